This design comes from an exercise in tuning for small area on the open sky130 flow, not from production work. In this exercise RTL edits were held to simulation tests only and were not proved equivalent to the original. Order is by start time. A run may have started before the one above it ended, and the first run may already hold edits. The series may have gaps, and a smaller design here may also do less where the tests do not look. Power is estimated from default activity; no workload was simulated.

### flow/run.sh
#!/bin/bash
# synth_recipe.tcl (not shown) runs the flow's synth.tcl, then flattens the netlist and writes it again
# the make line also repeats each setting of config.mk as NAME=value (left out here)
make -C /OpenROAD-flow-scripts/flow DESIGN_CONFIG=/design/flow/config.mk WORK_HOME=/design/flow/orfs CLKGATE_MAP_FILE= SYNTH_SCRIPT=/design/flow/synth_recipe.tcl finish
### flow/config.mk
export PLATFORM = sky130hd
export DESIGN_NAME = SDHOST
export DESIGN_NICKNAME = SDHOST
export VERILOG_FILES = /design/flow/design.v
export SDC_FILE = /design/flow/constraint.sdc
export NUM_CORES = 4
export LEC_CHECK = 0
export CAP_MARGIN = 20
export CORE_MARGIN = 2
export CORE_UTILIZATION = 40
export SLEW_MARGIN = 20
### flow/constraint.sdc
create_clock -name core_clock -period 5.0 [get_ports {clock}]
set_input_delay 1.0000 -clock core_clock [delete_from_list [all_inputs] [get_ports {clock}]]
set_output_delay 1.0000 -clock core_clock [all_outputs]
set_load 0.01 [all_outputs]
### flow/design.v
module reg_008h(
	clk,
	rst,
	CommandArgument_in,
	CommandArgument_out
	);
parameter width = 32;
input rst;						 
input clk;						 
input	[31:0] CommandArgument_in;
output	[31:0] CommandArgument_out;
wire [(width-1):0] data_in;
	wire rst;		
	wire clk;
	wire	[31:0] CommandArgument_in;
	wire	[31:0] CommandArgument_out;
	reg [(width-1):0] data_out;
	assign data_in  =	CommandArgument_in;
	assign	CommandArgument_out	= data_out;
always @(posedge clk) begin
	if (rst) begin
		data_out <= 32'b0;
	end
	else begin
		data_out <= data_in;
	end
end
endmodule
module reg_00eh(
	clk,
	rst,
	CommandIndex_in,
	CommandType_in,
	DataPresentState_in,
	CommandIndezCheckEnable_in,
	CommandCRCCheckEnable_in,
	ResponseTypeSelect_in,
	CommandIndex_out,
	CommandType_out,
	DataPresentState_out,
	CommandIndezCheckEnable_out,
	CommandCRCCheckEnable_out,
	ResponseTypeSelect_out
	);
parameter width = 16;
input rst;						 
input clk;						 
input	[5:0] CommandIndex_in;
input	[1:0] CommandType_in;
input	DataPresentState_in;
input	CommandIndezCheckEnable_in;		 
input	CommandCRCCheckEnable_in;
input	[1:0] ResponseTypeSelect_in;
output	[5:0] CommandIndex_out;
output	[1:0] CommandType_out;
output	DataPresentState_out;			 
output	CommandIndezCheckEnable_out;
output	CommandCRCCheckEnable_out;
output	[1:0] ResponseTypeSelect_out;
wire [(width-1):0] data_in;
	wire rst;		
	wire clk;
	wire	[5:0] CommandIndex_in;
	wire	[1:0] CommandType_in;
	wire	DataPresentState_in;
	wire	CommandIndezCheckEnable_in;
	wire	CommandCRCCheckEnable_in;
	wire	[1:0] ResponseTypeSelect_in;
	wire	[5:0] CommandIndex_out;
	wire	[1:0] CommandType_out;
	wire	DataPresentState_out;
	wire	CommandIndezCheckEnable_out;
	wire	CommandCRCCheckEnable_out;
	wire	[1:0] ResponseTypeSelect_out;
	reg [(width-1):0] data_out;
	assign data_in [15:14] = 0 ;		
	assign data_in [2] = 0 ;
	assign data_in [13:8] =	CommandIndex_in;
	assign data_in [7:6] =	CommandType_in;
	assign data_in [5] =	DataPresentState_in;
	assign data_in [4] =	CommandIndezCheckEnable_in;
	assign data_in [3] =	CommandCRCCheckEnable_in;
	assign data_in [1:0] =	ResponseTypeSelect_in;
	assign	CommandIndex_out	= data_out [13:8];
	assign	CommandType_out	= data_out [7:6];
	assign	DataPresentState_out	= data_out [5];
	assign	CommandIndezCheckEnable_out	= data_out [4];
	assign	CommandCRCCheckEnable_out	= data_out [3];
	assign	ResponseTypeSelect_out	= data_out [1:0];
always @(posedge clk) begin
	if (rst) begin
		data_out <= 16'b0;
	end
	else begin
		data_out <= data_in;
	end
end
endmodule
module reg_010h(
	clk,
	rst,
	ack,
	enb_block0,
	Response_in,
	Response_out
	);
parameter width = 128;
input rst;						 
input clk;						 
input enb_block0;
output 	ack;
input	[127:0] Response_in;
output	[127:0] Response_out;
wire [(width-1):0] data_in;
	wire rst;		
	wire clk;
	wire enb_block0;
	reg ack;
	wire	[127:0] Response_in;
	wire	[127:0] Response_out;
	reg [(width-1):0] data_out;
	assign data_in = Response_in;
	assign	Response_out = data_out [127:0];
always @(posedge clk) begin
	if (rst) begin
		data_out <= 128'b0;
	end
	else if (enb_block0) begin
		data_out <= data_in;
	end
	else begin
		data_out <= data_out;
	end
end
always @(*) begin
	if (data_in == data_out) begin
		ack = 1'b1;		
	end
	else begin
		ack = 1'b0;
	end
end
endmodule
module reg_024h(
	clk,
	rst,
	CMDLineSignalLevel_in,
	DAT3LineSignalLevel_in,
	WriteProtectSwitchPinLevel,
	CardDetectPinLevel_in,
	CardStateStable_in,
	CardInserted_in,
	BufferReadEnable_in,
	BufferWriteEnable_in,
	ReadTransferActive_in,
	WriteTransferActive_in,
	DATlineActive_in,
	CommandInhibitdat_in,
	CommandInhibitcmd_in,
	CMDLineSignalLevel_out,
	DAT3LineSignalLevel_out,
	WriteProtectSwitchPinLevout,
	CardDetectPinLevel_out,
	CardStateStable_out,
	CardInserted_out,
	BufferReadEnable_out,
	BufferWriteEnable_out,
	ReadTransferActive_out,
	WriteTransferActive_out,
	DATlineActive_out,
	CommandInhibitdat_out,
	CommandInhibitcmd_out
	);
parameter width = 32;
input rst;						 
input clk;						 
input CMDLineSignalLevel_in;
input [3:0] DAT3LineSignalLevel_in;
input WriteProtectSwitchPinLevel;
input CardDetectPinLevel_in;
input CardStateStable_in;
input CardInserted_in;
input BufferReadEnable_in;
input BufferWriteEnable_in;
input ReadTransferActive_in;
input WriteTransferActive_in;
input DATlineActive_in;
input CommandInhibitdat_in;
input CommandInhibitcmd_in;
output CMDLineSignalLevel_out;
output [3:0] DAT3LineSignalLevel_out;
output WriteProtectSwitchPinLevout;
output CardDetectPinLevel_out;
output CardStateStable_out;
output CardInserted_out;
output BufferReadEnable_out;
output BufferWriteEnable_out;
output ReadTransferActive_out;
output WriteTransferActive_out;
output DATlineActive_out;
output CommandInhibitdat_out;
output CommandInhibitcmd_out;
wire [(width-1):0] data_in;
	wire rst;		
	wire clk;
	wire CMDLineSignalLevel_in;
	wire [3:0] DAT3LineSignalLevel_in;
	wire WriteProtectSwitchPinLevel;
	wire CardDetectPinLevel_in;
	wire CardStateStable_in;
	wire CardInserted_in;
	wire BufferReadEnable_in;
	wire BufferWriteEnable_in;
	wire ReadTransferActive_in;
	wire WriteTransferActive_in;
	wire DATlineActive_in;
	wire CommandInhibitdat_in;
	wire CommandInhibitcmd_in;
	wire CMDLineSignalLevel_out;
	wire [3:0] DAT3LineSignalLevel_out;
	wire WriteProtectSwitchPinLevout;
	wire CardDetectPinLevel_out;
	wire CardStateStable_out;
	wire CardInserted_out;
	wire BufferReadEnable_out;
	wire BufferWriteEnable_out;
	wire ReadTransferActive_out;
	wire WriteTransferActive_out;
	wire DATlineActive_out;
	wire CommandInhibitdat_out;
	wire CommandInhibitcmd_out;
	reg [(width-1):0] data_out;
	assign data_in [31:25] = 7'b00 ;		
	assign data_in [15:12] = 4'b00 ;
	assign data_in [7:3] = 5'b00 ;
	assign data_in [24] = CMDLineSignalLevel_in;
	assign data_in [23:20] = DAT3LineSignalLevel_in;
	assign data_in [19] = WriteProtectSwitchPinLevel;
	assign data_in [18] = CardDetectPinLevel_in;
	assign data_in [17] = CardStateStable_in;
	assign data_in [16] = CardInserted_in;
	assign data_in [11] = BufferReadEnable_in;
	assign data_in [10] = BufferWriteEnable_in;
	assign data_in [9] = ReadTransferActive_in;
	assign data_in [8] = WriteTransferActive_in;
	assign data_in [2] = DATlineActive_in;
	assign data_in [1] = CommandInhibitdat_in;
	assign data_in [0] = CommandInhibitcmd_in;
	assign  CMDLineSignalLevel_out = data_out [24];
	assign  DAT3LineSignalLevel_out = data_out [23:20];
	assign  WriteProtectSwitchPinLevout = data_out [19];
	assign  CardDetectPinLevel_out = data_out [18];
	assign  CardStateStable_out = data_out [17];
	assign  CardInserted_out = data_out [16];
	assign  BufferReadEnable_out = data_out [11];
	assign  BufferWriteEnable_out = data_out [10];
	assign  ReadTransferActive_out = data_out [9] ;
	assign  WriteTransferActive_out = data_out [8] ;
	assign  DATlineActive_out = data_out [2] ;
	assign  CommandInhibitdat_out = data_out [1] ;
	assign  CommandInhibitcmd_out = data_out [0] ;
always @(posedge clk) begin
	if (rst) begin
		data_out <= 32'b0;
	end
	else if (1) begin
		data_out <= data_in;
	end
	else begin
		data_out <= data_out;
	end
end
endmodule
module reg_030h(
	clk,
	rst,
	ack,
	enb_block0,
	ErrInterrupt_in,
	CardInterrupt_in,
	CardRemoval_in,
	CardInsertion_in,
	BuffReadReady_in,
	BuffWriteReady_in,
	DMAInterrupt_in,
	BlockGapEvent_in,
	TransferComplete_in,
	CommandComplete_in,
	ErrInterrupt_out,
	CardInterrupt_out,
	CardRemoval_out,
	CardInsertion_out,
	BuffReadReady_out,
	BuffWriteReady_out,
	DMAInterrupt_out,
	BlockGapEvent_out,
	TransferComplete_out,
	CommandComplete_out
	);
parameter width = 16;
input rst;						 
input clk;						 
input enb_block0;
output 	ack;
input ErrInterrupt_in;
input CardInterrupt_in;
input CardRemoval_in;
input CardInsertion_in;
input BuffReadReady_in;
input BuffWriteReady_in;
input DMAInterrupt_in;
input BlockGapEvent_in;
input TransferComplete_in;
input CommandComplete_in;
output ErrInterrupt_out;
output CardInterrupt_out;
output CardRemoval_out;
output CardInsertion_out;
output BuffReadReady_out;
output BuffWriteReady_out;
output DMAInterrupt_out;
output BlockGapEvent_out;
output TransferComplete_out;
output CommandComplete_out;
wire [(width-1):0] data_in;
	wire rst;		
	wire clk;
	wire enb_block0;
	reg ack;
	wire ErrInterrupt_in;
	wire CardInterrupt_in;
	wire CardRemoval_in;
	wire CardInsertion_in;
	wire BuffReadReady_in;
	wire BuffWriteReady_in;
	wire DMAInterrupt_in;
	wire BlockGapEvent_in;
	wire TransferComplete_in;
	wire CommandComplete_in;
	wire ErrInterrupt_out;
	wire CardInterrupt_out;
	wire CardRemoval_out;
	wire CardInsertion_out;
	wire BuffReadReady_out;
	wire BuffWriteReady_out;
	wire DMAInterrupt_out;
	wire BlockGapEvent_out;
	wire TransferComplete_out;
	wire CommandComplete_out;
	reg [(width-1):0] data_out;
	assign data_in [14:9] = 0 ;
	assign data_in [15] = ErrInterrupt_in;
	assign data_in [8] = CardInterrupt_in;
	assign data_in [7] = CardRemoval_in;
	assign data_in [6] = CardInsertion_in;
	assign data_in [5] = BuffReadReady_in;
	assign data_in [4] = BuffWriteReady_in;
	assign data_in [3] = DMAInterrupt_in;
	assign data_in [2] = BlockGapEvent_in;
	assign data_in [1] = TransferComplete_in;
	assign data_in [0] = CommandComplete_in;
	assign ErrInterrupt_out = data_out [15];
	assign CardInterrupt_out = data_out [8];
	assign CardRemoval_out = data_out [7];
	assign CardInsertion_out = data_out [6];
	assign BuffReadReady_out = data_out [5];
	assign BuffWriteReady_out = data_out [4];
	assign DMAInterrupt_out = data_out [3];
	assign BlockGapEvent_out = data_out [2];
	assign TransferComplete_out = data_out [1];
	assign CommandComplete_out = data_out [0];
always @(posedge clk) begin
	if (rst) begin
		data_out <= 32'b0;
	end
	else if (1) begin
		data_out <= data_in;
	end
	else begin
		data_out <= data_out;
	end
end
always @(*) begin
	if (data_in == data_out) begin
		ack = 1'b1;		
	end
	else begin
		ack = 1'b0;
	end
end
endmodule
module reg_032h(
	clk,
	rst,
	VendorErr_in, 
	ADMAErr_in, 
	AutoCMD12Err_in, 
	CurrentLimitErr_in, 
	DataEndBitErr_in, 
	DataCRCErr_in, 
	DataTimeoutErr_in, 
	CommandIndexErr_in, 
	CommandEndBitErr_in, 
	CommandCRCErr_in, 
	CommandTimeoutErr_in, 
	VendorErr_out,
	ADMAErr_out,
	AutoCMD12Err_out,
	CurrentLimitErr_out,
	DataEndBitErr_out,
	DataCRCErr_out,
	DataTimeoutErr_out,
	CommandIndexErr_out,
	CommandEndBitErr_out,
	CommandCRCErr_out,
	CommandTimeoutErr_out
	);
parameter width = 16;
input rst;						 
input clk;						 
input [3:0] VendorErr_in;
input ADMAErr_in;
input AutoCMD12Err_in;
input CurrentLimitErr_in;
input DataEndBitErr_in;
input DataCRCErr_in;
input DataTimeoutErr_in;
input CommandIndexErr_in;
input CommandEndBitErr_in;
input CommandCRCErr_in;
input CommandTimeoutErr_in;
output [3:0] VendorErr_out;
output ADMAErr_out;
output AutoCMD12Err_out;
output CurrentLimitErr_out;
output DataEndBitErr_out;
output DataCRCErr_out;
output DataTimeoutErr_out;
output CommandIndexErr_out;
output CommandEndBitErr_out;
output CommandCRCErr_out;
output CommandTimeoutErr_out;
wire [(width-1):0] data_in;
	wire rst;		
	wire clk;
	wire [3:0] VendorErr_in;
	wire ADMAErr_in;
	wire AutoCMD12Err_in;
	wire CurrentLimitErr_in;
	wire DataEndBitErr_in;
	wire DataCRCErr_in;
	wire DataTimeoutErr_in;
	wire CommandIndexErr_in;
	wire CommandEndBitErr_in;
	wire CommandCRCErr_in;
	wire CommandTimeoutErr_in;
	wire [3:0] VendorErr_out;
	wire ADMAErr_out;
	wire AutoCMD12Err_out;
	wire CurrentLimitErr_out;
	wire DataEndBitErr_out;
	wire DataCRCErr_out;
	wire DataTimeoutErr_out;
	wire CommandIndexErr_out;
	wire CommandEndBitErr_out;
	wire CommandCRCErr_out;
	wire CommandTimeoutErr_out;
	reg [(width-1):0] data_out;
	assign data_in [11:10] = 0 ;
	assign data_in [15:12] = VendorErr_in;
	assign data_in [9] = ADMAErr_in;
	assign data_in [8] = AutoCMD12Err_in;
	assign data_in [7] = CurrentLimitErr_in;
	assign data_in [6] = DataEndBitErr_in;
	assign data_in [5] = DataCRCErr_in;
	assign data_in [4] = DataTimeoutErr_in;
	assign data_in [3] = CommandIndexErr_in;
	assign data_in [2] = CommandEndBitErr_in;
	assign data_in [1] = CommandCRCErr_in;
	assign data_in [0] = CommandTimeoutErr_in;
	assign VendorErr_out = data_out [15:12];
	assign ADMAErr_out = data_out [9];
	assign AutoCMD12Err_out = data_out [8];
	assign CurrentLimitErr_out = data_out [7];
	assign DataEndBitErr_out = data_out [6];
	assign DataCRCErr_out = data_out [5];
	assign DataTimeoutErr_out = data_out [4];
	assign CommandIndexErr_out = data_out [3];
	assign CommandEndBitErr_out = data_out [2];
	assign CommandCRCErr_out = data_out [1];
	assign CommandTimeoutErr_out = data_out [0];
always @(posedge clk) begin
	if (rst) begin
		data_out <= 32'b0;
	end
	else if (1) begin
		data_out <= data_in;
	end
	else begin
		data_out <= data_out;
	end
end
endmodule
module pad(output_input, enable, data_in, data_out, sd_clock, reset, i_port, o_port);
	input output_input;	 
	input enable;		 
	input data_in;		 
	input sd_clock;		 
	input reset;		 
	input i_port;		 
	output data_out;	 
	output o_port;		 
	reg data_out;
	reg o_port;
	always @(posedge sd_clock) begin
		if (reset) begin
			o_port <= 1'b1;
			data_out <= 1'b1;
		end else if (enable) begin
			if (output_input == 1) begin
				o_port <= data_in;
				data_out <= 1'b1;
			end else begin
				o_port <= 1'b1;
				data_out <= i_port;
			end
		end else begin
			o_port <= 1'b1;
			data_out <= 1'b1;
		end
	end
endmodule
module wrapper_serial_paralelo (parallel, serial, sd_clock, enable, reset, complete);
	input enable;
	input serial;
	input reset;
	input sd_clock;
	output [n-1:0] parallel;
	output         complete;
	parameter n = 128;
	reg [n-1:0] parallel;
	reg [6:0] count;
	assign complete = enable && (count == n-1);
	always @ (posedge sd_clock)
		begin
			if (reset) begin
				parallel [n-1:0] <= 0;
				count <= 0;
			end else begin
				if (enable) begin
					parallel [n-1-count] <= serial;
					count <= count + 1;
				end
			end
		end
endmodule
module wrapper_paralelo_serial (enable, parallel, serial, complete, reset, sd_clock, load_send);
	input           enable;			 
	input           load_send;		 
	input [n-1 : 0] parallel;		 
	input           reset;
	input           sd_clock;
	output serial;				 
	output complete;			 
	parameter n = 40;
	reg serial;
	reg complete;
	reg [5:0] count;
	reg [6:0] crc;
	reg [n-1 : 0] parallel_cargado;
	wire data_bit = parallel_cargado [n-1-count];
	wire crc_fb = data_bit ^ crc[6];
	always @ (posedge sd_clock)
		begin
			if (reset) begin
				serial <= 1;
				complete <= 0;
				count <= 0;
				crc <= 0;
				parallel_cargado <= 0;
			end else begin
				if (enable) begin
					parallel_cargado <= parallel;
				end
				complete <= 0;
				if (load_send && !complete) begin
					if (count < n) begin
						serial <= data_bit;
						crc <= {crc[5:0], 1'b0} ^ (crc_fb ? 7'h09 : 7'h00);
					end else if (count < n + 7) begin
						serial <= crc[6 - (count - n)];
					end else begin
						serial <= 1'b1;
					end
					if (count == n + 7) begin
						complete <= 1;
						count <= 0;
					end else begin
						count <= count + 1;
					end
				end else begin
					serial <= 1;
				end
			end
		end
endmodule
module control_capa_fisica(strobe_in, no_response, pad_response, line_in, reception_complete, transmission_complete, strobe_out, response, command_timeout, load_send, enable_pts_wrapper, enable_stp_wrapper, pad_state, pad_enable, reset, sd_clock, reset_wrapper);
   input           strobe_in;				 
   input           no_response;				 
   input [127 : 0] pad_response;			 
   input           line_in;				 
   input 	   reception_complete;			 
   input 	   transmission_complete;		 
   input 	   reset;				 
   input 	   sd_clock;				 
   output 	    strobe_out;				 
   output [127 : 0] response;				 
   output 	    command_timeout;			 
   output 	    load_send;				 
   output 	    enable_pts_wrapper;			 
   output 	    enable_stp_wrapper;			 
   output           reset_wrapper;			 
   output 	    pad_state;				 
   output	    pad_enable;				 
   reg 	         strobe_out;
   reg [127 : 0] response;
   reg   	 command_timeout;
   reg [7:0] 	 state;
   reg [7:0] 	 count;
   parameter reset_state = 8'b00000001;
   parameter idle = 8'b00000010;
   parameter load_command = 8'b00000100;
   parameter send_command = 8'b00001000;
   parameter wait_response = 8'b00010000;
   parameter receive_response = 8'b00100000;
   parameter send_response = 8'b01000000;
   parameter timeout_cycles = 136;
   assign enable_pts_wrapper = (state == load_command);
   assign load_send          = (state == send_command);
   assign enable_stp_wrapper = (state == receive_response) || (state == wait_response && line_in == 0);
   assign reset_wrapper      = reset || (state == idle) || (state == reset_state);
   assign pad_state          = (state == load_command) || (state == send_command) || (state == wait_response) || (state == receive_response);
   assign pad_enable         = (state == load_command) || (state == send_command);
   always @(posedge sd_clock) begin
      if (reset) begin
	 state           <= reset_state;
	 strobe_out      <= 0;
	 response        <= 128'h0;
	 command_timeout <= 0;
	 count           <= 0;
      end else begin
	 strobe_out <= 0;
	 case (state)
	   reset_state:
	     state <= idle;
	   idle:
	     begin
		command_timeout <= 0;
		count <= 0;
		if (strobe_in == 1)
		  state <= load_command;
	     end
	   load_command:
	     state <= send_command;
	   send_command:
	     if (transmission_complete == 1) begin
		if (no_response == 1)
		  state <= send_response;
		else
		  state <= wait_response;
	     end
	   wait_response:
	     begin
		count <= count + 1;
		if (line_in == 0) begin
		   state <= receive_response;
		end else if (count == timeout_cycles) begin
		   command_timeout <= 1;
		   state <= send_response;
		end
	     end
	   receive_response:
	     if (reception_complete == 1)
	       state <= send_response;
	   send_response:
	     begin
		strobe_out <= 1;
		response <= pad_response;
		state <= idle;
	     end
	   default: state <= reset_state;
	 endcase
      end
   end
endmodule
module capa_fisica(strobe_in, cmd_to_send, strobe_out, no_response, response, command_timeout, reset, sd_clock, cmd_pin_in, cmd_pin_out);
   input          strobe_in;
   input [39 : 0] cmd_to_send;
   input          no_response;
   input          reset;
   input 	  sd_clock;
   input	  cmd_pin_in;
   output 	   strobe_out;
   output [127 : 0] response;
   output 	   command_timeout;
   output	   cmd_pin_out;
   wire 	  enable_pts_wrapper;
   wire 	  enable_stp_wrapper;
   wire [127 : 0 ] pad_response;
   wire 	  reception_complete;
   wire 	  transmission_complete;
   wire		  load_send;
   wire		  pad_state;
   wire 	  pad_enable;
   wire		  reset_wrapper;
   wire		  data_in;
   wire  	  data_out;
   control_capa_fisica control1(	.strobe_in(strobe_in),
					.no_response(no_response),
					.pad_response(pad_response),
					.line_in(data_out),
					.reception_complete(reception_complete),
					.transmission_complete(transmission_complete),
					.strobe_out(strobe_out),
					.response(response),
					.command_timeout(command_timeout),
					.load_send(load_send),
					.enable_pts_wrapper(enable_pts_wrapper),
					.enable_stp_wrapper(enable_stp_wrapper),
					.pad_state(pad_state),
					.pad_enable(pad_enable),
					.reset(reset),
					.sd_clock(sd_clock),
					.reset_wrapper(reset_wrapper)
					);
   wrapper_paralelo_serial PTS1(	.enable(enable_pts_wrapper),
					.parallel(cmd_to_send),
					.serial(data_in),
					.complete(transmission_complete),
					.reset(reset_wrapper),
					.sd_clock(sd_clock),
					.load_send(load_send)
					);
   wrapper_serial_paralelo STP1(	.parallel(pad_response),
					.serial(data_out),
					.sd_clock(sd_clock),
					.enable(enable_stp_wrapper),
					.reset(reset_wrapper),
					.complete(reception_complete)
					);
   pad pad1 (				.output_input(pad_enable),
					.enable(pad_state),
					.data_in(data_in),
					.data_out(data_out),
					.sd_clock(sd_clock),
					.reset(reset),
					.i_port(cmd_pin_in),
					.o_port(cmd_pin_out)
					);
endmodule
module control_cmd(new_command, clock, reset, cmd_argument, cmd_index, response_type, strobe_in, cmd_in, time_out, response, command_complete, command_timeout, strobe_out, no_response, cmd_out, enable_response, enable_command_complete);
   input           new_command;            
   input           clock;                  
   input           reset;                  
   input [31 : 0]  cmd_argument;           
   input [5 : 0]   cmd_index;              
   input [1 : 0]   response_type;          
   input           strobe_in;              
   input [127 : 0] cmd_in;                 
   input 	   time_out;               
   output [127 : 0] response;              
   output 	    command_complete;      
   output 	    command_timeout;       
   output 	    strobe_out;            
   output 	    no_response;           
   output [39 : 0]  cmd_out;               
   output	    enable_response;       
   output	    enable_command_complete;  
   reg [127 : 0] response;
   reg 	         command_complete;
   reg 	         command_timeout;
   reg 	         strobe_out;
   reg 	         no_response;
   reg [39 : 0]  cmd_out;
   reg		 enable_response;
   reg		 enable_command_complete;
   reg [3:0] state;
   parameter reset_state = 4'b0001;
   parameter idle = 4'b0010;
   parameter setting_outputs = 4'b0100;
   parameter processing = 4'b1000;
   always @(posedge clock) begin
      if (reset) begin
	 state                   <= reset_state;
	 response                <= 128'h0;
	 command_complete        <= 0;
	 command_timeout         <= 0;
	 strobe_out              <= 0;
	 no_response             <= 0;
	 cmd_out                 <= 40'h0;
	 enable_response         <= 0;
	 enable_command_complete <= 0;
      end else begin
	 command_complete        <= 0;
	 command_timeout         <= 0;
	 strobe_out              <= 0;
	 enable_response         <= 0;
	 enable_command_complete <= 0;
	 case (state)
	   reset_state :
	     state <= idle;
	   idle :
	     if (new_command == 1) begin
		cmd_out[39]    <= 0;
		cmd_out[38]    <= 1;
		cmd_out[37:32] <= cmd_index[5:0];
		cmd_out[31:0]  <= cmd_argument[31:0];
		no_response    <= (response_type == 2'b00);
		state <= setting_outputs;
	     end
	   setting_outputs :
	     begin
		strobe_out <= 1;
		state <= processing;
	     end
	   processing :
	     if (strobe_in == 1) begin
		enable_command_complete <= 1;
		command_complete <= 1;
		command_timeout <= time_out;
		if (!no_response && !time_out) begin
		   enable_response <= 1;
		   response[127:0] <= cmd_in[127:0];
		end
		state <= idle;
	     end
	   default: state <= reset_state;
	 endcase
      end
   end
endmodule  
module CMD(new_command, cmd_argument, cmd_index, response_type, command_complete, command_timeout, cmd_pin_in, cmd_pin_out, clock, reset, response, enable_response, enable_command_complete);
   input          new_command;
   input [31:0]   cmd_argument;
   input [5:0]    cmd_index;
   input [1:0]    response_type;
   input	  clock;
   input	  reset;
   input	  cmd_pin_in;
   output 	   command_complete;
   output 	   command_timeout;
   output 	   cmd_pin_out;
   output [127:0]  response;
   output	   enable_response;
   output	   enable_command_complete;
   wire		   strobe_out_cf;
   wire		   strobe_out_ci;
   wire		   no_response_ci;
   wire [39:0]	   cmd_out_ci;
   wire [127:0]    response_out_cf;
   wire		   time_out_cf;
   control_cmd control_i1(		.new_command(new_command),
					.clock(clock),
					.reset(reset),
					.cmd_argument(cmd_argument),
					.cmd_index(cmd_index),
					.response_type(response_type),
					.strobe_in(strobe_out_cf),
					.cmd_in(response_out_cf),
					.time_out(time_out_cf),
					.response(response),
					.command_complete(command_complete),
					.command_timeout(command_timeout),
					.strobe_out(strobe_out_ci),
					.no_response(no_response_ci),
					.cmd_out(cmd_out_ci),
					.enable_response(enable_response),
					.enable_command_complete(enable_command_complete)
					);
   capa_fisica control_f1(		.strobe_in(strobe_out_ci),
					.cmd_to_send(cmd_out_ci),
					.strobe_out(strobe_out_cf),
					.no_response(no_response_ci),
					.response(response_out_cf),
					.command_timeout(time_out_cf),
					.reset(reset),
					.sd_clock(clock),
					.cmd_pin_in(cmd_pin_in),
					.cmd_pin_out(cmd_pin_out)
					);
endmodule
module SDHOST(clock, reset, cmd_pin_in, cmd_pin_out, response_outReg, R024h_CPU, R024h_CPU_out, R00eh_CPU, R00eh_CPU_out, R008h_CPU, R008h_CPU_out, R032h_CPU, R032h_CPU_out, R030h_CPU, R030h_CPU_out);
	input 		clock;
	input 		reset;
	input		cmd_pin_in;
	output		cmd_pin_out;
	input [31:0]    R024h_CPU;
	input [15:0]    R00eh_CPU;
	input [31:0]    R008h_CPU;
	input [15:0]    R032h_CPU;
	input [15:0]    R030h_CPU;
	output [127:0] response_outReg;
	output [31:0] 	 R024h_CPU_out;
	output [15:0]    R00eh_CPU_out;
	output [31:0]    R008h_CPU_out;
	output [15:0]    R032h_CPU_out;
	output [15:0]    R030h_CPU_out;
	wire  		clock;
	wire		reset;
	wire		cmd_pin_in;
	wire		cmd_pin_out;
	wire [127:0] 	response_outReg;
	wire command_complete;
	wire command_timeout;
	wire [127:0]	response_outCMD;
	wire		enable_response;
	wire		enable_command_complete;
	wire [31:0]	R024h_CPU;
	wire [31:0] R024h_CPU_out;
	wire [15:0]	R00eh_CPU;
	wire [15:0] R00eh_CPU_out;
	wire [31:0]	R008h_CPU;
	wire [31:0] R008h_CPU_out;
	wire [15:0]	R032h_CPU;
	wire [15:0] R032h_CPU_out;
	wire [15:0]	R030h_CPU;
	wire [15:0] R030h_CPU_out;
	assign R032h_CPU_out [11:10]  = 0;
	assign R030h_CPU_out [14:9] = 0;
	assign R024h_CPU_out [31:25]= 0;
	assign R024h_CPU_out [15:12] = 0;
	assign R024h_CPU_out [7:3] = 0;
	assign R00eh_CPU_out [15:14] = 0;
	assign R00eh_CPU_out [2] = 0;
	CMD CMD1 (		.new_command(R024h_CPU_out[0]),
					.cmd_argument(R008h_CPU_out),
					.cmd_index(R00eh_CPU_out [13:8]),
					.response_type(R00eh_CPU_out [1:0]),
					.command_complete(command_complete),
					.command_timeout(command_timeout),
					.cmd_pin_in(cmd_pin_in),
					.cmd_pin_out(cmd_pin_out),
					.clock(clock),
					.reset(reset),
					.response(response_outCMD),
					.enable_response(enable_response),
					.enable_command_complete(enable_command_complete)
					);
	reg_00eh R00eh (.clk(clock),
					.rst(reset),
					.CommandIndex_in(R00eh_CPU [13:8]),
					.CommandType_in(R00eh_CPU [7:6]),
					.DataPresentState_in(R00eh_CPU [5]),
					.CommandIndezCheckEnable_in(R00eh_CPU [4]),
					.CommandCRCCheckEnable_in(R00eh_CPU [3]),
					.ResponseTypeSelect_in(R00eh_CPU [1:0]),
					.CommandIndex_out(R00eh_CPU_out [13:8]),
					.CommandType_out(R00eh_CPU_out [7:6]),
					.DataPresentState_out(R00eh_CPU_out [5]),
					.CommandIndezCheckEnable_out(R00eh_CPU_out [4]),
					.CommandCRCCheckEnable_out(R00eh_CPU_out [3]),
					.ResponseTypeSelect_out(R00eh_CPU_out [1:0])
					);
	reg_008h R008h(	.clk(clock),
					.rst(reset),
					.CommandArgument_in(R008h_CPU),
					.CommandArgument_out(R008h_CPU_out)
					);
	reg_010h R010h(	.clk(clock),
					.rst(reset),
					.enb_block0(enable_response),
					.Response_in(response_outCMD),
					.Response_out(response_outReg)
					);
	reg_030h R030h(	.clk(clock),
					.rst(reset),
					.enb_block0(enable_command_complete),
					.ErrInterrupt_in(R030h_CPU [15]),
					.CardInterrupt_in(R030h_CPU [8]),
					.CardRemoval_in(R030h_CPU [7]),
					.CardInsertion_in(R030h_CPU [6]),
					.BuffReadReady_in(R030h_CPU [5]),
					.BuffWriteReady_in(R030h_CPU [4]),
					.DMAInterrupt_in(R030h_CPU [3]),
					.BlockGapEvent_in(R030h_CPU [2]),
					.TransferComplete_in(R030h_CPU [1]),
					.CommandComplete_in(command_complete),
					.ErrInterrupt_out(R030h_CPU_out [15]),
					.CardInterrupt_out(R030h_CPU_out [8]),
					.CardRemoval_out(R030h_CPU_out [7]),
					.CardInsertion_out(R030h_CPU_out [6]),
					.BuffReadReady_out(R030h_CPU_out [5]),
					.BuffWriteReady_out(R030h_CPU_out [4]),
					.DMAInterrupt_out(R030h_CPU_out [3]),
					.BlockGapEvent_out(R030h_CPU_out [2]),
					.TransferComplete_out(R030h_CPU_out [1]),
					.CommandComplete_out(R030h_CPU_out [0])
					);
	reg_032h R032h (			.clk(clock),
					.rst(reset),
					.VendorErr_in(R032h_CPU [15:12]),
					.ADMAErr_in(R032h_CPU [9]),
					.AutoCMD12Err_in(R032h_CPU [8]),
					.CurrentLimitErr_in(R032h_CPU [7]),
					.DataEndBitErr_in(R032h_CPU [6]),
					.DataCRCErr_in(R032h_CPU [5]),
					.DataTimeoutErr_in(R032h_CPU [4]),
					.CommandIndexErr_in(R032h_CPU [3]),
					.CommandEndBitErr_in(R032h_CPU [2]),
					.CommandCRCErr_in(R032h_CPU [1]),
					.CommandTimeoutErr_in(R032h_CPU [0] | command_timeout),
					.VendorErr_out(R032h_CPU_out [15:12]),
					.ADMAErr_out(R032h_CPU_out [9]),
					.AutoCMD12Err_out(R032h_CPU_out [8]),
					.CurrentLimitErr_out(R032h_CPU_out [7]),
					.DataEndBitErr_out(R032h_CPU_out [6]),
					.DataCRCErr_out(R032h_CPU_out [5]),
					.DataTimeoutErr_out(R032h_CPU_out [4]),
					.CommandIndexErr_out(R032h_CPU_out [3]),
					.CommandEndBitErr_out(R032h_CPU_out [2]),
					.CommandCRCErr_out(R032h_CPU_out [1]),
					.CommandTimeoutErr_out(R032h_CPU_out [0])
	);
	reg_024h R024h (.clk(clock),
					.rst(reset),
					.CMDLineSignalLevel_in(R024h_CPU [24]),
					.DAT3LineSignalLevel_in(R024h_CPU [23:20]),
					.WriteProtectSwitchPinLevel(R024h_CPU [19]),
					.CardDetectPinLevel_in(R024h_CPU [18]),
					.CardStateStable_in(R024h_CPU [17]),
					.CardInserted_in(R024h_CPU [16]),
					.BufferReadEnable_in(R024h_CPU [11]),
					.BufferWriteEnable_in(R024h_CPU [10]),
					.ReadTransferActive_in(R024h_CPU [9]),
					.WriteTransferActive_in(R024h_CPU [8]),
					.DATlineActive_in(R024h_CPU [2]),
					.CommandInhibitdat_in(R024h_CPU [1]),
					.CommandInhibitcmd_in(R024h_CPU [0]),
					.CMDLineSignalLevel_out(R024h_CPU_out [24]),
					.DAT3LineSignalLevel_out(R024h_CPU_out [23:20]),
					.WriteProtectSwitchPinLevout(R024h_CPU_out [19]),
					.CardDetectPinLevel_out(R024h_CPU_out [18]),
					.CardStateStable_out(R024h_CPU_out [17]),
					.CardInserted_out(R024h_CPU_out [16]),
					.BufferReadEnable_out(R024h_CPU_out [11]),
					.BufferWriteEnable_out(R024h_CPU_out [10]),
					.ReadTransferActive_out(R024h_CPU_out [9]),
					.WriteTransferActive_out(R024h_CPU_out [8]),
					.DATlineActive_out(R024h_CPU_out [2]),
					.CommandInhibitdat_out(R024h_CPU_out [1]),
					.CommandInhibitcmd_out(R024h_CPU_out [0])
					);
endmodule
==> summary.txt, run 1 <==
Synthesis
  – Post-synth EDFFs: 0
  – Top FF cell, synth: dfxtp_1
  – Seq cells post-synth: 725
  – Synth area leader: dfxtp_1
  – Sequential fraction of the synthesis area: 53.66%
  – Post-synth top area share: 53.66%
  – Cells after Synth: 3137
  – Synth warn: 11
  – Syn_area_per_cell: 8.622 um^2
  – Synth unique cells: 69
  – Synth Cell Area: ~0.027 mm^2
  – Asr flop ratio synth: 0%
  – Synth top area cells: dfxtp_1 54%, nand2_1 11%, a21oi_1 9.0%

Run
  – Max-cap violations: 0

CTS
  – Clk Latency, worst-skew pair: 0.62 ns
  – Max Root-Sink Buffers: 3
  – Clk sinks: 725
  – Clk slew on worst S/H paths: 0.06 ns
  – # Post-CTS Setup Buffers: 0
  – Total CTS buffers: 79
  – CTS tree: done
  – Root buffer cell: clkbuf_16
  – Post-CTS Hold Buffers: 0
  – CTS resizes: 0
  – H-tree levels: 3

Worst setup path
  – CP Max Fanout: 20
  – CP cell instances: ha_1, nand3_4, nor2_1, ha_1, a311oi_2, nand4_1, or3_1, a21oi_1
  – CP Class: flip-flop to flip-flop
  – CP most frequent cell: ha_1
  – Biggest cell delay along the critical path: 0.80 ns
  – CP arrival: ~4.3 ns
  – Flop2flop setup slack: 1.21 ns
  – Critical path's slowest cell: nand4_1
  – Setup crit end kind: flip-flop
  – Worst Path Required: 5.53 ns
  – Critical Path Start Type: flip-flop

Cells and area
  – Fin util: 48.80%
  – Share of cells above drive strength 1: roughly 5.7%
  – Filler cells: 6363
  – Layout Area Growth over Synthesis: 20.97%
  – Finished Cell Area: roughly 0.033 mm^2
  – Final nets: 3399

Global routing
  – Gr usage total: 18.51%
  – Vias in the first global route: around 21000
  – Largest net degree at the start of global routing: approximately 230
  – Grt ovf: 0
  – Initial antenna violation count: 3
  – First-pass GRT wire length: 107000 um

Timing
  – Clk_skew: 0.02462 ns
  – Final setup vio count: 0
  – Setup TNS: 0 ns
  – Fin crit period: 3.790 ns
  – F_max: 263.8 MHz
  – Final period util: 75.80%
  – Slew @ Worst Pin: ~1.2 ns
  – Unrepaired setup endpoints after global routing: false
  – Final max-slew violation count: 0
  – Hold WS: approximately 0.44 ns
  – Final worst slack: 1.210 ns
  – Max transition margin: 19.50%
  – Final Hold Viols: 0

Route
  – Vias per cell: 5.019
  – DR DRC count: 0
  – DR iter-0 viols: about 1300
  – Antenna-violating nets left: 0
  – DRT Pass-1 Iters: 5
  – Vias: 21080
  – Final WL: 65490 um
  – Wire per inst: 15.59 um

Floorplan
  – Die area: about 0.070 mm^2
  – Row cnt: 95
  – Chip width: 264.0 um
  – Die H: 264.0 um
  – Num ports: between 300 and 400
  – Core area: between 0.06 and 0.07 mm^2
  – Initial Utilization: 40.34%

Power and ir drop
  – Worst-case vdd ir drop: 0.2823 mV
  – P per Cell Area: 369.0 mW/mm^2
  – Static leakage: ~10 nW

Place
  – Gpl congestion: around 0.84
  – HPWL Detailed: 42050 um
  – Post-DP Area: approximately 0.030 mm^2
  – I/O Buffers: 300
  – Worst slack, placed: 1.428 ns

Outcome
  – Status: finished clean

Hold path
  – Hold Crit Class: flip-flop to flip-flop
cell families after synthesis:
group | count (synthesis) | synth area share [%]
AO/OA/AOI/OAI | 604 | 11.89
XOR/XNOR | 22 | 0.8790
adder cells (fa/ha/maj) | 8 | 0.3701
buffers and inverters | 302 | 5.362
flip-flops | 725 | 53.66
multiplexers | 160 | 6.315
other | 1 | 0.01387
AND/OR/NAND/NOR | 1315 | 21.51
state kept, by name, indices dropped and copies added (netlist names), 10 cells and up:
signal / flops
R00eh.data_out: 13
R024h.data_out: 16
R010h.data_out: 128
CMD1.control_i1.cmd_out: 39
CMD1.control_f1.STP1.parallel: 128
R008h.data_out: 32
CMD1.control_i1.response: 128
CMD1.control_f1.control1.response: 128
R032h.data_out: 14
R030h.data_out: 10
CMD1.control_f1.PTS1.parallel_cargado: 39
worst paths after layout:
check	start	endpoint	cells after the start
min reg2reg	CMD1.control_i1.command_complete	R030h.data_out[0]	1
max reg2reg	CMD1.control_f1.STP1.count[0]	CMD1.control_f1.STP1.parallel[91]	8
min	CMD1.control_i1.command_complete	R030h.data_out[0]	1
max	CMD1.control_f1.STP1.count[0]	CMD1.control_f1.STP1.parallel[91]	8
per-layer routing:
metal  GRT usage, %  wire, um  up-vias
li1               -         -    10630
met1          22.90     28550     9861
met2          31.98     31640      466
met3          3.598      3331      122
met4          6.711      1959        2
met5              0        12        -
critical path: cells and delay by family (launching register included):
family                   cells  cell delay [ns]
AND/OR/NAND/NOR              4             1.69
adder cells (fa/ha/maj)      2             0.71
flip-flops                   1             0.50
AO/OA/AOI/OAI                2             0.78
power breakdown:
group          total [mW]  internal, mW  switching, mW
Clock                5.75          3.45           2.30
Sequential           5.86          5.82         0.0318
Combinational       0.465         0.176          0.289
Total                12.1          9.45           2.62
metrics by stage:
stage,power (mW),instances
after global placement,6.436,4067
after global routing,12.51,4201
after CTS,12.24,4199
final,12.07,4201
after detailed placement,6.448,4067
after floorplan,6.269,3163
area by class of cell:
| class | instances | area (um^2) | share of cell area (%) |
|---|---|---|---|
| clock inverter | 20 | 257.7 | 0.7878 |
| multi-input combinational | 2136 | 11250 | 34.39 |
| clock buffer | 112 | 2305 | 7.045 |
| tap | 873 | 1092 | 3.339 |
| antenna | 1 | 2.502 | 0.007649 |
| timing repair buffer | 322 | 3243 | 9.913 |
| inverter | 12 | 45.04 | 0.1377 |
| sequential | 725 | 14520 | 44.38 |
cells in the final DEF, fill, tap and decap left out, types with 5 or more instances in the layout:
| master | instances |
|---|---|
| buf_4 | 16 |
| nand4_1 | 30 |
| mux4_2 | 8 |
| inv_1 | 10 |
| mux2_2 | 5 |
| nor3_1 | 9 |
| nor2b_1 | 91 |
| xnor2_1 | 10 |
| buf_12 | 5 |
| dfxtp_1 | 723 |
| nand2b_1 | 5 |
| nor2_1 | 174 |
| bufinv_16 | 5 |
| nand3b_1 | 5 |
| conb_1 | 27 |
| a21oi_1 | 484 |
| o21ai_0 | 87 |
| clkbuf_8 | 14 |
| nor4_2 | 8 |
| or3_1 | 82 |
| clkinv_2 | 10 |
| ha_1 | 8 |
| mux2i_1 | 147 |
| nand3_1 | 66 |
| xor2_1 | 9 |
| nand2_1 | 809 |
| clkbuf_16 | 82 |
| clkbuf_1 | 16 |
| clkdlybuf4s50_1 | 299 |
cells in the mapped netlist (8+ instances only):
cell and number:
o21ai_0 87, xor2_1 9, clkbuf_1 173, nor4_2 11, xnor2_1 10, buf_4 65, mux2i_1 147, a21oi_1 484
nand3_1 66, dfxtp_1 725, nand4_1 30, buf_1 14, nor2b_1 91, nor2_1 174, nor3_1 10, mux4_2 8
or3_1 83, nand2_1 809, ha_1 8, buf_2 34, inv_1 10
==> run 2, diff against run 1 <==
==> flow/design.v (replaced) <==
module SDHOST(clock, reset, cmd_pin_in, cmd_pin_out, response_outReg, R024h_CPU, R024h_CPU_out, R00eh_CPU, R00eh_CPU_out, R008h_CPU, R008h_CPU_out, R032h_CPU, R032h_CPU_out, R030h_CPU, R030h_CPU_out);
	input          clock;
	input          reset;
	input          cmd_pin_in;
	output         cmd_pin_out;
	output [127:0] response_outReg;
	input  [31:0]  R024h_CPU;
	output [31:0]  R024h_CPU_out;
	input  [15:0]  R00eh_CPU;
	output [15:0]  R00eh_CPU_out;
	input  [31:0]  R008h_CPU;
	output [31:0]  R008h_CPU_out;
	input  [15:0]  R032h_CPU;
	output [15:0]  R032h_CPU_out;
	input  [15:0]  R030h_CPU;
	output [15:0]  R030h_CPU_out;
	reg [15:0] r024;    
	reg [12:0] r00e;    
	reg [31:0] r008;
	reg [13:0] r032;    
	reg [8:0]  r030;    
	reg        cc;      
	reg [125:0] sh;
	reg [126:0] resp;
	reg [6:0]   crc;
	reg [6:0]   cnt;
	reg         txr;    
	reg         txn;    
	reg         wt;     
	reg         rx;     
	wire ld      = r024[0];               
	wire tx      = txr | txn;
	wire dp      = tx & (cnt <= 7'd38);   
	wire fend    = tx & (cnt == 7'd46);   
	wire c126    = (cnt == 7'd126);
	wire start   = wt & ~cmd_pin_in;
	wire tmo     = wt & c126;
	wire rdone   = rx & c126;
	wire crc_fb  = sh[125] ^ crc[6];
	assign cmd_pin_out = dp ? sh[125] : crc[6];
	always @(posedge clock) begin
		if (reset) begin
			r024 <= 0;
			r00e <= 0;
			r008 <= 0;
			r032 <= 0;
			r030 <= 0;
			cc   <= 0;
			txr  <= 0;
			txn  <= 0;
			wt   <= 0;
			rx   <= 0;
			crc  <= 7'h7f;
		end else begin
			r024 <= {R024h_CPU[24:16], R024h_CPU[11:8], R024h_CPU[2:0]};
			r00e <= {R00eh_CPU[13:3], R00eh_CPU[1:0]};
			r008 <= R008h_CPU;
			r032 <= {R032h_CPU[15:12], R032h_CPU[9:1], R032h_CPU[0] | tmo};
			r030 <= {R030h_CPU[15], R030h_CPU[8:1]};
			cc   <= (txn & fend) | tmo | rdone;
			txr  <= (ld & (r00e[1:0] != 2'b00)) | (txr & ~fend);
			txn  <= (ld & (r00e[1:0] == 2'b00)) | (txn & ~fend);
			wt   <= (txr & fend) | (wt & cmd_pin_in & ~c126);
			rx   <= (start & ~c126) | (rx & ~c126);
			if (ld)
				crc <= 7'h00;
			else if (dp)
				crc <= {crc[5:0], 1'b0} ^ (crc_fb ? 7'h09 : 7'h00);
			else
				crc <= {crc[5:0] , 1'b1} & {~R024h_CPU[0], 6'h3f};
		end
	end
	always @(posedge clock) begin
		if (reset)
			resp <= 0;
		else if (rdone)
			resp <= {sh, cmd_pin_in};
	end
	always @(posedge clock) begin
		cnt <= (ld | start) ? 7'd0 : cnt + 7'd1;
		sh  <= {sh[124] | ld, ld ? {r00e[12:7], r008} : sh[123:86], sh[85:0], cmd_pin_in};
	end
	assign response_outReg = {1'b0, resp};
	assign R024h_CPU_out = {7'b0, r024[15:7], 4'b0, r024[6:3], 5'b0, r024[2:0]};
	assign R00eh_CPU_out = {2'b0, r00e[12:2], 1'b0, r00e[1:0]};
	assign R008h_CPU_out = r008;
	assign R032h_CPU_out = {r032[13:10], 2'b0, r032[9:0]};
	assign R030h_CPU_out = {r030[8], 6'b0, r030[7:0], cc};
endmodule
==> summary.txt, run 2 <==
Timing
  – Final max-slew violation count: 0 (unchanged)
  – Final Hold Viols: 0 (unchanged)
  – Max transition margin: 30.13% (+11 points)
  – Slew @ Worst Pin: 1.048 ns (-0.1595 ns)
  – F_max: 270.9 MHz (+2.7%)
  – Fin crit period: 3.692 ns (-0.09814 ns)
  – Hold WS: 0.3458 ns (-0.09424 ns)
  – Final period util: 73.84% (-2.0 points)
  – Setup TNS: 0 ns (unchanged)
  – Final setup vio count: 0 (unchanged)
  – Clk_skew: 0.01357 ns (-0.01105 ns)
  – Unrepaired setup endpoints after global routing: false

Floorplan
  – Row cnt: 59 (-38%)
  – Chip width: 166.8 um (-37%)
  – Core area: 0.02606 mm^2 (-61%)
  – Die area: 0.02781 mm^2 (-60%)
  – Initial Utilization: 40.66% (+0.32 points)
  – Num ports: 356 (unchanged)
  – Die H: 166.8 um (-37%)

Worst setup path
  – Critical Path Start Type: flip-flop
  – CP Class: flip-flop to primary output
  – Worst Path Required: 4.00 ns (-1.53 ns)
  – CP Max Fanout: 5 (-75%)
  – CP arrival: 2.69 ns (-1.63 ns)
  – Worst r2r path cells: 6 (-2)
  – Setup crit end kind: primary output

Synthesis
  – Post-synthesis xor/xnor area fraction: 0.4959% (-0.38 points)
  – Cells after Synth: 1015 (-68%)
  – Multiplexer area fraction after synthesis: 4.145% (-2.2 points)
  – Top-count cell post-synth: dfxtp_1
  – Post-synth top cells: 356 x dfxtp_1, 257 x nand2_1, 134 x a21oi_1
  – Seq cells post-synth: 356 (-51%)
  – Synth top area cells: dfxtp_1 67%, nand2_1 9.1%, a21oi_1 6.3%
  – Synth unique cells: 35 (-49%)
  – Post-synthesis compound-gate area fraction: 7.451% (-4.4 points)
  – Sequential fraction of the synthesis area: 67.26% (+14 points)
  – Syn_area_per_cell: 10.44 um^2 (+21%)
  – Post-synth EDFFs: 0 (unchanged)
  – Largest family of logic cells by synthesized area: simple AND/OR/NAND/NOR gates
  – Top FF cell, synth: dfxtp_1
  – Post-synth top area share: 67.26% (+14 points)
  – Synth area leader: dfxtp_1
  – Synth Cell Area: 0.01060 mm^2 (-61%)
  – Synth Area in Simple Gates: 15.49% (-6.0 points)
  – Asr flop ratio synth: 0% (unchanged)
  – Adder-cell share of the synthesized area: 0.2362% (-0.13 points)
  – Synth warn: 1 (-10)

Power and ir drop
  – Static leakage: 5.562 nW (-47%)
  – Worst-case vdd ir drop: 0.2723 mV (-3.6%)
  – P per Cell Area: 408.9 mW/mm^2 (+11%)

CTS
  – Clk sinks: 356 (-51%)
  – Max Root-Sink Buffers: 3 (unchanged)
  – Total CTS buffers: 38 (-52%)
  – H-tree levels: 2 (-1)
  – Root buffer cell: clkbuf_16
  – Clk Latency, worst-skew pair: 0.51 ns (-0.11 ns)
  – CTS resizes: 0 (unchanged)
  – # Post-CTS Setup Buffers: 0 (unchanged)
  – CTS tree: done
  – Clk slew on worst S/H paths: 0.06 ns (about the same)
  – Post-CTS Hold Buffers: 0 (unchanged)

Global routing
  – Vias in the first global route: 7037 (-66%)
  – Grt ovf: 0 (unchanged)
  – Gr usage total: 16.81% (-1.7 points)
  – Largest net degree at the start of global routing: 136 (-40%)
  – First-pass GRT wire length: 37890 um (-65%)
  – Initial antenna violation count: 1 (-2)

Outcome
  – Status: finished clean

Run
  – Max-cap violations: 0 (unchanged)

Route
  – DR DRC count: 0 (unchanged)
  – Vias: 7378 (-65%)
  – Final WL: 24080 um (-63%)
  – Vias per cell: 4.445 (-11%)
  – DRT Pass-1 Iters: 4 (-1)
  – DR iter-0 viols: 395 (-69%)
  – Antenna-violating nets left: 0 (unchanged)
  – Wire per inst: 14.51 um (-6.9%)

Cells and area
  – Number of inserted diodes: 0 (-1)
  – Most frequent cells in the layout: 355 x dfxtp_1, 298 x clkdlybuf4s50_1, 257 x nand2_1
  – Reg with most FFs: resp
  – Max reg flops: between 100 and 150
  – Commonest non-fill, non-tap cell in the layout: dfxtp_1
  – Finished Cell Area: 0.01496 mm^2 (-54%)
  – Layout Area Growth over Synthesis: 41.20%
  – Top Registers: resp (127), sh (126), r008 (32)
  – Final nets: 1416 (-58%)
  – Filler cells: 2352 (-63%)
  – Share of cells above drive strength 1: 8.226% (+2.5 points)

Hold path
  – Hold Crit Class: flip-flop to flip-flop
  – Hold-critical path depth: 0 (-1)

Place
  – Gpl congestion: 0.7497 (-11%)
  – HPWL Detailed: 15740 um (-63%)
  – I/O Buffers: 299 (-0.33%)
  – Post-DP Area: 0.01368 mm^2 (-55%)
run 2: power breakdown:
part           internal [mW]  switching, mW
Clock                   1.73           1.06
Combinational          0.191          0.121
Sequential              2.95         0.0655
run 2: critical path, stage by stage, from the launching register on:
cell	delay, ns
dfxtp_1	0.39
inv_1	0.06
ha_1	0.20
and4b_1	0.21
nor3b_2	0.17
o22ai_1	0.24
mux2_1	0.35
clkdlybuf4s50_1	0.56
run 2: area by class of cell:
| class | instances | area [um^2] | share of cell area, % |
|---|---|---|---|
| sequential | 356 | 7128 | 47.64 |
| multi-input combinational | 594 | 3070 | 20.52 |
| timing repair buffer | 304 | 3044 | 20.35 |
| clock buffer | 61 | 1231 | 8.229 |
| tap | 335 | 419.2 | 2.801 |
| clock inverter | 5 | 50.05 | 0.3345 |
| inverter | 5 | 18.77 | 0.1254 |
run 2: kinds of logic (layout without fill, tap and decap cells):
logic type	count (synthesis)	count (layout)
fa+ha+maj	2	2
simple gates	369	369
xor+xnor	6	6
flops	356	356
mux	39	39
other cells	1	28
compound gates	150	150
buf+inv	92	375
run 2: routing by layer:
layer  global-route usage [%]  vias to the layer above  routed length (um)
met5                        0                        -                  11
met4                    4.610                        2                 404
met3                    6.725                       30                2217
met2                    26.86                      246               10830
met1                    21.15                     3331               10620
li1                         -                     3769                   -
run 2: final timing paths:
kind	from	to	slack (ns)
worst max-delay path	cnt[0]	cmd_pin_out	1.31
worst min-delay path	sh[28]	sh[29]	0.35
worst max register to register	cnt[1]	resp[45]	2.37
worst min register to register	sh[28]	sh[29]	0.35
run 2: through the flow:
stage	util, %	cells	setup WS, ns	power, mW
3_3_place_gp	52.50	1594	1.844	3.390
5_1_grt	57.42	1660	1.106	6.368
6_report	57.42	1660	1.308	6.118
3_5_place_dp	52.50	1594	1.836	3.393
4_1_cts	57.42	1660	1.276	6.202
2_1_floorplan	-	1042	2.473	3.227
==> run 3, diff against run 2 <==
--- a/flow/design.v
+++ b/flow/design.v
@@ -70,15 +70,26 @@
 				crc <= {crc[5:0] , 1'b1} & {~R024h_CPU[0], 6'h3f};
 		end
 	end
+	wire         rload = rdone & ~reset;
+	wire         rhold = ~rdone & ~reset;
+	wire [126:0] resp_d;
+	wire [125:0] sh_d;
+	genvar i;
+	generate
+		for (i = 0; i < 127; i = i + 1) begin : g_resp
+			ao22 u (.a(i == 0 ? cmd_pin_in : sh[(i == 0 ? 0 : i - 1)]), .b(rload), .c(resp[i]), .e(rhold), .y(resp_d[i]));
+		end
+		for (i = 87; i < 125; i = i + 1) begin : g_load
+			ao22 u (.a(i > 118 ? r00e[i - 112] : r008[i - 87]), .b(ld), .c(sh[i - 1]), .e(~ld), .y(sh_d[i]));
+		end
+	endgenerate
+	assign sh_d[125]   = sh[124] | ld;
+	assign sh_d[86:1]  = sh[85:0];
+	assign sh_d[0]     = cmd_pin_in;
 	always @(posedge clock) begin
-		if (reset)
-			resp <= 0;
-		else if (rdone)
-			resp <= {sh, cmd_pin_in};
-	end
-	always @(posedge clock) begin
-		cnt <= (ld | start) ? 7'd0 : cnt + 7'd1;
-		sh  <= {sh[124] | ld, ld ? {r00e[12:7], r008} : sh[123:86], sh[85:0], cmd_pin_in};
+		resp <= resp_d;
+		cnt  <= (ld | start) ? 7'd0 : cnt + 7'd1;
+		sh   <= sh_d;
 	end
 	assign response_outReg = {1'b0, resp};
 	assign R024h_CPU_out = {7'b0, r024[15:7], 4'b0, r024[6:3], 5'b0, r024[2:0]};
@@ -87,3 +98,8 @@
 	assign R032h_CPU_out = {r032[13:10], 2'b0, r032[9:0]};
 	assign R030h_CPU_out = {r030[8], 6'b0, r030[7:0], cc};
 endmodule
+module ao22(a, b, c, e, y);
+	input  a, b, c, e;
+	output y;
+	assign y = (a & b) | (c & e);
+endmodule
--- a/flow/config.mk
+++ b/flow/config.mk
@@ -9,3 +9,5 @@
 export CORE_MARGIN = 2
 export CORE_UTILIZATION = 40
 export SLEW_MARGIN = 20
+export SYNTH_HIERARCHICAL = 1
+export SYNTH_MINIMUM_KEEP_SIZE = 0
==> summary.txt, run 3 <==
CTS
  – H-tree levels: 2 (unchanged)
  – Clk Latency, worst-skew pair: 0.50 ns (about the same)
  – Max Root-Sink Buffers: 3 (unchanged)
  – # Post-CTS Setup Buffers: 0 (unchanged)
  – Post-CTS Hold Buffers: 0 (unchanged)
  – Total CTS buffers: 37 (-2.6%)
  – CTS tree: done
  – CTS resizes: 0 (unchanged)
  – Clk sinks: 356 (unchanged)
  – Clk slew on worst S/H paths: 0.06 ns (about the same)
  – Root buffer cell: clkbuf_16

Worst setup path
  – CP Max Fanout: 5 (unchanged)
  – Critical Path Start Type: flip-flop
  – CP arrival: 2.45 ns (-0.24 ns)
  – Critical path's slowest cell: clkdlybuf4s50_1
  – Top Family by Delay on Critical Path: buffers and inverters
  – CP cell instances: ha_1, nand4b_1, nor3_4, o22ai_2, mux2_4, clkdlybuf4s50_1
  – Setup crit end kind: primary output
  – Worst path bufs/invs: 1 (-1)
  – Biggest cell delay along the critical path: 0.52 ns (-0.04 ns)
  – CP Class: flip-flop to primary output
  – Worst Path Required: 4.00 ns (about the same)

Cells and area
  – Register Area: 0.007128 mm^2 (unchanged)
  – Layout Area Growth over Synthesis: 47.23%
  – Reg with most FFs: resp
  – Multi-input logic area: 0.002510 mm^2 (-18%)
  – Share of cells above drive strength 1: 7.750% (-0.48 points)
  – Top Registers: resp (127), sh (126), r008 (32)
  – Most frequent cells in the layout: 355 x dfxtp_1, 298 x clkdlybuf4s50_1, 165 x a22o_1
  – Filler cells: 1982 (-16%)
  – Final nets: 1160 (-18%)
  – Commonest non-fill, non-tap cell in the layout: dfxtp_1
  – Finished Cell Area: 0.01443 mm^2 (-3.5%)
  – Max reg flops: 127 (unchanged)

Timing
  – Clk_skew: 0.01295 ns (-0.0006147 ns)
  – Max transition margin: 29.54% (-0.60 points)
  – Unrepaired setup endpoints after global routing: false
  – Final Hold Viols: 0 (unchanged)
  – Fin crit period: 3.452 ns (-0.2401 ns)
  – Final period util: 69.04% (-4.8 points)
  – F_max: 289.7 MHz (+7.0%)
  – Final max-slew violation count: 0 (unchanged)
  – Setup TNS: 0 ns (unchanged)
  – Final setup vio count: 0 (unchanged)
  – Slew @ Worst Pin: 1.057 ns (+0.008954 ns)

Route
  – Antenna-violating nets left: 0 (unchanged)
  – DRT Pass-1 Iters: 4 (unchanged)
  – Final WL: 23090 um (-4.1%)
  – Vias: 6588 (-11%)
  – Wire per inst: 16.54 um (+14%)
  – Vias per cell: 4.719 (+6.2%)
  – DR iter-0 viols: 357 (-9.6%)
  – DR DRC count: 0 (unchanged)

Synthesis
  – Synth Cell Area: 0.009802 mm^2 (-7.5%)
  – Synth Area in Simple Gates: 6.982% (-8.5 points)
  – Sequential fraction of the synthesis area: 72.71% (+5.5 points)
  – Largest family of logic cells by synthesized area: compound AO/OA/AOI/OAI gates
  – Top FF cell, synth: dfxtp_1
  – Synth unique cells: 34 (-2.9%)
  – Post-synth EDFFs: 0 (unchanged)
  – Post-synthesis xor/xnor area fraction: 0.5361% (+0.040 points)
  – Adder-cell share of the synthesized area: 0.2553% (+0.019 points)
  – Multiplexer area fraction after synthesis: 0.1532% (-4.0 points)
  – Cells after Synth: 712 (-30%)
  – Top-count cell post-synth: dfxtp_1
  – Synth warn: 7 (+6)
  – Syn_area_per_cell: 13.77 um^2 (+32%)
  – Post-synth top cells: 356 x dfxtp_1, 165 x a22o_1, 84 x nor2b_1
  – Seq cells post-synth: 356 (unchanged)
  – Post-synth top area share: 72.71% (+5.5 points)
  – Post-synthesis compound-gate area fraction: 16.44% (+9.0 points)
  – Asr flop ratio synth: 0% (unchanged)
  – Synth area leader: dfxtp_1
  – Synth top area cells: dfxtp_1 73%, a22o_1 15%, nor2b_1 5.4%

Floorplan
  – Num ports: 356 (unchanged)
  – Initial Utilization: 40.54% (-0.12 points)
  – Die H: 160.5 um (-3.7%)
  – Core area: 0.02418 mm^2 (-7.2%)
  – Row cnt: 57 (-3.4%)
  – Die area: 0.02577 mm^2 (-7.3%)
  – Chip width: 160.5 um (-3.7%)

Place
  – Post-DP Area: 0.01310 mm^2 (-4.3%)
  – I/O Buffers: 299 (unchanged)
  – HPWL Detailed: 14920 um (-5.2%)
  – Gpl congestion: 0.7390 (-1.4%)

Power and ir drop
  – Static leakage: 5.705 nW (+2.6%)
  – Worst-case vdd ir drop: 0.2435 mV (-11%)
  – P per Cell Area: 431.4 mW/mm^2 (+5.5%)

Global routing
  – Largest net degree at the start of global routing: 96 (-29%)
  – First-pass GRT wire length: 35480 um (-6.4%)
  – Grt ovf: 0 (unchanged)
  – Vias in the first global route: 6388 (-9.2%)
  – Initial antenna violation count: 1 (unchanged)
  – Gr usage total: 17.29% (+0.47 points)

Outcome
  – Status: finished clean

Run
  – Max-cap violations: 0 (unchanged)

Hold path
  – Hold Crit Class: flip-flop to flip-flop
## run 3: cell types whose count changed in the layout (fill, tap and decap cells not counted), moves of 3 or more
cell       before  now
a21oi_1       134    7
mux2_2         38    0
bufinv_16       1    4
nand2_1       257    2
clkbuf_1        7    2
buf_4           4    7
a22o_1          0  165
## run 3: where the power goes
part | internal (mW) | leakage, nW | switching [mW] | total, mW
combinational | 0.185 | 2.12 | 0.131 | 0.316
clock | 1.81 | 0.659 | 1.09 | 2.90
sequential | 2.94 | 2.92 | 0.0668 | 3.01
## run 3: Yosys stat by module, one instance, submodules excluded
module / cells / times used
SDHOST: 547 / 1
ao22: 1 / 165
## run 3: cells by family (layout without fill, tap and decap cells)
logic type | after synthesis | after routing
buffers and inverters | 45 | 377
and+or+nand+nor | 112 | 112
AOI/OAI and AO/OA | 189 | 189
DFF | 356 | 356
adders and majority gates | 2 | 2
muxes | 1 | 1
xor gates and xnor gates | 6 | 6
other | 1 | 29
## run 3: path summary, 6_finish.rpt
check / to / startpoint / cells past startpoint / slack (ns)
max: cmd_pin_out / cnt[1] / 6 / 1.55
min: sh[7] / sh[6] / 0 / 0.34
max reg2reg: resp[19] / cnt[3] / 5 / 2.45
min reg2reg: sh[7] / sh[6] / 0 / 0.34
## run 3: per-stage QoR
stage	util, %	hold WS, ns	power (mW)	setup slack (ns)	cells
after detailed placement	54.17	0.3375	3.393	2.082	1328
after floorplan	-	0.3319	3.216	0.7246	739
after global routing	59.68	0.3402	6.458	1.415	1395
final	59.69	0.3416	6.226	1.548	1396
after global placement	54.17	0.3356	3.391	2.083	1328
after CTS	59.68	0.3460	6.301	1.519	1395
## run 3: metal layers
metal | share of wire, % | global-route usage, % | wire length [um]
met1 | 44 | 22.52 | 10250
met2 | 45 | 26.78 | 10400
met3 | 8.8 | 6.508 | 2039
met4 | 1.7 | 5.283 | 400
met5 | 0 | 0 | 0
## run 3: cell type report
cell class	count	share of cell area, %
diodes	1	0.01734
clock buffers	53	7.959
clock inverters	14	1.266
inverters	5	0.1301
multi-input cells	338	17.39
flip-flops and latches	356	49.39
well taps	324	2.809
repair buffers	305	21.03
==> run 4, diff against run 3 <==
==> flow/flow/run.sh (new file) <==
#!/bin/bash
# Standard ORFS layout (standard.sh, standard synthesis unchanged), with the
# port buffers made from the smallest buffer cell instead of clkdlybuf4s50_1.
set -euo pipefail
bash standard.sh "BUFFER_PORTS_ARGS=-buffer_cell sky130_fd_sc_hd__buf_1" finish > standard_flow.log 2>&1
==> flow/standard.sh (new file) <==
#!/bin/bash
# synth_recipe.tcl (not shown) runs the flow's synth.tcl, then flattens the netlist and writes it again
# the make line also repeats each setting of config.mk as NAME=value (left out here)
make -C /OpenROAD-flow-scripts/flow DESIGN_CONFIG=/design/flow/config.mk WORK_HOME=/design/flow/orfs CLKGATE_MAP_FILE= SYNTH_SCRIPT=/design/flow/synth_recipe.tcl "${@:-finish}"
--- a/flow/config.mk
+++ b/flow/config.mk
@@ -8,6 +8,7 @@
 export CAP_MARGIN = 20
 export CORE_MARGIN = 2
 export CORE_UTILIZATION = 40
+export CTS_BUF_LIST = sky130_fd_sc_hd__clkbuf_4
 export SLEW_MARGIN = 20
 export SYNTH_HIERARCHICAL = 1
 export SYNTH_MINIMUM_KEEP_SIZE = 0
removed: flow/run.sh
==> summary.txt, run 4 <==
Power and ir drop
  – PnR Total Power: 5.581 mW (-10%)
  – Static leakage: 4.961 nW (-13%)
  – Int Power: 4.316 mW (-13%)
  – P per Cell Area: 452.7 mW/mm^2 (+4.9%)
  – Comb power frac: 4.0% (-1.1 points)
  – Sw frac: 22.67% (+2.0 points)
  – Worst-case vdd ir drop: 0.2119 mV (-13%)
  – Switch Pwr: 1.265 mW (-1.7%)
  – Seq pwr share: 54.1% (+5.7 points)
  – Clock group share of total power: 42.0% (-4.6 points)

Synthesis
  – Post-synth top cells: 356 x dfxtp_1, 165 x a22o_1, 84 x nor2b_1
  – Synth Cell Area: 0.009802 mm^2 (unchanged)
  – Synth warn: 7 (unchanged)
  – Top FF cell, synth: dfxtp_1
  – Seq cells post-synth: 356 (unchanged)
  – Synth area leader: dfxtp_1
  – Syn_area_per_cell: 13.77 um^2 (unchanged)
  – Synth top area cells: dfxtp_1 73%, a22o_1 15%, nor2b_1 5.4%
  – Post-synth top area share: 72.71% (unchanged)
  – Cells after Synth: 712 (unchanged)
  – Post-synth EDFFs: 0 (unchanged)
  – Top-count cell post-synth: dfxtp_1
  – Asr flop ratio synth: 0% (unchanged)
  – Sequential fraction of the synthesis area: 72.71% (unchanged)
  – Synth unique cells: 34 (unchanged)

Timing
  – F_max: 310.7 MHz (+7.2%)
  – Final Hold Viols: 0 (unchanged)
  – Hold WS: 0.3318 ns (-0.009776 ns)
  – Slew @ Worst Pin: 0.9698 ns (-0.08714 ns)
  – Clk_skew: 0.03972 ns (+0.02677 ns)
  – Final worst slack: 1.781 ns (+0.2332 ns)
  – Max transition margin: 35.35% (+5.8 points)
  – Final max-slew violation count: 0 (unchanged)
  – Fin crit period: 3.219 ns (-0.2332 ns)
  – Final setup vio count: 0 (unchanged)
  – Final period util: 64.37% (-4.7 points)
  – Setup TNS: 0 ns (unchanged)
  – Unrepaired setup endpoints after global routing: false

Worst setup path
  – Worst r2r path cells: 5 (unchanged)
  – CP arrival: 2.22 ns (-0.23 ns)
  – CP Class: flip-flop to primary output
  – Setup crit end kind: primary output
  – RR Startpoint: cnt[3]
  – CP Max Fanout: 5 (unchanged)
  – Critical Path Start Type: flip-flop
  – Worst Path Required: 4.00 ns (about the same)
  – Worst reg2reg endpoint: resp[8]
  – Flop2flop setup slack: 2.66 ns (+0.21 ns)

Floorplan
  – Core area: 0.02418 mm^2 (unchanged)
  – Die area: 0.02577 mm^2 (unchanged)
  – Initial Utilization: 40.54% (unchanged)
  – Num ports: 356 (unchanged)
  – Die H: 160.5 um (unchanged)
  – Chip width: 160.5 um (unchanged)
  – Row cnt: 57 (unchanged)

CTS
  – CTS tree: done
  – Max Root-Sink Buffers: 3 (unchanged)
  – CTS resizes: 0 (unchanged)
  – Root buffer cell: clkbuf_4
  – Clk Latency, worst-skew pair: 0.67 ns (+0.17 ns)
  – Clk sinks: 356 (unchanged)
  – Post-CTS Hold Buffers: 0 (unchanged)
  – H-tree levels: 3 (+1)
  – Clk slew on worst S/H paths: 0.07 ns (about the same)
  – Total CTS buffers: 87 (+140%)
  – # Post-CTS Setup Buffers: 0 (unchanged)

Global routing
  – First-pass GRT wire length: 35040 um (-1.2%)
  – Grt ovf: 0 (unchanged)
  – Largest net degree at the start of global routing: 97 (+1.0%)
  – Gr usage total: 16.99% (-0.29 points)
  – Initial antenna violation count: 2 (+1)
  – Vias in the first global route: 6766 (+5.9%)

Hold path
  – Hold-critical path depth: 0 (unchanged)
  – Hold path startpoint: sh[12]
  – Hold Crit Class: flip-flop to flip-flop
  – Hold Path End: sh[13]

Route
  – Final WL: 22600 um (-2.1%)
  – DR DRC count: 0 (unchanged)
  – Antenna-violating nets left: 0 (unchanged)
  – Vias: 6784 (+3.0%)
  – Vias per cell: 4.612 (-2.3%)
  – DR iter-0 viols: 447 (+25%)
  – Wire per inst: 15.37 um (-7.1%)
  – DRT Pass-1 Iters: 4 (unchanged)

Place
  – HPWL Detailed: 14310 um (-4.1%)
  – Gpl congestion: 0.7582 (+2.6%)
  – Post-DP Area: 0.01124 mm^2 (-14%)
  – I/O Buffers: 299 (unchanged)
  – Worst slack, placed: 2.127 ns (+0.04477 ns)
  – Placed insts: 1329 (+0.075%)

Cells and area
  – Most frequent cells in the layout: 355 x dfxtp_1, 298 x buf_1, 165 x a22o_1
  – Top Registers: resp (127), sh (126), r008 (32)
  – Layout Area Growth over Synthesis: 25.77%
  – Commonest non-fill, non-tap cell in the layout: dfxtp_1
  – Finished Cell Area: 0.01233 mm^2 (-15%)
  – Final nets: 1211 (+4.4%)
  – Non-filler cells, final: 1471 (+5.4%)
  – Reg with most FFs: resp
  – Register Area: 0.007128 mm^2 (unchanged)
  – Max reg flops: 127 (unchanged)
  – Filler cells: 2258 (+14%)
  – Share of cells above drive strength 1: 13.10% (+5.4 points)
  – Multi-input logic area: 0.002510 mm^2 (unchanged)
  – Fin util: 50.99% (-8.7 points)

Outcome
  – Status: finished clean

Run
  – Max-cap violations: 0 (unchanged)
-- run 4: cell count changes in the layout (fill, tap and decap cells not counted), sizes merged --
cell | previous run | this run
clkdlybuf4s50 | 298 | 0
diode | 1 | 2
bufinv | 4 | 3
clkbuf | 53 | 123
clkinv | 6 | 12
inv | 7 | 6
buf | 7 | 305
-- run 4: how the worst max path moves through the flow --
stage                      start          end  slack, ns  cells past startpoint
after floorplan            reset      resp[0]       0.72                      4
after global placement     reset     resp[74]       2.14                      5
after detailed placement   reset     resp[63]       2.13                      5
after CTS                 cnt[1]  cmd_pin_out       1.70                      6
after global routing      cnt[1]  cmd_pin_out       1.57                      6
final                     cnt[1]  cmd_pin_out       1.78                      6
-- run 4: logic make-up after synthesis --
| group | Yosys count | share of synthesized area, % |
|---|---|---|
| and+or+nand+nor | 112 | 6.983 |
| muxes | 1 | 0.1531 |
| buffers and inverters | 45 | 2.885 |
| DFF | 356 | 72.71 |
| xor gates and xnor gates | 6 | 0.5361 |
| other | 1 | 0.03826 |
| AOI/OAI and AO/OA | 189 | 16.44 |
| adders and majority gates | 2 | 0.2553 |
-- run 4: power groups by stage --
stage	registers [mW]	clock network, mW	logic [mW]
6_report	3.02	2.34	0.223
2_1_floorplan	3.08	0	0.138
3_5_place_dp	3.08	0	0.225
5_1_grt	3.03	2.57	0.248
3_3_place_gp	3.08	0	0.224
4_1_cts	3.02	2.44	0.226
-- run 4: area by class of cell --
cell class	count	share of cell area, %
clock inverter	18	1.350
inverter	5	0.1522
sequential	356	57.82
tap	324	3.288
multi-input combinational	338	20.36
timing repair buffer	306	9.561
clock buffer	122	7.429
antenna	2	0.04060
-- run 4: routing by layer --
metal	global-route usage, %	part of all wire (%)	vias up
met4	7.002	1.5	0
li1	-	-	3296
met3	5.785	8.2	37
met1	21.92	45	3162
met5	0	0	-
met2	26.21	45	289
-- run 4: worst max-delay path: stages (launching register included) --
cell	delay, ns
dfxtp_1	0.42
ha_1	0.20
nand4b_1	0.18
nor3_4	0.20
o22ai_2	0.12
mux2_4	0.32
buf_1	0.14
-- run 4: modules after synthesis (local to each module, per instance) --
module,area [um^2],times used,cells
SDHOST,8357,1,547
ao22,8.758,165,1
==> run 5, diff against run 4 <==
--- a/flow/config.mk
+++ b/flow/config.mk
@@ -7,8 +7,8 @@
 export LEC_CHECK = 0
 export CAP_MARGIN = 20
 export CORE_MARGIN = 2
-export CORE_UTILIZATION = 40
-export CTS_BUF_LIST = sky130_fd_sc_hd__clkbuf_4
+export CORE_UTILIZATION = 65
+export CTS_BUF_LIST = sky130_fd_sc_hd__clkbuf_2 sky130_fd_sc_hd__clkbuf_4 sky130_fd_sc_hd__clkbuf_8
 export SLEW_MARGIN = 20
 export SYNTH_HIERARCHICAL = 1
 export SYNTH_MINIMUM_KEEP_SIZE = 0
==> summary.txt, run 5 <==
Synthesis
  – Synth warn: 7 (unchanged)
  – Cells after Synth: 712 (unchanged)
  – Post-synth top cells: 356 x dfxtp_1, 165 x a22o_1, 84 x nor2b_1
  – Top-count cell post-synth: dfxtp_1
  – Syn_area_per_cell: 13.77 um^2 (unchanged)
  – Sequential fraction of the synthesis area: 72.71% (unchanged)
  – Seq cells post-synth: 356 (unchanged)
  – Synth Cell Area: 0.009802 mm^2 (unchanged)
  – Synth area leader: dfxtp_1
  – Post-synth EDFFs: 0 (unchanged)
  – Asr flop ratio synth: 0% (unchanged)
  – Top FF cell, synth: dfxtp_1
  – Post-synth top area share: 72.71% (unchanged)
  – Synth unique cells: 34 (unchanged)
  – Synth top area cells: dfxtp_1 73%, a22o_1 15%, nor2b_1 5.4%

Floorplan
  – Die area: 0.01608 mm^2 (-38%)
  – Core area: 0.01464 mm^2 (-39%)
  – Chip width: 126.8 um (-21%)
  – Initial Utilization: 66.93% (+26 points)
  – Die H: 126.8 um (-21%)
  – Num ports: 356 (unchanged)
  – Row cnt: 44 (-23%)

Outcome
  – Status: finished clean

Hold path
  – Hold path startpoint: sh[83]
  – Hold Crit Class: flip-flop to flip-flop

Cells and area
  – Max reg flops: 127 (unchanged)
  – Final nets: 1171 (-3.3%)
  – Reg with most FFs: resp
  – Top Registers: resp (127), sh (126), r008 (32)
  – Commonest non-fill, non-tap cell in the layout: dfxtp_1
  – Finished Cell Area: 0.01209 mm^2 (-1.9%)
  – Number of inserted diodes: 0 (-2)
  – Layout Area Growth over Synthesis: 23.39%
  – Most frequent cells in the layout: 355 x dfxtp_1, 298 x buf_1, 165 x a22o_1
  – Share of cells above drive strength 1: 9.366% (-3.7 points)

Worst setup path
  – CP Class: flip-flop to primary output
  – CP startpoint: cnt[1]
  – Worst Path Required: 4.00 ns (about the same)
  – Flop2flop setup slack: 2.53 ns (-0.13 ns)
  – Critical Path Start Type: flip-flop
  – RR Startpoint: cnt[3]
  – Setup crit end kind: primary output
  – CP arrival: 2.19 ns (-0.03 ns)
  – CP Max Fanout: 5 (unchanged)

Timing
  – Unrepaired setup endpoints after global routing: false
  – Final period util: 63.80% (-0.58 points)
  – Fin crit period: 3.190 ns (-0.02879 ns)
  – Final max-slew violation count: 0 (unchanged)
  – Clk_skew: 0.01973 ns (-0.01999 ns)
  – Max transition margin: 37.75% (+2.4 points)
  – F_max: 313.5 MHz (+0.90%)
  – Slew @ Worst Pin: 0.9337 ns (-0.03609 ns)
  – Setup TNS: 0 ns (unchanged)
  – Final Hold Viols: 0 (unchanged)
  – Final setup vio count: 0 (unchanged)

CTS
  – Total CTS buffers: 49 (-44%)
  – Clk sinks: 356 (unchanged)
  – H-tree levels: 2 (-1)
  – # Post-CTS Setup Buffers: 0 (unchanged)
  – Max Root-Sink Buffers: 3 (unchanged)
  – Root buffer cell: clkbuf_8
  – CTS resizes: 0 (unchanged)
  – Clk Latency, worst-skew pair: 0.55 ns (-0.12 ns)
  – Post-CTS Hold Buffers: 0 (unchanged)
  – CTS tree: done
  – Clk slew on worst S/H paths: 0.06 ns (about the same)

Place
  – Gpl congestion: 0.8286 (+9.3%)
  – HPWL Detailed: 14500 um (+1.3%)
  – Post-DP Area: 0.01106 mm^2 (-1.6%)
  – I/O Buffers: 299 (unchanged)

Run
  – Max-cap violations: 0 (unchanged)

Route
  – Wire per inst: 17.49 um (+14%)
  – Vias per cell: 5.300 (+15%)
  – DR DRC count: 0 (unchanged)
  – DRT Pass-1 Iters: 4 (unchanged)
  – Antenna-violating nets left: 0 (unchanged)
  – Vias: 6747 (-0.55%)
  – DR iter-0 viols: 383 (-14%)
  – Final WL: 22270 um (-1.5%)

Power and ir drop
  – Worst-case vdd ir drop: 0.4104 mV (+94%)
  – Static leakage: 4.869 nW (-1.8%)
  – P per Cell Area: 454.5 mW/mm^2 (+0.39%)

Global routing
  – Initial antenna violation count: 0 (-2)
  – Vias in the first global route: 6646 (-1.8%)
  – First-pass GRT wire length: 33940 um (-3.1%)
  – Gr usage total: 26.35% (+9.4 points)
  – Grt ovf: 0 (unchanged)
  – Largest net degree at the start of global routing: 128 (+32%)
-- run 5: changes by cell type in the layout (fill, tap and decap cells not counted) --
cell,previous run,this run
bufinv_16,3,0
inv_1,4,5
buf_4,7,4
clkinv_1,9,0
buf_12,0,1
diode_2,2,0
clkinv_4,1,0
clkinv_2,2,6
clkbuf_4,123,15
clkbuf_8,0,64
inv_2,1,0
inv_6,1,0
-- run 5: final cells by class --
cell class | instances | area [um^2]
tap | 184 | 230.2
clock buffer | 78 | 985.9
clock inverter | 8 | 45.04
multi-input combinational | 338 | 2510
inverter | 5 | 18.77
timing repair buffer | 304 | 1176
sequential | 356 | 7128
fill | 879 | 2550
-- run 5: cells by family (layout without fill, tap and decap cells) --
group / Yosys count / count (layout) / synth area share, %
multiplexers: 1 / 1 / 0.1531
AND/OR/NAND/NOR: 112 / 112 / 6.983
flip-flops: 356 / 356 / 72.71
other: 1 / 28 / 0.03826
adder cells (fa/ha/maj): 2 / 2 / 0.2553
buffers and inverters: 45 / 395 / 2.885
XOR/XNOR: 6 / 6 / 0.5361
AO/OA/AOI/OAI: 189 / 189 / 16.44
-- run 5: per-layer routing --
layer  up-vias  share of wire, %  track usage, %
li1       3187                 -               -
met1      3243                38           31.23
met2       272                53           46.87
met3        45               6.3           5.609
met4         0               2.6           10.41
met5         -                 0               0
-- run 5: final timing paths --
check,endpoint,cells past startpoint
max,cmd_pin_out,6
max reg2reg,resp[17],5
min reg2reg,sh[84],0
min,sh[84],0
-- run 5: stage by stage --
| stage | cells | worst slack [ns] | power, mW | hold slack, ns | util (%) |
|---|---|---|---|---|---|
| after floorplan | 739 | 0.7246 | 3.216 | 0.3319 | - |
| after global placement | 1187 | 2.371 | 3.288 | 0.3343 | 75.55 |
| after detailed placement | 1187 | 2.320 | 3.304 | 0.3375 | 75.55 |
| after CTS | 1273 | 1.778 | 5.534 | 0.3463 | 82.59 |
| after global routing | 1273 | 1.718 | 5.678 | 0.3500 | 82.59 |
| final | 1273 | 1.810 | 5.496 | 0.3470 | 82.59 |
-- run 5: per-module statistics from Yosys (local to each module, per instance) --
module,cells,times used
SDHOST,547,1
ao22,1,165
-- run 5: worst max-delay path, stage by stage (launching register included) --
cell,delay [ns]
dfxtp_1,0.42
ha_1,0.23
nand4b_1,0.21
nor3_4,0.21
o22ai_2,0.12
mux2_4,0.31
buf_1,0.15
-- run 5: where the power goes --
part           internal (mW)  leakage [nW]  switching [mW]  total (mW)
Combinational         0.0984          1.40           0.124       0.223
Sequential              2.95          2.92          0.0778        3.02
Clock                   1.25         0.548            1.00        2.25
==> run 6, diff against run 5 <==
==> flow/flow/run.sh (replaced) <==
#!/bin/bash
# The standard layout (standard.sh, standard synthesis unchanged) with three changes:
# - port buffers use the smallest buffer cell (buf_1) instead of clkdlybuf4s50_1;
# - clock tree from clkbuf_4 with small sink clusters and no dummy loads;
# - one tie cell for all constant outputs (no tie fanout repair).
set -euo pipefail
bash standard.sh \
  "BUFFER_PORTS_ARGS=-buffer_cell sky130_fd_sc_hd__buf_1" \
  "CTS_ARGS=-sink_clustering_enable -repair_clock_nets -buf_list sky130_fd_sc_hd__clkbuf_4 -sink_clustering_size 10 -sink_clustering_max_diameter 40 -dont_use_dummy_load" \
  SKIP_REPAIR_TIE_FANOUT=1 \
  finish > standard_flow.log 2>&1
--- a/flow/config.mk
+++ b/flow/config.mk
@@ -7,8 +7,7 @@
 export LEC_CHECK = 0
 export CAP_MARGIN = 20
 export CORE_MARGIN = 2
-export CORE_UTILIZATION = 65
-export CTS_BUF_LIST = sky130_fd_sc_hd__clkbuf_2 sky130_fd_sc_hd__clkbuf_4 sky130_fd_sc_hd__clkbuf_8
+export CORE_UTILIZATION = 80
 export SLEW_MARGIN = 20
 export SYNTH_HIERARCHICAL = 1
 export SYNTH_MINIMUM_KEEP_SIZE = 0
==> summary.txt, run 6 <==
Run
  – Max-cap violations: 0 (unchanged)

Global routing
  – First-pass GRT wire length: 39560 um (+17%)
  – Vias in the first global route: 7263 (+9.3%)
  – Grt ovf: 0 (unchanged)
  – Gr usage total: 38.94% (+13 points)
  – Initial antenna violation count: 0 (unchanged)
  – Largest net degree at the start of global routing: 103 (-20%)

Worst setup path
  – Critical Path Start Type: flip-flop
  – Worst path bufs/invs: 1 (unchanged)
  – Crit path capture: cmd_pin_out
  – Biggest cell delay along the critical path: 0.43 ns (about the same)
  – Critical path's slowest cell: dfxtp_1
  – CP startpoint: cnt[1]
  – Top Family by Delay on Critical Path: flip-flops
  – Worst r2r path cells: 7 (+2)
  – RR Startpoint: cnt[0]
  – Cell depth of the worst setup path: 6 (unchanged)
  – CP cell instances: ha_1, nand4b_1, nor3_4, o22ai_2, mux2_4, buf_1
  – Worst reg2reg endpoint: resp[55]
  – Worst Path Required: 4.00 ns (about the same)
  – CP Class: flip-flop to primary output
  – CP Max Fanout: 5 (unchanged)
  – Flop2flop setup slack: 2.30 ns (-0.23 ns)
  – Setup crit end kind: primary output
  – CP arrival: 2.21 ns (+0.02 ns)

Hold path
  – Hold Crit Class: flip-flop to flip-flop
  – Hold path startpoint: sh[3]

Floorplan
  – Die H: 114.7 um (-9.6%)
  – Initial Utilization: 81.95% (+15 points)
  – Die area: 0.01315 mm^2 (-18%)
  – Num ports: 356 (unchanged)
  – Chip width: 114.7 um (-9.6%)
  – Core area: 0.01196 mm^2 (-18%)
  – Row cnt: 40 (-9.1%)

Synthesis
  – Seq cells post-synth: 356 (unchanged)
  – Post-synth top area share: 72.71% (unchanged)
  – Top FF cell, synth: dfxtp_1
  – Syn_area_per_cell: 13.77 um^2 (unchanged)
  – Sequential fraction of the synthesis area: 72.71% (unchanged)
  – Synth area leader: dfxtp_1
  – Post-synth top cells: 356 x dfxtp_1, 165 x a22o_1, 84 x nor2b_1
  – Cells after Synth: 712 (unchanged)
  – Asr flop ratio synth: 0% (unchanged)
  – Top-count cell post-synth: dfxtp_1
  – Synth unique cells: 34 (unchanged)
  – Synth Cell Area: 0.009802 mm^2 (unchanged)
  – Post-synth EDFFs: 0 (unchanged)
  – Synth top area cells: dfxtp_1 73%, a22o_1 15%, nor2b_1 5.4%
  – Synth warn: 7 (unchanged)

Timing
  – Final Hold Viols: 0 (unchanged)
  – Unrepaired setup endpoints after global routing: false
  – Final worst slack: 1.795 ns (-0.01523 ns)
  – Final setup vio count: 0 (unchanged)
  – Fin crit period: 3.205 ns (+0.01523 ns)
  – Clk_skew: 0.04461 ns (+0.02488 ns)
  – Slew @ Worst Pin: 0.9802 ns (+0.04650 ns)
  – F_max: 312.0 MHz (-0.48%)
  – Final period util: 64.10% (+0.30 points)
  – Final max-slew violation count: 0 (unchanged)
  – Setup TNS: 0 ns (unchanged)
  – Max transition margin: 34.65% (-3.1 points)

Route
  – Wl on met1: 9468 um (+10%)
  – Metal2 WL: 13350 um (+14%)
  – Met3 WL: 2200 um (+56%)
  – Antenna-violating nets left: 0 (unchanged)
  – Vias per cell: 6.163 (+16%)
  – DRT Pass-1 Iters: 6 (+2)
  – Top routing layer in use: met4
  – Vias: 7180 (+6.4%)
  – Wire per inst: 22.71 um (+30%)
  – DR DRC count: 0 (unchanged)
  – DR iter-0 viols: 843 (+120%)
  – Final WL: 26460 um (+19%)

Place
  – I/O Buffers: 299 (unchanged)
  – Gpl congestion: 0.8468 (+2.2%)
  – Worst slack, placed: 2.093 ns (-0.2267 ns)
  – Placed insts: 1123 (-5.4%)
  – HPWL Detailed: 16280 um (+12%)

Power and ir drop
  – Static leakage: 4.428 nW (-9.1%)
  – Worst-case vdd ir drop: 0.2756 mV (-33%)
  – P per Cell Area: 399.2 mW/mm^2 (-12%)
  – PnR Total Power: 4.487 mW (-18%)

Cells and area
  – Reg with most FFs: resp
  – Final nets: 1137 (-2.9%)
  – Number of inserted diodes: 0 (unchanged)
  – Share of cells above drive strength 1: 5.697% (-3.7 points)
  – Most frequent cells in the layout: 355 x dfxtp_1, 298 x buf_1, 165 x a22o_1
  – Layout Area Growth over Synthesis: 14.65%
  – Max reg flops: 127 (unchanged)
  – Non-filler cells, final: 1165 (-8.5%)
  – Top Registers: resp (127), sh (126), r008 (32)
  – Commonest non-fill, non-tap cell in the layout: dfxtp_1

CTS
  – # Post-CTS Setup Buffers: 0 (unchanged)
  – Root buffer cell: clkbuf_4
  – Clk sinks: 356 (unchanged)
  – CTS resizes: 0 (unchanged)
  – Max Root-Sink Buffers: 3 (unchanged)
  – Total CTS buffers: 41 (-16%)
  – CTS tree: done
  – Clk Latency, worst-skew pair: 0.60 ns (+0.05 ns)
  – Clk slew on worst S/H paths: 0.11 ns (+0.05 ns)
  – Post-CTS Hold Buffers: 0 (unchanged)
  – H-tree levels: 2 (unchanged)

Outcome
  – Status: finished clean
-- run 6: worst min path at each step --
stage	slack, ns	cells after the start	end
floorplan	0.33	0	sh[10]
global placement	0.33	0	sh[11]
detailed placement	0.34	0	sh[42]
CTS	0.32	0	sh[4]
global route	0.33	0	sh[4]
finish	0.32	0	sh[4]
-- run 6: modules after synthesis (local to each module, per instance) --
| module | times used | cell area, um^2 | cells inside |
|---|---|---|---|
| SDHOST | 1 | 8357 | 547 |
| ao22 | 165 | 8.758 | 1 |
-- run 6: cells by family after synthesis --
family / share of synthesized area (%)
xor+xnor: 0.5361
fa+ha+maj: 0.2553
compound gates: 16.44
flops: 72.71
buf+inv: 2.885
mux: 0.1531
other cells: 0.03826
simple gates: 6.983
-- run 6: per-stage QoR --
step | area [um^2] | hold WS [ns] | utilization (%)
after floorplan | 9806 | 0.3319 | -
after global placement | 10900 | 0.3339 | 91.15
after detailed placement | 10900 | 0.3379 | 91.15
after CTS | 11210 | 0.3152 | 93.72
after global routing | 11240 | 0.3324 | 93.95
final | 11240 | 0.3202 | 93.95
-- run 6: worst reg2reg max path: stages (launching register included) --
cell	delay [ns]
dfxtp_1	0.42
inv_1	0.07
ha_1	0.22
and4_4	0.18
a21oi_4	0.15
buf_4	0.53
buf_4	0.75
a22o_1	0.31
-- run 6: area by class of cell --
class	instances	area, um^2
clock buffer	41	307.8
fill	372	723.2
inverter	5	18.77
multi-input combinational	311	2409
sequential	356	7128
tap	147	183.9
timing repair buffer	305	1191
-- run 6: metal layers --
layer | GRT usage [%] | vias to the layer above
met5 | 0 | -
li1 | - | 3115
met4 | 18.55 | 0
met1 | 46.30 | 3416
met3 | 8.100 | 123
met2 | 67.77 | 526
-- run 6: power breakdown --
| group | total, mW | internal, mW | switching, mW | leakage, nW |
|---|---|---|---|---|
| combinational | 0.233 | 0.0979 | 0.135 | 1.32 |
| clock | 1.23 | 0.381 | 0.846 | 0.189 |
| sequential | 3.03 | 2.94 | 0.0845 | 2.92 |
==> run 7, diff against run 6 <==
--- a/flow/design.v
+++ b/flow/design.v
@@ -22,7 +22,6 @@
 	reg        cc;      
 	reg [125:0] sh;
 	reg [126:0] resp;
-	reg [6:0]   crc;
 	reg [6:0]   cnt;
 	reg         txr;    
 	reg         txn;    
@@ -36,8 +35,8 @@
 	wire start   = wt & ~cmd_pin_in;
 	wire tmo     = wt & c126;
 	wire rdone   = rx & c126;
-	wire crc_fb  = sh[125] ^ crc[6];
-	assign cmd_pin_out = dp ? sh[125] : crc[6];
+	wire crc_fb  = dp & (sh[125] ^ sh[6]);
+	assign cmd_pin_out = ~ld & (dp ? sh[125] : (sh[6] | ~tx));
 	always @(posedge clock) begin
 		if (reset) begin
 			r024 <= 0;
@@ -50,7 +49,6 @@
 			txn  <= 0;
 			wt   <= 0;
 			rx   <= 0;
-			crc  <= 7'h7f;
 		end else begin
 			r024 <= {R024h_CPU[24:16], R024h_CPU[11:8], R024h_CPU[2:0]};
 			r00e <= {R00eh_CPU[13:3], R00eh_CPU[1:0]};
@@ -62,12 +60,6 @@
 			txn  <= (ld & (r00e[1:0] == 2'b00)) | (txn & ~fend);
 			wt   <= (txr & fend) | (wt & cmd_pin_in & ~c126);
 			rx   <= (start & ~c126) | (rx & ~c126);
-			if (ld)
-				crc <= 7'h00;
-			else if (dp)
-				crc <= {crc[5:0], 1'b0} ^ (crc_fb ? 7'h09 : 7'h00);
-			else
-				crc <= {crc[5:0] , 1'b1} & {~R024h_CPU[0], 6'h3f};
 		end
 	end
 	wire         rload = rdone & ~reset;
@@ -84,8 +76,8 @@
 		end
 	endgenerate
 	assign sh_d[125]   = sh[124] | ld;
-	assign sh_d[86:1]  = sh[85:0];
-	assign sh_d[0]     = cmd_pin_in;
+	assign sh_d[86:7]  = sh[85:6];
+	assign sh_d[6:0]   = {sh[5:3], sh[2] ^ crc_fb, sh[1:0], tx ? (~dp | crc_fb) : cmd_pin_in} & {7{~ld}};
 	always @(posedge clock) begin
 		resp <= resp_d;
 		cnt  <= (ld | start) ? 7'd0 : cnt + 7'd1;
==> summary.txt, run 7 <==
Timing
  – F_max: 320.9 MHz (+2.9%)
  – Max transition margin: 40.04% (+5.4 points)
  – Unrepaired setup endpoints after global routing: false
  – Setup TNS: 0 ns (unchanged)
  – Final setup vio count: 0 (unchanged)
  – Final Hold Viols: 0 (unchanged)
  – Clk_skew: 0.02891 ns (-0.01570 ns)
  – Final period util: 62.32% (-1.8 points)
  – Final max-slew violation count: 0 (unchanged)
  – Slew @ Worst Pin: 0.8993 ns (-0.08088 ns)
  – Fin crit period: 3.116 ns (-0.08902 ns)

Synthesis
  – Synth unique cells: 33 (-2.9%)
  – Synth warn: 7 (unchanged)
  – Cells after Synth: 709 (-0.42%)
  – Asr flop ratio synth: 0% (unchanged)
  – Synth area leader: dfxtp_1
  – Post-synth top area share: 72.43% (-0.27 points)
  – Post-synth top cells: 349 x dfxtp_1, 165 x a22o_1, 89 x nor2b_1
  – Post-synth EDFFs: 0 (unchanged)
  – Syn_area_per_cell: 13.60 um^2 (-1.2%)
  – Synth Cell Area: 0.009646 mm^2 (-1.6%)
  – Top FF cell, synth: dfxtp_1
  – Sequential fraction of the synthesis area: 72.43% (-0.27 points)
  – Seq cells post-synth: 349 (-2.0%)
  – Top-count cell post-synth: dfxtp_1
  – Synth top area cells: dfxtp_1 72%, a22o_1 15%, nor2b_1 5.8%

Worst setup path
  – CP Max Fanout: 7 (+2)
  – Worst r2r path cells: 6 (-1)
  – Worst path bufs/invs: 1 (unchanged)
  – RR Startpoint: cnt[0]
  – Top Family by Delay on Critical Path: simple AND/OR/NAND/NOR gates
  – CP Class: flip-flop to primary output
  – Worst reg2reg endpoint: resp[29]
  – CP cell instances: and4bb_1, nand3b_1, and3_4, o31a_1, buf_1
  – Worst Path Required: 4.00 ns (about the same)
  – CP arrival: 2.12 ns (-0.09 ns)
  – Setup crit end kind: primary output
  – Biggest cell delay along the critical path: 0.45 ns (+0.02 ns)
  – Critical Path Start Type: flip-flop
  – Flop2flop setup slack: 2.57 ns (+0.27 ns)
  – Critical path's slowest cell: dfxtp_1

Route
  – Vias: 7034 (-2.0%)
  – DR iter-0 viols: 734 (-13%)
  – Final WL: 25650 um (-3.1%)
  – Antenna-violating nets left: 0 (unchanged)
  – Wire per inst: 22.08 um (-2.8%)
  – DRT Pass-1 Iters: 5 (-1)
  – DR DRC count: 0 (unchanged)
  – Vias per cell: 6.053 (-1.8%)

Floorplan
  – Row cnt: 40 (unchanged)
  – Initial Utilization: 80.98% (-0.97 points)
  – Num ports: 356 (unchanged)
  – Die area: 0.01295 mm^2 (-1.5%)
  – Chip width: 113.8 um (-0.77%)
  – Die H: 113.8 um (-0.77%)
  – Core area: 0.01191 mm^2 (-0.42%)

Power and ir drop
  – PnR Total Power: 4.421 mW (-1.5%)
  – Worst-case vdd ir drop: 0.2702 mV (-2.0%)
  – Static leakage: 4.368 nW (-1.4%)
  – P per Cell Area: 398.4 mW/mm^2 (-0.22%)

CTS
  – Total CTS buffers: 41 (unchanged)
  – H-tree levels: 2 (unchanged)
  – Root buffer cell: clkbuf_4
  – CTS tree: done
  – Clk sinks: 349 (-2.0%)
  – CTS resizes: 0 (unchanged)
  – Clk Latency, worst-skew pair: 0.65 ns (+0.05 ns)
  – Clk slew on worst S/H paths: 0.11 ns (about the same)
  – # Post-CTS Setup Buffers: 0 (unchanged)
  – Max Root-Sink Buffers: 3 (unchanged)
  – Post-CTS Hold Buffers: 0 (unchanged)

Hold path
  – Hold Path End: sh[33]
  – Hold-critical path depth: 0 (unchanged)
  – Hold path startpoint: sh[32]
  – Hold Crit Class: flip-flop to flip-flop

Place
  – Gpl congestion: 0.8697 (+2.7%)
  – HPWL Detailed: 15980 um (-1.8%)
  – I/O Buffers: 299 (unchanged)

Global routing
  – Initial antenna violation count: 1 (+1)
  – Vias in the first global route: 7095 (-2.3%)
  – Gr usage total: 38.31% (-0.63 points)
  – Largest net degree at the start of global routing: 91 (-12%)
  – First-pass GRT wire length: 38310 um (-3.2%)
  – Grt ovf: 0 (unchanged)

Outcome
  – Status: finished clean

Cells and area
  – Reg with most FFs: resp
  – Share of cells above drive strength 1: 5.523% (-0.17 points)
  – Most frequent cells in the layout: 348 x dfxtp_1, 298 x buf_1, 165 x a22o_1
  – Final nets: 1133 (-0.35%)
  – Commonest non-fill, non-tap cell in the layout: dfxtp_1
  – Max reg flops: 127 (unchanged)
  – Top Registers: resp (127), sh (126), r008 (32)
  – Layout Area Growth over Synthesis: 15.05%

Run
  – Max-cap violations: 0 (unchanged)
## run 7: cell types whose count changed in the layout (fill, tap and decap cells not counted), moves of 2 or more
cell      before  now
nand2b_1       3    0
dfxtp_1      355  348
nand2_1        2    6
a21o_1         5    2
inv_1          5    3
nor2b_1       84   89
a21oi_1        7    5
nor2_1        10   14
and3_1         0    2
## run 7: routing by layer
layer | wire [um] | up-vias | GRT usage [%]
met5 | 0 | - | 0
met4 | 1563 | 0 | 23.74
met3 | 2085 | 128 | 9.989
met2 | 12870 | 467 | 66.19
met1 | 9137 | 3342 | 42.31
li1 | - | 3097 | -
## run 7: worst max-delay path by stage
stage,depth (start not counted),endpoint,from
6_report,5,cmd_pin_out,cnt[2]
5_1_grt,5,cmd_pin_out,cnt[2]
4_1_cts,5,cmd_pin_out,cnt[2]
3_5_place_dp,5,resp[50],reset
3_3_place_gp,5,resp[53],reset
2_1_floorplan,4,resp[0],reset
## run 7: power by group
| part | internal (mW) | switching [mW] | total [mW] |
|---|---|---|---|
| Sequential | 2.89 | 0.0837 | 2.98 |
| Clock | 0.380 | 0.832 | 1.21 |
| Combinational | 0.0981 | 0.133 | 0.231 |
| Total | 3.37 | 1.05 | 4.42 |
## run 7: worst reg2reg max path, stage by stage, from the launching register on
cell and delay [ns]:
dfxtp_1 0.42, inv_1 0.06, ha_1 0.23, and3_1 0.26, a21oi_4 0.68, buf_12 0.39
a22o_1 0.34
## run 7: final cells by class
| type | instances | area [um^2] |
|---|---|---|
| antenna | 1 | 2.502 |
| clock buffer | 41 | 307.8 |
| fill | 393 | 814.5 |
| inverter | 3 | 11.26 |
| multi-input combinational | 315 | 2395 |
| sequential | 349 | 6988 |
| tap | 147 | 183.9 |
| timing repair buffer | 306 | 1209 |
## run 7: modules after synthesis (local to each module, per instance)
module	cells inside	flip-flops and latches	area (um^2)	times used
ao22	1	0	8.758	165
SDHOST	544	349	8200	1
## run 7: kinds of logic (layout without fill, tap and decap cells)
kind of cell / count (synthesis) / count (layout) / share of synthesized area (%)
AND/OR/NAND/NOR: 123 / 123 / 7.550
flip-flops: 349 / 349 / 72.43
buffers and inverters: 45 / 350 / 2.932
adder cells (fa/ha/maj): 2 / 2 / 0.2594
multiplexers: 1 / 1 / 0.1167
AO/OA/AOI/OAI: 182 / 182 / 16.12
other: 1 / 2 / 0.03888
XOR/XNOR: 6 / 6 / 0.5448
## run 7: through the flow
| step | cells | worst slack, ns | hold slack (ns) | area [um^2] | util, % |
|---|---|---|---|---|---|
| detailed placement | 1119 | 2.215 | 0.3385 | 10760 | 90.33 |
| global route | 1162 | 1.729 | 0.3598 | 11100 | 93.16 |
| finish | 1162 | 1.884 | 0.3477 | 11100 | 93.16 |
| global placement | 1119 | 2.324 | 0.3333 | 10760 | 90.33 |
| floorplan | 709 | 0.6673 | 0.3319 | 9652 | - |
| CTS | 1160 | 1.873 | 0.3563 | 11070 | 92.91 |
==> run 8, diff against run 7 <==
--- a/flow/design.v
+++ b/flow/design.v
@@ -22,16 +22,17 @@
 	reg        cc;      
 	reg [125:0] sh;
 	reg [126:0] resp;
-	reg [6:0]   cnt;
+	reg [6:0]   cnt;    
+	reg         dp;     
 	reg         txr;    
 	reg         txn;    
 	reg         wt;     
 	reg         rx;     
 	wire ld      = r024[0];               
 	wire tx      = txr | txn;
-	wire dp      = tx & (cnt <= 7'd38);   
-	wire fend    = tx & (cnt == 7'd46);   
-	wire c126    = (cnt == 7'd126);
+	wire c38     = (cnt == 7'd116);
+	wire fend    = tx & (cnt == 7'd69);   
+	wire c126    = (cnt == 7'd64);
 	wire start   = wt & ~cmd_pin_in;
 	wire tmo     = wt & c126;
 	wire rdone   = rx & c126;
@@ -49,6 +50,7 @@
 			txn  <= 0;
 			wt   <= 0;
 			rx   <= 0;
+			dp   <= 0;
 		end else begin
 			r024 <= {R024h_CPU[24:16], R024h_CPU[11:8], R024h_CPU[2:0]};
 			r00e <= {R00eh_CPU[13:3], R00eh_CPU[1:0]};
@@ -60,6 +62,7 @@
 			txn  <= (ld & (r00e[1:0] == 2'b00)) | (txn & ~fend);
 			wt   <= (txr & fend) | (wt & cmd_pin_in & ~c126);
 			rx   <= (start & ~c126) | (rx & ~c126);
+			dp   <= ld | (dp & ~c38);
 		end
 	end
 	wire         rload = rdone & ~reset;
@@ -80,7 +83,7 @@
 	assign sh_d[6:0]   = {sh[5:3], sh[2] ^ crc_fb, sh[1:0], tx ? (~dp | crc_fb) : cmd_pin_in} & {7{~ld}};
 	always @(posedge clock) begin
 		resp <= resp_d;
-		cnt  <= (ld | start) ? 7'd0 : cnt + 7'd1;
+		cnt  <= (ld | start) ? 7'd0 : {cnt[5:0], ~(cnt[6] ^ cnt[5])};
 		sh   <= sh_d;
 	end
 	assign response_outReg = {1'b0, resp};
==> summary.txt, run 8 <==
Outcome
  – Status: finished clean

Route
  – Antenna-violating nets left: 0 (unchanged)
  – Vias: 6923 (-1.6%)
  – Vias per cell: 6.020 (-0.55%)
  – DRT Pass-1 Iters: 6 (+1)
  – Wire per inst: 21.44 um (-2.9%)
  – DR DRC count: 0 (unchanged)
  – Final WL: 24650 um (-3.9%)
  – DR iter-0 viols: 733 (-0.14%)

Synthesis
  – Synth Cell Area: 0.009609 mm^2 (-0.38%)
  – Cells after Synth: 698 (-1.6%)
  – Synth top area cells: dfxtp_1 73%, a22o_1 15%, nor2b_1 5.9%
  – Top FF cell, synth: dfxtp_1
  – Seq cells post-synth: 350 (+0.29%)
  – Synth area leader: dfxtp_1
  – Synth unique cells: 32 (-3.0%)
  – Post-synth EDFFs: 0 (unchanged)
  – Top-count cell post-synth: dfxtp_1
  – Post-synth top area share: 72.92% (+0.48 points)
  – Asr flop ratio synth: 0% (unchanged)
  – Post-synth top cells: 350 x dfxtp_1, 165 x a22o_1, 90 x nor2b_1
  – Synth warn: 7 (unchanged)
  – Sequential fraction of the synthesis area: 72.92% (+0.48 points)
  – Syn_area_per_cell: 13.77 um^2 (+1.2%)

Worst setup path
  – CP Max Fanout: 53 (+46)
  – Worst Path Required: 4.00 ns (about the same)
  – Flop2flop setup slack: 2.51 ns (-0.06 ns)
  – Worst reg2reg endpoint: resp[18]
  – Setup crit end kind: primary output
  – Worst r2r path cells: 5 (-1)
  – RR Startpoint: cnt[6]
  – CP arrival: 1.87 ns (-0.25 ns)
  – CP Class: flip-flop to primary output
  – Critical Path Start Type: flip-flop

Power and ir drop
  – Comb power frac: 5.0% (-0.2 points)
  – Seq pwr share: 68.0% (+0.6 points)
  – Clock group share of total power: 27.0% (-0.4 points)
  – Switch Pwr: 1.007 mW (-3.9%)
  – Int Power: 3.354 mW (-0.56%)
  – Static leakage: 4.285 nW (-1.9%)
  – Worst-case vdd ir drop: 0.2921 mV (+8.1%)
  – Sw frac: 23.09% (-0.62 points)
  – P per Cell Area: 394.6 mW/mm^2 (-0.94%)

Cells and area
  – Commonest non-fill, non-tap cell in the layout: dfxtp_1
  – Layout Area Growth over Synthesis: 15.00% (about the same)
  – Top Registers: resp (127), sh (126), r008 (32)
  – Register Area: 0.007008 mm^2 (+0.29%)
  – Reg with most FFs: resp
  – Most frequent cells in the layout: 349 x dfxtp_1, 298 x buf_1, 165 x a22o_1
  – Share of cells above drive strength 1: 5.683% (+0.16 points)
  – Filler cells: 380 (-3.3%)
  – Number of inserted diodes: 0 (-1)
  – Final nets: 1120 (-1.1%)
  – Fin util: 93.16% (about the same)
  – Max reg flops: 127 (unchanged)
  – Non-filler cells, final: 1150 (-1.0%)
  – Multi-input logic area: 0.002351 mm^2 (-1.8%)

Floorplan
  – Die H: 113.6 um (-0.18%)
  – Core area: 0.01186 mm^2 (-0.42%)
  – Row cnt: 40 (unchanged)
  – Initial Utilization: 81.01% (about the same)
  – Die area: 0.01290 mm^2 (-0.37%)
  – Chip width: 113.6 um (-0.18%)
  – Num ports: 356 (unchanged)

Global routing
  – Initial antenna violation count: 0 (-1)
  – Gr usage total: 36.92% (-1.4 points)
  – Largest net degree at the start of global routing: 92 (+1.1%)
  – First-pass GRT wire length: 36830 um (-3.9%)
  – Vias in the first global route: 6816 (-3.9%)
  – Grt ovf: 0 (unchanged)

Place
  – Gpl congestion: 0.9177 (+5.5%)
  – I/O Buffers: 299 (unchanged)
  – Placed insts: 1110 (-0.80%)
  – HPWL Detailed: 16360 um (+2.4%)

CTS
  – H-tree levels: 2 (unchanged)
  – Clk Latency, worst-skew pair: 0.66 ns (about the same)
  – # Post-CTS Setup Buffers: 0 (unchanged)
  – CTS tree: done
  – Post-CTS Hold Buffers: 0 (unchanged)
  – Root buffer cell: clkbuf_4
  – Max Root-Sink Buffers: 3 (unchanged)
  – Clk slew on worst S/H paths: 0.10 ns (about the same)
  – Clk sinks: 350 (+0.29%)
  – CTS resizes: 0 (unchanged)
  – Total CTS buffers: 40 (-2.4%)

Run
  – Max-cap violations: 0 (unchanged)

Timing
  – Final period util: 57.34% (-5.0 points)
  – Final setup vio count: 0 (unchanged)
  – Slew @ Worst Pin: 1.041 ns (+0.1414 ns)
  – Unrepaired setup endpoints after global routing: false
  – Fin crit period: 2.867 ns (-0.2489 ns)
  – Final Hold Viols: 0 (unchanged)
  – Final max-slew violation count: 0 (unchanged)
  – Clk_skew: 0.04895 ns (+0.02004 ns)
  – F_max: 348.8 MHz (+8.7%)
  – Setup TNS: 0 ns (unchanged)
  – Max transition margin: 30.46% (-9.6 points)

Hold path
  – Hold Path End: sh[76]
  – Hold-critical path depth: 0 (unchanged)
  – Hold Crit Class: flip-flop to flip-flop
  – Hold path startpoint: sh[75]
[run 8: worst max-delay path by stage]
stage	from	depth (start not counted)	end
4_1_cts	r024[0]	3	cmd_pin_out
5_1_grt	r024[0]	3	cmd_pin_out
3_3_place_gp	reset	4	resp[64]
3_5_place_dp	reset	4	resp[18]
6_report	r024[0]	3	cmd_pin_out
2_1_floorplan	reset	4	resp[0]
[run 8: logic make-up after synthesis]
| logic type | share of synthesized area (%) |
|---|---|
| DFF | 72.92 |
| AOI/OAI and AO/OA | 15.99 |
| and+or+nand+nor | 8.060 |
| buffers and inverters | 2.813 |
| xor gates and xnor gates | 0.1823 |
| other | 0.03903 |
[run 8: per-module statistics from Yosys (local to each module, per instance)]
| module | cell area [um^2] | times used | flip-flops and latches | cells inside |
|---|---|---|---|---|
| ao22 | 8.758 | 165 | 0 | 1 |
| SDHOST | 8164 | 1 | 350 | 533 |
[run 8: critical path, stage by stage, from the launching register on]
cell and delay, ns:
dfxtp_2 0.32, buf_4 0.29, nor3_1 0.36, buf_1 0.19
[run 8: layer usage]
layer  part of all wire (%)  GRT usage (%)
met2                     51          63.31
met5                      0              0
met3                    7.7          8.980
met4                    4.8          18.94
met1                     37          43.47
[run 8: metrics by stage]
| stage | instance area, um^2 | worst slack, ns | power, mW | hold WS (ns) |
|---|---|---|---|---|
| finish | 11050 | 2.133 | 4.361 | 0.3200 |
| global route | 11050 | 2.104 | 4.500 | 0.3197 |
| CTS | 11050 | 2.196 | 4.363 | 0.3147 |
| detailed placement | 10750 | 2.322 | 3.235 | 0.3368 |
| global placement | 10750 | 2.402 | 3.215 | 0.3344 |
| floorplan | 9615 | 0.6773 | 3.146 | 0.3319 |
[run 8: layout make-up]
type                       instances  share of cell area, %
timing repair buffer             306                  10.89
multi-input combinational        306                  21.27
inverter                           1                0.03397
tap                              147                  1.664
sequential                       350                  63.42
clock buffer                      40                  2.717
[run 8: power by group through the flow]
stage | combinational, mW | clock [mW] | sequential [mW]
after global routing | 0.234 | 1.29 | 2.97
after global placement | 0.202 | 0 | 3.01
after floorplan | 0.123 | 0 | 3.02
after detailed placement | 0.213 | 0 | 3.02
final | 0.218 | 1.18 | 2.96
after CTS | 0.216 | 1.19 | 2.96

==> port drivers added, routing unchanged <==
Ports are ideal in the flow. The routed layouts listed here were re-timed in OpenROAD. Step 1 (the two cells are an assumption about what drives the block):
set clk [get_ports {clock}]
set_driving_cell -lib_cell sky130_fd_sc_hd__clkbuf_16 $clk
set_driving_cell -lib_cell sky130_fd_sc_hd__buf_2 [delete_from_list [all_inputs] $clk]
Step 2 also shifts input and output timing later by t, the mid clock arrival at the registers, as if the neighbouring blocks saw the same clock. Slacks: no drivers / after step 1 / after step 2; pairs: no drivers / after step 1.
run	t, ns	setup WS [ns]	hold slack, ns	slew at the worst register clock pin (ns)
run 1	0.667	1.210 / 1.210 / 1.210	0.440 / 0.440 / 0.440	0.06 / 0.06
run 2	0.550	1.308 / 1.260 / 1.810	0.346 / 0.346 / 0.346	0.06 / 0.06
run 3	0.546	1.548 / 1.502 / 2.048	0.342 / 0.342 / 0.342	0.06 / 0.06
run 4	0.692	1.781 / 1.742 / 2.141	0.332 / 0.332 / 0.332	0.08 / 0.08
run 5	0.575	1.810 / 1.777 / 2.258	0.347 / 0.347 / 0.347	0.07 / 0.07
run 6	0.620	1.795 / 1.758 / 2.026	0.320 / 0.320 / 0.320	0.11 / 0.11
run 7	0.653	1.884 / 1.843 / 2.153	0.348 / 0.348 / 0.348	0.11 / 0.11
run 8	0.672	2.133 / 2.096 / 2.256	0.320 / 0.320 / 0.320	0.11 / 0.11
After both steps setup and hold are still met in every run listed.
